This design comes from an exercise in tuning for small area and a short achievable clock period on the open sky130 flow, not from production work.
In this exercise RTL edits were held to simulation tests only and were not proved equivalent to the original.
The runs stand in the order in which they began. Some may have run side by side, so a run need not build on the results above it, and the first need not be the original design.
Some runs may be left out. An edit can pass the tests and still lose a function that they never use.

## design/flow/design.v

```verilog
typedef enum logic [1:0] {
IDLE = 2'b00,
RUN  = 2'b01,    
ERR  = 2'b11
} state_e;
parameter rd_size_gp             = 5;
parameter rs_imm_size_gp         = 6; 
parameter instruction_size_gp    = 16;
parameter imem_addr_width_gp     = 7; 
parameter data_mem_addr_width_gp = 12;  
parameter ID_length_gp = 10;
parameter mask_length_gp = 3;
typedef struct packed{
        logic [4:0]  opcode;
        logic [rd_size_gp-1:0] rd;
        logic [rs_imm_size_gp-1:0] rs_imm;
        } instruction_s;
typedef enum logic [2:0] {
NULL  = 3'b000,
INSTR = 3'b001,
REG   = 3'b010,
PC    = 3'b011,
BAR   = 3'b100
} net_op_e;
typedef struct packed{
        logic [ID_length_gp-1:0] ID;  
        net_op_e     net_op;          
        logic [5:0]  reserved;        
        logic [13:0] net_addr;        
        logic [31:0] net_data;        
        } net_packet_s;
typedef struct packed{
        logic [31:0] write_data;
        logic valid;
        logic wen;
        logic byte_not_word;
        logic yumi;    
        } mem_in_s;
typedef struct packed{
        logic [31:0] read_data;
        logic valid;
        logic yumi;    
        } mem_out_s;
typedef struct packed{
        logic [imem_addr_width_gp-1:0] PC_r_f;
        logic [instruction_size_gp-1:0] instruction_i_f;
        logic [1:0] state_r_f;
        logic [mask_length_gp-1:0] barrier_mask_r_f;
        logic [mask_length_gp-1:0] barrier_r_f;
} debug_s;
typedef struct packed{
		instruction_s instruction_fd;
		logic [imem_addr_width_gp-1:0] pc_fd;
} fd_pipeline_s;
typedef struct packed{
		instruction_s instruction_de;
		logic [imem_addr_width_gp-1:0] pc_de;
		logic [31:0] rs_val_de;
		logic [31:0] rd_val_de;
		logic is_load_op_c_de;
		logic op_writes_rf_c_de;
		logic is_store_op_c_de;
		logic is_mem_op_c_de;
		logic is_byte_op_c_de;
} de_pipeline_s;
typedef struct packed{
		instruction_s instruction_em;
		logic [imem_addr_width_gp-1:0] pc_em;
		logic [31:0] rs_val_or_zero_em;
		logic [31:0] alu_result_em;
		logic is_load_op_c_em;
		logic op_writes_rf_c_em;
		logic is_store_op_c_em;
		logic is_mem_op_c_em;
		logic is_byte_op_c_em;
} em_pipeline_s;
typedef struct packed{
		instruction_s instruction_mw;
		logic [imem_addr_width_gp-1:0] pc_mw;
		logic [31:0] rf_wd_mw;
		logic [31:0] alu_result_mw;
		logic is_load_op_c_mw;
		logic op_writes_rf_c_mw;
} mw_pipeline_s;
module alu (input  [31:0] rd_i 
		   ,input  [31:0] rs_i 
		   ,input  instruction_s op_i
		   ,output logic [31:0] result_o
		   ,output logic jump_now_o);
always_comb
begin
	result_o   = 32'd0; 
	jump_now_o = 1'b0; 
	unique casez (op_i)
		16'b00000_?????_??????:		result_o   = rd_i +  rs_i;
		16'b00001_?????_??????:		result_o   = rd_i -  rs_i;
		16'b00010_?????_??????:		result_o   = rd_i << rs_i[4:0];
		16'b00011_?????_??????:		result_o   = $signed (rd_i)   >>> rs_i[4:0];
		16'b00100_?????_??????:		result_o   = $unsigned (rd_i) >>  rs_i[4:0]; 
		16'b00101_?????_??????: 		result_o   = rd_i & rs_i;
		16'b00110_?????_??????:    	result_o   = rd_i | rs_i;
		16'b00111_?????_??????:   	result_o   = ~ (rd_i|rs_i);
		16'b01000_?????_??????:   	result_o   = ($signed(rd_i)<$signed(rs_i))     ? 32'd1 : 32'd0;
		16'b01001_?????_??????:  	result_o   = ($unsigned(rd_i)<$unsigned(rs_i)) ? 32'd1 : 32'd0;
		16'b10000_?????_??????:  	jump_now_o = (rd_i==32'd0)                     ? 1'b1  : 1'b0;
		16'b10001_?????_??????: 	jump_now_o = (rd_i!=32'd0)                     ? 1'b1  : 1'b0;
		16'b10010_?????_??????:  	jump_now_o = ($signed(rd_i)>$signed(32'd0))    ? 1'b1  : 1'b0;
		16'b10011_?????_??????:  	jump_now_o = ($signed(rd_i)<$signed(32'd0))    ? 1'b1  : 1'b0;
		16'b01010_?????_??????, 16'b11000_?????_??????, 16'b11001_?????_??????, 16'b10111_?????_??????, 16'b01100_100??_??????:   
			result_o = rs_i;
		16'b01011_?????_??????:
			result_o = (rd_i << rs_i[4:0]) | (rd_i >> (32 - rs_i[4:0]));
		16'b01101_?????_??????:
			result_o = rd_i ^ rs_i;
		16'b01110_?????_??????:
		   result_o = (rd_i >> rs_i[4:0]) | (rd_i << (32 - rs_i[4:0]));
		16'b11010_?????_??????, 16'b11011_?????_??????:    
			result_o = rd_i;
		default: 
		begin 
			result_o = 32'd0; 
			jump_now_o = 1'b0; 
		end
	endcase
end
endmodule 
module cl_decode (input instruction_s instruction_i
                 ,output logic is_load_op_o
                 ,output logic op_writes_rf_o
                 ,output logic is_store_op_o
                 ,output logic is_mem_op_o
                 ,output logic is_byte_op_o
                 );
always_comb
  unique casez (instruction_i)
    16'b11000_?????_??????,16'b11001_?????_??????:
      is_load_op_o = 1'b1;
    default:
      is_load_op_o = 1'b0;
  endcase
always_comb
  unique casez (instruction_i)
    16'b00000_?????_??????, 16'b00001_?????_??????, 16'b00010_?????_??????, 16'b00011_?????_??????, 16'b00100_?????_??????,
    16'b00101_?????_??????,  16'b00110_?????_??????,   16'b00111_?????_??????,  16'b01000_?????_??????,  16'b01001_?????_??????, 
    16'b01010_?????_??????,  16'b01011_?????_??????, 16'b10111_?????_??????, 16'b11000_?????_??????,   16'b11001_?????_??????,
	16'b01101_?????_??????, 	16'b01110_?????_??????:
      op_writes_rf_o = 1'b1; 
    default:
      op_writes_rf_o = 1'b0;
  endcase
always_comb       
  unique casez (instruction_i)
    16'b11000_?????_??????, 16'b11001_?????_??????, 16'b11010_?????_??????, 16'b11011_?????_??????:
      is_mem_op_o = 1'b1;
    default:
      is_mem_op_o = 1'b0;
  endcase
always_comb       
  unique casez (instruction_i)
    16'b11010_?????_??????, 16'b11011_?????_??????:
      is_store_op_o = 1'b1;
    default:
      is_store_op_o = 1'b0;
  endcase
always_comb
  unique casez (instruction_i)
    16'b11001_?????_??????,16'b11011_?????_??????:
      is_byte_op_o = 1'b1;
    default: 
      is_byte_op_o = 1'b0;
  endcase
endmodule
module cl_state_machine(input  instruction_s instruction_i
                       ,input  state_e       state_i
                       ,input                exception_i
                       ,input                net_PC_write_cmd_IDLE_i
                       ,input                stall_i
                       ,output state_e       state_o
                       );
always_comb	
  if (~stall_i && exception_i)
    state_o = ERR;
  else unique case (state_i)
    IDLE:
      if (net_PC_write_cmd_IDLE_i)   
        state_o = RUN;
	  else
	    state_o = IDLE;
    RUN:
      if(instruction_i==16'b01100_00000_000000)
        state_o = IDLE;
	  else
	    state_o = RUN;
    default:
      state_o = ERR;
  endcase
endmodule
module fd_register
(
		input logic clk,
		input logic reset,
		input logic stall,
		input logic flush,
		input logic bubble,
		input logic IDLE_WAIT,
		input fd_pipeline_s fd_s_i,
		output fd_pipeline_s fd_s_o
);
always_ff @(posedge clk) 
begin
	if (!reset)
	begin
		fd_s_o <= '0;
		fd_s_o.instruction_fd <= 16'b11111_00000_000000;
	end
	else
	if (stall | bubble)
		fd_s_o <= fd_s_o;
	else
	begin
		if (flush | IDLE_WAIT)
		begin
			fd_s_o.instruction_fd <= 16'b11111_00000_000000;
			fd_s_o.pc_fd <= fd_s_o.pc_fd;
		end
		else 
			fd_s_o <= fd_s_i;
	end
end
endmodule
module de_register
(
	 input logic clk,
		input logic reset,
	 input logic stall,
	 input logic flush,
	 input logic bubble,
	 input de_pipeline_s de_s_i,
	 output de_pipeline_s de_s_o
);
always_ff @(posedge clk) 
begin
	if (!reset)
	begin
		de_s_o <= '0;
		de_s_o.instruction_de <= 16'b11111_00000_000000;
	end
	else
	if (stall)
		begin
			de_s_o <= de_s_o;
		end
	else
		begin
			if (flush | bubble)
				begin
					de_s_o.instruction_de <= 16'b11111_00000_000000;
					de_s_o.pc_de <= de_s_o.pc_de;
					de_s_o.rs_val_de <= 32'b0;
					de_s_o.rd_val_de <= 32'b0;
					de_s_o.is_load_op_c_de <= 1'b0;
					de_s_o.op_writes_rf_c_de <= 1'b0;
					de_s_o.is_store_op_c_de <= 1'b0;
					de_s_o.is_mem_op_c_de <= 1'b0;
					de_s_o.is_byte_op_c_de <= 1'b0;
				end
			else 
				de_s_o <= de_s_i;
		end
end
endmodule
module em_register
(
		input logic clk,
		input logic reset,
		input logic stall,
		input em_pipeline_s em_s_i,
		output em_pipeline_s em_s_o
);
always_ff @(posedge clk)
begin
	if (!reset)
	begin
		em_s_o <= '0;
		em_s_o.instruction_em <= 16'b11111_00000_000000;
	end
	else
	if (stall)
		em_s_o <= em_s_o;
	else
		em_s_o <= em_s_i;
end
endmodule
module mw_register
(
		input logic clk,
		input logic reset,
		input logic stall,
		input mw_pipeline_s mw_s_i,
		output mw_pipeline_s mw_s_o
);
always_ff @(posedge clk) 
begin
	if (!reset)
	begin
		mw_s_o <= '0;
		mw_s_o.instruction_mw <= 16'b11111_00000_000000;
	end
	else
	if (stall)
		mw_s_o <= mw_s_o;
	else
		mw_s_o <= mw_s_i;
end
endmodule
module detect_hazards
(
		input logic is_load_op_o,
		input logic is_store_op_o,
		input fd_pipeline_s fd_s_o,
		input de_pipeline_s de_s_o,
		input em_pipeline_s em_s_o,
		input mw_pipeline_s mw_s_o,
		output logic bubble,
		output logic [1:0] fwd_a,
		output logic [1:0] fwd_b,
		output logic [1:0] fwd_c
);
always_comb
begin
	if (em_s_o.op_writes_rf_c_em && em_s_o.instruction_em.rd &&
		(em_s_o.instruction_em.rd == de_s_o.instruction_de.rs_imm))
			fwd_a = 2'b10;
	else if (mw_s_o.op_writes_rf_c_mw && mw_s_o.instruction_mw.rd &&
			~(em_s_o.op_writes_rf_c_em && em_s_o.instruction_em.rd &&
			 (em_s_o.instruction_em.rd == de_s_o.instruction_de.rs_imm)) &&
			 (mw_s_o.instruction_mw.rd == de_s_o.instruction_de.rs_imm))
			fwd_a = 2'b01;
	else
			fwd_a = 2'b00;
end
always_comb
begin
	if (em_s_o.op_writes_rf_c_em && em_s_o.instruction_em.rd &&
		(em_s_o.instruction_em.rd === de_s_o.instruction_de.rd))
			fwd_b = 2'b10;
	else if (mw_s_o.op_writes_rf_c_mw && mw_s_o.instruction_mw.rd &&
			~(em_s_o.op_writes_rf_c_em && em_s_o.instruction_em.rd &&
			 (em_s_o.instruction_em.rd === de_s_o.instruction_de.rd)) &&
			 (mw_s_o.instruction_mw.rd === de_s_o.instruction_de.rd))
			fwd_b = 2'b01;
	else
			fwd_b = 2'b00;
end
always_comb
begin
	if (mw_s_o.is_load_op_c_mw && em_s_o.is_mem_op_c_em)
	begin
		if (mw_s_o.instruction_mw.rd == em_s_o.instruction_em.rd)
			fwd_c = 2'b10;
		else if(mw_s_o.instruction_mw.rd == em_s_o.instruction_em.rs_imm)
			fwd_c = 2'b01;
		else
			fwd_c = 2'b00;
	end
	else
		fwd_c = 2'b00;
end
always_comb
begin
	bubble = 1'b0;
	if (de_s_o.is_load_op_c_de &&
		((de_s_o.instruction_de.rd == fd_s_o.instruction_fd.rd) ||
		 (de_s_o.instruction_de.rd == fd_s_o.instruction_fd.rs_imm)))
			bubble = 1'b1;
end
endmodule
module reg_file#(parameter NUM_REG = 6, BITS = 32)
(
	input clk,
	input wen_i,
	input [NUM_REG - 1 : 0] wa_i,
	input [BITS - 1 : 0] wd_i,
	input [NUM_REG - 1 : 0] ra0_i,
	input [NUM_REG - 1 : 0] ra1_i,
	output [BITS - 1 : 0] rd0_o,
	output [BITS - 1 : 0] rd1_o
);
 logic [BITS - 1 : 0] rf [2**NUM_REG - 1 : 0];
 logic [BITS - 1 : 0] rd0_n, rd1_n;
 always_comb
 begin
	if((wa_i == ra0_i) && wen_i)
		rd0_n = wd_i;
	else
		rd0_n = rf[ra0_i];
	if((wa_i == ra1_i) && wen_i)
		rd1_n = wd_i;
	else
		rd1_n = rf[ra1_i];
 end
 assign rd0_o = rd0_n;
 assign rd1_o = rd1_n;
always_ff @(posedge clk)
begin
	if(wen_i)
	begin
		rf[wa_i] <= wd_i;
	end
end
endmodule
module instr_mem #(parameter addr_width_p = 10)
                 (input clk
                 ,input [addr_width_p-1:0] addr_i
                 ,input instruction_s instruction_i
                 ,input wen_i
                 ,output instruction_s instruction_o
                 );
logic [instruction_size_gp-1:0] mem [(2**addr_width_p)-1:0];
always_ff @ (posedge clk)
  begin
    if (wen_i)
      mem[addr_i] <= instruction_i;
    else
      instruction_o <= mem[addr_i];
  end
endmodule
module core #(parameter imem_addr_width_p=10
                       ,net_ID_p = 10'b0000000001)
             (input  clk
             ,input  reset
             ,input  net_packet_s net_packet_i
             ,output net_packet_s net_packet_o
             ,input  mem_out_s from_mem_i
             ,output mem_in_s  to_mem_o
             ,output logic [mask_length_gp-1:0] barrier_o
             ,output logic                      exception_o
             ,output debug_s                    debug_o
             ,output logic [31:0]               data_mem_addr
             );
logic [imem_addr_width_p-1:0] PC_r, PC_n,
                              pc_plus1, imem_addr,
                              imm_jump_add;
instruction_s instruction, imem_out, instruction_r;
logic [31:0] alu_result, rs_val_or_zero, rd_val_or_zero, rs_val, rd_val;
logic [($bits(instruction.rs_imm))-1:0] rd_addr;
logic [($bits(instruction.rs_imm))-1:0] rd_read_addr;
logic [31:0] rf_wd;
logic jump_now;
logic is_load_op_c,  op_writes_rf_c, valid_to_mem_c,
      is_store_op_c, is_mem_op_c,    PC_wen,
      is_byte_op_c,  PC_wen_r;
logic yumi_to_mem_c;
logic imem_wen, rf_wen;
logic net_ID_match,      net_PC_write_cmd,  net_imem_write_cmd,
      net_reg_write_cmd, net_bar_write_cmd, net_PC_write_cmd_IDLE;
logic [1:0] mem_stage_r, mem_stage_n;
logic stall, stall_non_mem;
logic exception_n;
state_e state_r,state_n;
instruction_s net_instruction;
logic [mask_length_gp-1:0] barrier_r,      barrier_n,
                           barrier_mask_r, barrier_mask_n;
logic bubble;
logic flush;
logic IDLE_WAIT;
logic [1:0] wait_count;
logic [1:0] fwd_a,fwd_b,fwd_c;
logic [31:0] mem_write_data;
fd_pipeline_s fd_s_i, fd_s_o;
de_pipeline_s de_s_i, de_s_o;
em_pipeline_s em_s_i, em_s_o;
mw_pipeline_s mw_s_i, mw_s_o;
logic [31:0] rf_wd_mw_n;
assign fd_s_i.instruction_fd = instruction;
assign fd_s_i.pc_fd = PC_r;
fd_register fd_reg(.clk(clk)
			 ,.reset(reset)
			 ,.stall(stall)
			 ,.flush(flush)
			 ,.bubble(bubble)
			 ,.IDLE_WAIT(IDLE_WAIT)
		     ,.fd_s_i(fd_s_i)
             ,.fd_s_o(fd_s_o)
			 );	 
always_comb
begin
	IDLE_WAIT = 1'b0;
	if(fd_s_o.instruction_fd==16'b01100_00000_000000 || wait_count > 2'b00)
		IDLE_WAIT = 1'b1;
	else
		IDLE_WAIT = 1'b0;
end
always_ff @(posedge clk)
begin
	if(!reset)
		wait_count <= 2'b00;
	else if(fd_s_o.instruction_fd==16'b01100_00000_000000)
		wait_count <= 2'b11;
	else if(wait_count > 2'b00)
		wait_count <= wait_count - 2'b01;
	else
		wait_count <= 2'b00;
end
assign de_s_i.instruction_de = fd_s_o.instruction_fd;
assign de_s_i.pc_de = fd_s_o.pc_fd;
assign de_s_i.rs_val_de = rs_val;
assign de_s_i.rd_val_de = rd_val;
assign de_s_i.is_load_op_c_de = is_load_op_c;
assign de_s_i.op_writes_rf_c_de = op_writes_rf_c;
assign de_s_i.is_store_op_c_de = is_store_op_c;
assign de_s_i.is_mem_op_c_de = is_mem_op_c;
assign de_s_i.is_byte_op_c_de = is_byte_op_c;			 
de_register de_reg(.clk(clk)
			 ,.reset(reset)
			 ,.stall(stall)
			 ,.flush(flush)
			 ,.bubble(bubble)
		     ,.de_s_i(de_s_i)
             ,.de_s_o(de_s_o)
			 );
assign em_s_i.instruction_em = de_s_o.instruction_de;
assign em_s_i.pc_em = de_s_o.pc_de;
assign em_s_i.alu_result_em = alu_result;
assign em_s_i.rs_val_or_zero_em = rs_val_or_zero;
assign em_s_i.is_load_op_c_em = de_s_o.is_load_op_c_de;
assign em_s_i.op_writes_rf_c_em = de_s_o.op_writes_rf_c_de;
assign em_s_i.is_store_op_c_em = de_s_o.is_store_op_c_de;
assign em_s_i.is_mem_op_c_em = de_s_o.is_mem_op_c_de;
assign em_s_i.is_byte_op_c_em = de_s_o.is_byte_op_c_de;			 
em_register em_reg(.clk(clk)
			 ,.reset(reset)
			 ,.stall(stall)
			 ,.em_s_i(em_s_i)
			 ,.em_s_o(em_s_o)
			 );
assign mw_s_i.instruction_mw = em_s_o.instruction_em;
assign mw_s_i.pc_mw = em_s_o.pc_em;
assign mw_s_i.rf_wd_mw = rf_wd_mw_n;
assign mw_s_i.op_writes_rf_c_mw = em_s_o.op_writes_rf_c_em;
assign mw_s_i.alu_result_mw = em_s_o.alu_result_em;
assign mw_s_i.is_load_op_c_mw = em_s_o.is_load_op_c_em;
always_comb
begin
	if (em_s_o.is_load_op_c_em)
		rf_wd_mw_n = from_mem_i.read_data;
	else
		rf_wd_mw_n = em_s_o.alu_result_em;
end				 
mw_register mw_reg(.clk(clk)
			 ,.reset(reset)
			 ,.stall(stall)
			 ,.mw_s_i(mw_s_i)
			 ,.mw_s_o(mw_s_o)
			 );
assign net_packet_o = net_packet_i;
assign to_mem_o.write_data = mem_write_data;
assign to_mem_o.valid = valid_to_mem_c;
assign to_mem_o.wen = em_s_o.is_store_op_c_em;
assign to_mem_o.byte_not_word = em_s_o.is_byte_op_c_em;
assign to_mem_o.yumi = yumi_to_mem_c;
assign debug_o = {mw_s_o.pc_mw, mw_s_o.instruction_mw, state_r, barrier_mask_r, barrier_r};
instr_mem #(.addr_width_p(imem_addr_width_p)) imem
           (.clk(clk)
           ,.addr_i(imem_addr)
           ,.instruction_i(net_instruction)
           ,.wen_i(imem_wen)
           ,.instruction_o(imem_out)
           );
assign instruction = (PC_wen_r) ? imem_out : instruction_r;
reg_file #(.NUM_REG($bits(instruction.rs_imm))) rf
          (.clk(clk)
          ,.ra0_i(fd_s_o.instruction_fd.rs_imm)
          ,.ra1_i(rd_read_addr)
          ,.wen_i(rf_wen)
          ,.wd_i(rf_wd)  
          ,.rd0_o(rs_val)
          ,.rd1_o(rd_val)
			 ,.wa_i(rd_addr)
          );
always_comb
begin
	unique casez (fwd_a)
		2'b10:
			rs_val_or_zero = em_s_o.alu_result_em;
		2'b01:
			rs_val_or_zero = rf_wd;
		default:
			rs_val_or_zero = de_s_o.instruction_de.rs_imm ? de_s_o.rs_val_de : 32'b0;
	endcase
end	
always_comb
begin
	unique casez(fwd_b)
		2'b10:
			rd_val_or_zero = em_s_o.alu_result_em;
		2'b01:
			rd_val_or_zero = rf_wd;
		default:
			rd_val_or_zero = de_s_o.instruction_de.rd     ? de_s_o.rd_val_de : 32'b0;
	endcase
end
always_comb
begin
	unique casez(fwd_c)
		2'b10:
		begin
			data_mem_addr = mw_s_o.rf_wd_mw;
			mem_write_data = em_s_o.rs_val_or_zero_em;
		end
		2'b01:
		begin
			data_mem_addr = em_s_o.alu_result_em;
			mem_write_data = mw_s_o.rf_wd_mw;
		end
		default:
		begin
			data_mem_addr = em_s_o.alu_result_em;
			mem_write_data = em_s_o.rs_val_or_zero_em;
		end
	endcase
end
alu alu_1 (.rd_i(rd_val_or_zero)
          ,.rs_i(rs_val_or_zero)
          ,.op_i(de_s_o.instruction_de)
          ,.result_o(alu_result)
          ,.jump_now_o(jump_now)
          );
always_comb
  begin
    if (net_reg_write_cmd)
      rf_wd = net_packet_i.net_data;
    else if (mw_s_o.instruction_mw.opcode==5'b10111)
      rf_wd = mw_s_o.pc_mw + 1;
    else
      rf_wd = mw_s_o.rf_wd_mw;
  end
assign pc_plus1     = PC_r + 1'b1;
assign imm_jump_add = $signed(de_s_o.instruction_de.rs_imm)  + $signed(de_s_o.pc_de);
always_comb
  begin
    PC_n = pc_plus1;
	if (net_PC_write_cmd_IDLE)
      PC_n = net_packet_i.net_addr;
    else
      unique casez (de_s_o.instruction_de)
        16'b10111_?????_??????: 
		  if(fwd_a == 2'b10)
			PC_n = em_s_o.alu_result_em;
		  else
			PC_n = alu_result[0+:imem_addr_width_p];
        16'b10001_?????_??????,16'b10000_?????_??????,16'b10011_?????_??????,16'b10010_?????_??????: 
          if (jump_now)
            PC_n = imm_jump_add;
        default: begin end
      endcase
  end
always_comb
begin
	if(de_s_o.instruction_de.opcode==5'b10111)
		flush = 1'b1;
	else
		flush = jump_now;
end
detect_hazards hazard (.is_load_op_o(is_load_op_c),
					.is_store_op_o(is_store_op_c),
					.fd_s_o(fd_s_o),
					.de_s_o(de_s_o),
					.em_s_o(em_s_o),
					.mw_s_o(mw_s_o),
					.bubble(bubble),
					.fwd_a(fwd_a),
					.fwd_b(fwd_b),
					.fwd_c(fwd_c)
                  );
assign PC_wen = (net_PC_write_cmd_IDLE || (~stall && ~bubble && ~IDLE_WAIT) || flush);
always_ff @ (posedge clk)
  begin
    if (!reset)
      begin
        PC_r            <= 0;
        barrier_mask_r  <= {(mask_length_gp){1'b0}};
        barrier_r       <= {(mask_length_gp){1'b0}};
        state_r         <= IDLE;
        instruction_r   <= 0;
        PC_wen_r        <= 0;
        exception_o     <= 0;
        mem_stage_r     <= 2'b00;
      end
    else
      begin
        if (PC_wen)
          PC_r         <= PC_n;
        barrier_mask_r <= barrier_mask_n;
        barrier_r      <= barrier_n;
        state_r        <= state_n;
        instruction_r  <= instruction;
        PC_wen_r       <= PC_wen;
        exception_o    <= exception_n;
        mem_stage_r    <= mem_stage_n;
      end
  end
assign stall_non_mem = (net_reg_write_cmd && mw_s_o.op_writes_rf_c_mw)
                    || (net_imem_write_cmd);
assign stall = stall_non_mem || (mem_stage_n != 2'b00) || (state_r != RUN);
assign valid_to_mem_c = em_s_o.is_mem_op_c_em & (mem_stage_r < 2'b10);
always_comb
  begin
    yumi_to_mem_c = 1'b0;
    mem_stage_n   = mem_stage_r;
    if (valid_to_mem_c)
        mem_stage_n   = 2'b01;
    if (from_mem_i.yumi)
        mem_stage_n   = 2'b10;
    if (from_mem_i.valid & ~stall_non_mem)
      begin
        mem_stage_n   = 2'b00;
        yumi_to_mem_c = 1'b1;
      end
  end
cl_decode decode (.instruction_i(fd_s_o.instruction_fd)
                  ,.is_load_op_o(is_load_op_c)
                  ,.op_writes_rf_o(op_writes_rf_c)
                  ,.is_store_op_o(is_store_op_c)
                  ,.is_mem_op_o(is_mem_op_c)
                  ,.is_byte_op_o(is_byte_op_c)
                  );
cl_state_machine state_machine (.instruction_i(mw_s_o.instruction_mw)
                               ,.state_i(state_r)
                               ,.exception_i(exception_o)
                               ,.net_PC_write_cmd_IDLE_i(net_PC_write_cmd_IDLE)
                               ,.stall_i(stall)
                               ,.state_o(state_n)
                               );
assign net_ID_match = (net_packet_i.ID==net_ID_p);
assign net_PC_write_cmd      = (net_ID_match && (net_packet_i.net_op==PC));
assign net_imem_write_cmd    = (net_ID_match && (net_packet_i.net_op==INSTR));
assign net_reg_write_cmd     = (net_ID_match && (net_packet_i.net_op==REG));
assign net_bar_write_cmd     = (net_ID_match && (net_packet_i.net_op==BAR));
assign net_PC_write_cmd_IDLE = (net_PC_write_cmd && (state_r==IDLE));
assign barrier_o = barrier_mask_r & barrier_r;
assign imem_wen  = net_imem_write_cmd;
assign rf_wen    = (net_reg_write_cmd || (mw_s_o.op_writes_rf_c_mw && ~stall));
assign imem_addr = (net_imem_write_cmd) ? net_packet_i.net_addr
                                       : PC_n;
assign rd_addr = (net_reg_write_cmd)
                 ? (net_packet_i.net_addr [0+:($bits(instruction.rs_imm))])
                 : ({{($bits(instruction.rs_imm)-$bits(instruction.rd)){1'b0}}
                    ,{mw_s_o.instruction_mw.rd}});
assign rd_read_addr = (net_reg_write_cmd)
                 ? (net_packet_i.net_addr [0+:($bits(instruction.rs_imm))])
                 : ({{($bits(instruction.rs_imm)-$bits(instruction.rd)){1'b0}}
                    ,{fd_s_o.instruction_fd.rd}});
assign net_instruction = net_packet_i.net_data [0+:($bits(instruction))];
always_comb
  if (net_bar_write_cmd && (state_r != ERR))
    barrier_mask_n = net_packet_i.net_data [0+:mask_length_gp];
  else
    barrier_mask_n = barrier_mask_r;
assign barrier_n = net_PC_write_cmd_IDLE
                   ? net_packet_i.net_data[0+:mask_length_gp]
                   : ((mw_s_o.instruction_mw[15:8]==8'b01100_100) & ~stall)
                     ? mw_s_o.alu_result_mw [0+:mask_length_gp]
                     : barrier_r;
always_comb
  if ((state_r==ERR) || (net_PC_write_cmd && (state_r!=IDLE)))
    exception_n = 1'b1;
  else
    exception_n = exception_o;
endmodule
module core_flattened 
                       (input  clk
                       ,input  reset
                       ,input  [65-1:0] net_packet_flat_i
                       ,output [65-1:0] net_packet_flat_o
                       ,input  [34-1:0] from_mem_flat_i
                       ,output [36-1:0]  to_mem_flat_o
                       ,output logic [mask_length_gp-1:0] barrier_o
                       ,output logic                      exception_o
                       ,output [31-1:0]       debug_flat_o
                       ,output logic [31:0]               data_mem_addr
                       );
core #(.imem_addr_width_p(imem_addr_width_gp),.net_ID_p(10'b0000000001)) core1
             (.clk(clk)
             ,.reset(reset)
             ,.net_packet_i(net_packet_flat_i)
             ,.net_packet_o(net_packet_flat_o)
             ,.from_mem_i(from_mem_flat_i)
             ,.to_mem_o(to_mem_flat_o)
             ,.barrier_o(barrier_o)
             ,.exception_o(exception_o)
             ,.debug_o(debug_flat_o)
             ,.data_mem_addr(data_mem_addr)
             );
endmodule
```

## design/flow/run.sh

```bash
#!/bin/bash
# synth_recipe.tcl (not shown) runs the flow's synth.tcl, then flattens the netlist and writes it again
# the make line also repeats each setting of config.mk as NAME=value (left out here)
make -C /OpenROAD-flow-scripts/flow DESIGN_CONFIG=/design/flow/config.mk WORK_HOME=/design/flow/orfs CLKGATE_MAP_FILE= SYNTH_SCRIPT=/design/flow/synth_recipe.tcl finish
```

## design/flow/config.mk

```make
export PLATFORM = sky130hd
export DESIGN_NAME = core_flattened
export DESIGN_NICKNAME = core_flattened
export VERILOG_FILES = /design/flow/design.v
export SDC_FILE = /design/flow/constraint.sdc
export NUM_CORES = 4
export LEC_CHECK = 0
export CAP_MARGIN = 20
export CORE_MARGIN = 2
export CORE_UTILIZATION = 40
export SLEW_MARGIN = 20
```

## design/flow/constraint.sdc

```tcl
create_clock -name core_clock -period 10.0 [get_ports {clk}]
set_input_delay 2.0000 -clock core_clock [delete_from_list [all_inputs] [get_ports {clk}]]
set_output_delay 2.0000 -clock core_clock [all_outputs]
set_load 0.01 [all_outputs]
```

==> results.toml, run 1 <==
[placement]
pre_cts_slack_ns = -0.574
post-place-cells = 19893
dp_hpwl_um = 453000
port-buffer-count = 242
place.gp.congestion = 1.01

[synth]
seq_area_frac_synth_pct = 67.4
synth_compound_area_share_pct = 11.7
synth_xor_area_share_pct = 0.392
synth_mux_area_share_pct = 10.6
synthFlopType = "edfxtp_1"
synth_top_family_by_area = "compound AO/OA/AOI/OAI gates"
ys_types = 105
synth_cells = 12947
synth_area_mm2 = 0.192
syn_avg_cell_area_um2 = 14.9
synth_edf_count = 4112
synth-simple-area-share_pct = 6.42
async_reset_ff_share_pct = 0
syn_nets = 13160
synth_seq_cells = 4422
yosysWarnings = 11
synthAdderAreaFrac_pct = 0.745

[setup_path]
slowest_delay_ns = 0.56
r2r-start = "core1.mw_reg.mw_s_o[84]"
r2r_cells = 31
end_kind = "flip-flop"
crit_start = "net_packet_flat_i[60]"
critPathMaxFanout = 16
critical_path_class = "primary input to flip-flop"
critPathLaunchType = "primary input"
required_ns = 10.79
worst_path_max_delay_cell = "o211ai_1"
cp_common_cell = "buf_4"
cp.arrival_ns = 10.36

[min_path]
hp-class = "flip-flop to flip-flop"
min_from = "core1.em_reg.em_s_o[69]"
whs_path_depth = 2

[detailed_routing]
ant_nets = 0
drt_iter0_drc = 18833
routed_wl_um = 685000
drc = 0
first_pass_iters = 7
wl_per_cell_um = 33.1
vias = 129147
via_per_inst = 6.23

[global_route]
grt_pass1_vias = 123723
track_usage_pct = 27.3
grt_pass1_wl_um = 955000
grt_max_degree = 129
antenna_found_initial = 44
grt.overflow.total = 0

[floorplanning]
die_h_um = 697
core-area_mm2 = 0.479
ioPinCount = 269
die-area_mm2 = 0.486
rows = 254
die-width_um = 697
initial_utilization_pct = 40.2

[cells_and_area]
final_nets = 14150
syn_to_final_growth_pct = 18.4
final_cells = 20730
final_layout_size_suffix_gt1_share_pct = 21.4

[sta]
fin_crit_ns = 9.57
setup-violations-final = 0
tightestPinTransition_ns = 1.29
relSlewSlack_pct = 13.4
rsz0062_at_grt = "false"
finalMaxSlewViolations = 0
layout_setup_ws_ns = 0.431
timing.setup.tns_ns = 0
fin_crit_sh_pct = 95.7
hold_viol_final = 0
max_freq_ghz = 0.105
finClkSkew_ns = 0.0648

[clock_network]
post-cts-setup-buffers = 0
ctsResizeCount = 0
clockBufferDepth = 4
hold_buffers = 0
htreeDepth = 5
cts-root-buf = "clkbuf_16"
clock_sink_count = 4422
clk_latency_ns = 1.06
cts_tree = "yes"
clkSlewWorstSetupHoldPaths_ns = 0.07
cts_buffers = 442

[job]
maxCapViolCount = 0

[outcome]
status = "timing/DRC/antenna clean"
[area by class of cell]
class | instances | area (um2)
clock buffers | 561 | 11700
fillers | 41069 | 251000
well taps | 6400 | 8010
clock inverters | 262 | 2740
diodes | 14 | 35.0
flip-flops and latches | 4422 | 130000
inverters | 140 | 534
repair buffers | 1641 | 16400
multi-input cells | 7290 | 58600
[registers in the layout (all words and copies together) (netlist names), named ones only]
| register | flops |
|---|---|
| core1.PC_r | 7 |
| core1.PC_wen_r | 1 |
| core1.barrier_mask_r | 3 |
| core1.barrier_r | 3 |
| core1.de_reg.de_s_o | 92 |
| core1.em_reg.em_s_o | 92 |
| core1.exception_o | 1 |
| core1.fd_reg.fd_s_o | 23 |
| core1.imem.instruction_o | 16 |
| core1.imem.mem | 2048 |
| core1.instruction_r | 16 |
| core1.mem_stage_r | 2 |
| core1.mw_reg.mw_s_o | 60 |
| core1.rf.rf | 2048 |
| core1.state_r | 2 |
| core1.wait_count | 2 |
[worst max-delay path: cells and delay by family]
kind | cells | cell delay (ns)
compound gates | 11 | 2.98
fa+ha+maj | 2 | 0.61
simple gates | 12 | 2.42
buf+inv | 12 | 2.32
[layout by cell type, fill, tap and decap left out, types with 24 or more instances in the layout]
| cell type | instances |
|---|---|
| xor2_1 | 29 |
| nor2_1 | 692 |
| nand3_1 | 148 |
| mux2_2 | 102 |
| clkbuf_16 | 447 |
| clkbuf_1 | 106 |
| o22ai_1 | 54 |
| inv_1 | 131 |
| nor2_4 | 67 |
| clkinv_2 | 86 |
| dfxtp_1 | 301 |
| nor3_1 | 75 |
| and2_1 | 119 |
| o211ai_1 | 237 |
| a22o_1 | 135 |
| mux2i_1 | 347 |
| mux4_2 | 686 |
| a221oi_1 | 164 |
| o21ai_0 | 267 |
| clkinv_1 | 93 |
| nor4_1 | 24 |
| nor2b_1 | 122 |
| a31oi_1 | 136 |
| o221ai_1 | 50 |
| a21oi_1 | 540 |
| nand2_1 | 1088 |
| mux2i_4 | 25 |
| a311oi_1 | 44 |
| xnor2_1 | 48 |
| buf_4 | 1131 |
| a211oi_1 | 515 |
| a22oi_1 | 724 |
| bufinv_16 | 44 |
| nand4_1 | 228 |
| clkdlybuf4s50_1 | 224 |
| edfxtp_1 | 4112 |
| buf_12 | 284 |
| ha_1 | 109 |
| a2bb2oi_1 | 28 |
| a21o_1 | 43 |
[layer usage]
| metal | GRT usage (%) | share of wire, % | up-vias |
|---|---|---|---|
| li1 | - | - | 53932 |
| met1 | 37.6 | 39 | 66263 |
| met2 | 41.5 | 45 | 7525 |
| met3 | 6.08 | 11 | 1415 |
| met4 | 12.5 | 5.3 | 12 |
| met5 | 0 | 0.013 | - |
[stage by stage]
stage | hold slack [ns] | instance area (um2) | utilization, %
finish | 0.452 | 228000 | 47.6
global route | 0.461 | 228000 | 47.6
CTS | 0.451 | 228000 | 47.6
detailed placement | 0.442 | 213000 | 44.6
global placement | 0.438 | 213000 | 44.6
floorplan | 0.432 | 192000 | -
[final timing paths]
check                                                     to  slack [ns]
worst min register to register       core1.mw_reg.mw_s_o[66]        0.45
worst max-delay path            core1.imem.instruction_o[11]        0.43
worst max register to register   core1.imem.instruction_o[5]        0.48
worst min-delay path                 core1.mw_reg.mw_s_o[66]        0.45
[logic make-up (layout without fill, tap and decap cells)]
kind of cell    after synthesis  in the layout
flops                      4422           4422
mux                        1162           1162
buf+inv                    1235           2604
compound gates             3186           3186
other cells                   0             14
fa+ha+maj                   113            113
simple gates               2746           2746
xor+xnor                     83             83
[synthesized netlist by cell type, types with 149 or more instances]
| master | n | area share [%] |
|---|---|---|
| nand3_1 | 149 | 0.39 |
| edfxtp_1 | 4112 | 64 |
| a21oi_1 | 548 | 1.4 |
| a211oi_1 | 516 | 2.0 |
| nand4_1 | 228 | 0.74 |
| a221oi_1 | 164 | 0.75 |
| o211ai_1 | 237 | 0.93 |
| dfxtp_1 | 310 | 3.2 |
| nor2_1 | 780 | 1.5 |
| o21ai_0 | 268 | 0.70 |
| a22oi_1 | 724 | 2.8 |
| clkbuf_1 | 722 | 1.4 |
| nand2_1 | 1092 | 2.1 |
| mux4_2 | 686 | 8.0 |
| mux2i_1 | 373 | 1.9 |
Power of run 1 is not shown: the default activity estimate is doubtful for this run.
==> inputs of run 2 (changes only) <==
==> design/flow/design.v (replaced) <==
module yumi_ctrl (input  [9:0] net_id
                 ,input  [2:0] net_op
                 ,input        mw_writes
                 ,input        mem_valid
                 ,output       yumi
                 );
wire net_stall = (net_id == 10'd1)
               & ((net_op == 3'd1) | ((net_op == 3'd2) & mw_writes));
assign yumi = mem_valid & ~net_stall;
endmodule
module net_ctrl (input  [9:0] net_id
                ,input  [2:0] net_op
                ,input        mw_writes
                ,input        mem_valid
                ,input        mem_yumi
                ,input        mem_busy      
                ,input        running       
                ,input        idle          
                ,input [31:0] net_data
                ,input        fa_mw         
                ,input        fb_mw         
                ,input        is_branch     
                ,input  [1:0] br_kind       
                ,input        jump_int      
                ,input        is_jalr       
                ,input        pc_hold       
                ,output       n_instr
                ,output       n_reg
                ,output       n_pc
                ,output       n_bar
                ,output       stall_non_mem
                ,output       stall
                ,output       n_pc_idle     
                ,output       jump_now      
                ,output       jalr_net      
                ,output       PC_wen
                );
wire net_match = (net_id == 10'd1);
assign n_instr = net_match & (net_op == 3'd1);
assign n_reg   = net_match & (net_op == 3'd2);
assign n_pc    = net_match & (net_op == 3'd3);
assign n_bar   = net_match & (net_op == 3'd4);
assign stall_non_mem = (n_reg & mw_writes) | n_instr;
assign stall = stall_non_mem | ~running | (~mem_valid & (mem_yumi | mem_busy));
wire fwd_net = fb_mw & n_reg;
wire net_zero = (net_data == 32'd0);
wire net_neg  = net_data[31];
logic jump_net;
always_comb
  case (br_kind)
    2'd0: jump_net = net_zero;
    2'd1: jump_net = ~net_zero;
    2'd2: jump_net = ~net_neg & ~net_zero;
    default: jump_net = net_neg;
  endcase
assign jump_now  = fwd_net ? (is_branch & jump_net) : jump_int;
assign jalr_net  = fa_mw & n_reg;
assign n_pc_idle = n_pc & idle;
assign PC_wen    = n_pc_idle | (~stall & ~pc_hold) | is_jalr | jump_now;
endmodule
module core_flattened
                       (input  clk
                       ,input  reset
                       ,input  [65-1:0] net_packet_flat_i
                       ,output [65-1:0] net_packet_flat_o
                       ,input  [34-1:0] from_mem_flat_i
                       ,output [36-1:0]  to_mem_flat_o
                       ,output logic [3-1:0] barrier_o
                       ,output logic         exception_o
                       ,output [31-1:0]       debug_flat_o
                       ,output logic [31:0]   data_mem_addr
                       );
localparam [1:0] IDLE = 2'b00, RUN = 2'b01, ERR = 2'b11;
wire [9:0]  net_id   = net_packet_flat_i[64:55];
wire [2:0]  net_op   = net_packet_flat_i[54:52];
wire [13:0] net_addr = net_packet_flat_i[45:32];
wire [31:0] net_data = net_packet_flat_i[31:0];
wire n_instr, n_reg, n_pc, n_bar;
assign net_packet_flat_o = net_packet_flat_i;
wire [31:0] mem_rdata = from_mem_flat_i[33:2];
wire        mem_valid = from_mem_flat_i[1];
wire        mem_yumi  = from_mem_flat_i[0];
logic [6:0]  PC_r;
logic [2:0]  barrier_mask_r, barrier_r;
logic [1:0]  state_r;
logic [15:0] instruction_alt;
logic        use_arr;
logic [1:0]  mem_stage_r;
logic [1:0]  wait_count;
logic [15:0] fd_instr;  logic [6:0] fd_pc;
logic [15:0] de_instr;  logic [6:0] de_pc;
logic [31:0] de_rs_val, de_rd_val;    
logic        de_is_load, de_writes, de_is_mem;
logic [15:0] em_instr;  logic [6:0] em_pc;
logic [31:0] em_rs_val, em_alu;
logic        em_is_load, em_writes, em_is_store, em_is_mem, em_is_byte;
logic [15:0] mw_instr;  logic [6:0] mw_pc;
logic [31:0] mw_wd;                   
logic        mw_is_load, mw_writes;
logic fa_em, fa_mw, fb_em, fb_mw, fc_rd, fc_rs;
wire net_PC_write_cmd_IDLE, jump_now, jalr_net, PC_wen;
wire stall_non_mem, yumi_to_mem_c, stall;
wire valid_to_mem_c = em_is_mem & (mem_stage_r < 2'b10);
logic [1:0] mem_stage_n;
always_comb begin
  mem_stage_n = mem_stage_r;
  if (valid_to_mem_c) mem_stage_n = 2'b01;
  if (mem_yumi)       mem_stage_n = 2'b10;
  if (mem_valid & ~stall_non_mem) mem_stage_n = 2'b00;
end
wire [4:0] de_op = de_instr[15:11];
wire [4:0] de_rd = de_instr[10:6];
wire [5:0] de_rs = de_instr[5:0];
wire [31:0] rs_op = fa_em ? em_alu : fa_mw ? mw_wd : de_rs_val;
wire [31:0] rd_op = fb_em ? em_alu : fb_mw ? mw_wd : de_rd_val;
logic de_sub, de_sh_left, de_sh_rot, de_sh_sra;
logic de_s_add, de_s_sh, de_s_and, de_s_or, de_s_nor, de_s_slt, de_s_sltu,
      de_s_xor, de_s_rs, de_s_rd, de_branch, de_jalr;
wire [31:0] add_b   = de_sub ? ~rs_op : rs_op;
wire [32:0] add_r   = {1'b0, rd_op} + {1'b0, add_b} + {32'd0, de_sub};
wire        slt_r   = (rd_op[31] ^ rs_op[31]) ? rd_op[31] : add_r[31];
wire        sltu_r  = ~add_r[32];
wire [4:0]  sh      = rs_op[4:0];
wire        sh_left = de_sh_left;
wire        sh_rot  = de_sh_rot;
wire        sh_sra  = de_sh_sra;
logic [31:0] rd_rev, sh_in, rot, sh_mask, sh_t, sh_t_rev, sh_out;
always_comb begin
  for (int i = 0; i < 32; i++) rd_rev[i] = rd_op[31-i];
  sh_in   = sh_left ? rd_rev : rd_op;
  rot     = sh_in;
  if (sh[0]) rot = {rot[0],    rot[31:1]};
  if (sh[1]) rot = {rot[1:0],  rot[31:2]};
  if (sh[2]) rot = {rot[3:0],  rot[31:4]};
  if (sh[3]) rot = {rot[7:0],  rot[31:8]};
  if (sh[4]) rot = {rot[15:0], rot[31:16]};
  sh_mask = 32'hFFFF_FFFF >> sh;
  sh_t    = sh_rot ? rot : ((rot & sh_mask) | ((sh_sra & rd_op[31]) ? ~sh_mask : 32'd0));
  for (int i = 0; i < 32; i++) sh_t_rev[i] = sh_t[31-i];
  sh_out  = sh_left ? sh_t_rev : sh_t;
end
wire [31:0] alu_result = ({32{de_s_add}}  & add_r[31:0])
                      | ({32{de_s_sh}}   & sh_out)
                      | ({32{de_s_and}}  & (rd_op & rs_op))
                      | ({32{de_s_or}}   & (rd_op | rs_op))
                      | ({32{de_s_nor}}  & ~(rd_op | rs_op))
                      | ({32{de_s_xor}}  & (rd_op ^ rs_op))
                      | ({32{de_s_rs}}   & rs_op)
                      | ({32{de_s_rd}}   & rd_op)
                      | {31'd0, (de_s_slt & slt_r) | (de_s_sltu & sltu_r)};
wire is_branch = de_branch;
wire is_jalr  = de_jalr;
logic jump_cond_p;
wire rd_zero_p = (rd_op == 32'd0);
always_comb
  case (de_op[1:0])
    2'd0: jump_cond_p = rd_zero_p;
    2'd1: jump_cond_p = ~rd_zero_p;
    2'd2: jump_cond_p = ~rd_op[31] & ~rd_zero_p;
    default: jump_cond_p = rd_op[31];
  endcase
wire jump_p  = is_branch & jump_cond_p;
wire flush_p = is_jalr | jump_p;
wire [6:0] jalr_target = jalr_net ? net_data[6:0] : rs_op[6:0];
wire [6:0] br_target   = {de_rs[5], de_rs} + de_pc;
wire [4:0] fd_op = fd_instr[15:11];
wire [4:0] fd_rd = fd_instr[10:6];
wire [5:0] fd_rs = fd_instr[5:0];
wire fd_is_load  = (fd_op == 5'd24) | (fd_op == 5'd25);
wire fd_is_store = (fd_op == 5'd26) | (fd_op == 5'd27);
wire fd_is_mem   = fd_is_load | fd_is_store;
wire fd_is_byte  = (fd_op == 5'd25) | (fd_op == 5'd27);
wire fd_writes   = (fd_op <= 5'd11) | (fd_op == 5'd13) | (fd_op == 5'd14)
                 | (fd_op == 5'd23) | fd_is_load;
wire fd_sub     = (fd_op == 5'd1) | (fd_op == 5'd8) | (fd_op == 5'd9);
wire fd_sh_left = (fd_op == 5'd2) | (fd_op == 5'd11);
wire fd_sh_rot  = (fd_op == 5'd11) | (fd_op == 5'd14);
wire fd_sh_sra  = (fd_op == 5'd3);
wire fd_s_add   = (fd_op == 5'd0) | (fd_op == 5'd1);
wire fd_s_sh    = (fd_op == 5'd2) | (fd_op == 5'd3) | (fd_op == 5'd4) | fd_sh_rot;
wire fd_s_rs    = (fd_op == 5'd10) | (fd_op == 5'd23) | fd_is_load
                | ((fd_op == 5'd12) & (fd_rd[4:2] == 3'b100));
wire [15:0] fd_ctl = {fd_sub, fd_sh_left, fd_sh_rot, fd_sh_sra,
                      fd_s_add, fd_s_sh, (fd_op == 5'd5), (fd_op == 5'd6), (fd_op == 5'd7),
                      (fd_op == 5'd8), (fd_op == 5'd9), (fd_op == 5'd13), fd_s_rs, fd_is_store,
                      (fd_op[4:2] == 3'b100), (fd_op == 5'd23)};
wire bubble = de_is_load & ((de_rd == fd_rd) | ({1'b0, de_rd} == fd_rs));
wire IDLE_WAIT = (fd_instr == 16'b01100_00000_000000) | (wait_count != 2'b00);
logic [6:0] PC_n;
always_comb begin
  if (net_PC_write_cmd_IDLE) PC_n = net_addr[6:0];
  else if (is_jalr)          PC_n = jalr_target;
  else if (jump_now)         PC_n = br_target;
  else                       PC_n = PC_r + 7'd1;
end
logic [31:0] rf [1:63];
wire        rf_wen  = n_reg | (mw_writes & ~stall);
wire [5:0]  rd_addr = n_reg ? net_addr[5:0] : {1'b0, mw_instr[10:6]};
wire [31:0] rf_wd   = n_reg ? net_data : mw_wd;
always_ff @(posedge clk)
  for (int i = 1; i < 64; i++)
    if (rf_wen && rd_addr == i[5:0]) rf[i] <= rf_wd;
logic [31:0] rf_rs_arr, rf_rd_arr;
logic [63:1] rs_dec;
logic [31:1] rd_dec;
always_comb begin
  for (int i = 1; i < 64; i++) rs_dec[i] = (fd_rs == i[5:0]);
  for (int i = 1; i < 32; i++) rd_dec[i] = (fd_rd == i[4:0]);
  rf_rs_arr = 32'd0;
  for (int i = 1; i < 64; i++) rf_rs_arr = rf_rs_arr | (rf[i] & {32{rs_dec[i]}});
  rf_rd_arr = 32'd0;
  for (int i = 1; i < 32; i++) rf_rd_arr = rf_rd_arr | (rf[i] & {32{rd_dec[i]}});
end
wire rs_nz = (fd_rs != 6'd0);
wire rd_nz = (fd_rd != 5'd0);
wire rs_hit_w = n_reg ? (net_addr[5:0] == fd_rs) : (mw_writes & ({1'b0, mw_instr[10:6]} == fd_rs));
wire [31:0] rs_read = (rs_hit_w & rs_nz) ? rf_wd : rf_rs_arr;
wire rd_hit_w = mw_writes & (mw_instr[10:6] == fd_rd);
wire [31:0] rd_read = ~rd_nz ? 32'd0 : n_reg ? net_data : rd_hit_w ? mw_wd : rf_rd_arr;
logic [15:0] imem [0:127];
logic [6:0]  imem_aq;
logic        imem_sel;
logic [15:0] imem_hold;
always_ff @(posedge clk)
  if (n_instr) imem[net_addr[6:0]] <= net_data[15:0];
logic [127:0] im_dec;
logic [15:0]  imem_arr;
always_comb begin
  for (int i = 0; i < 128; i++) im_dec[i] = (imem_aq == i[6:0]);
  imem_arr = 16'd0;
  for (int i = 0; i < 128; i++) imem_arr = imem_arr | (imem[i] & {16{im_dec[i]}});
end
wire [15:0] imem_rd = imem_sel ? imem_arr : imem_hold;
always_ff @(posedge clk)
  if (~n_instr) begin
    imem_aq  <= PC_n;
    imem_sel <= 1'b1;
  end else begin
    imem_hold <= imem_rd;
    imem_sel  <= 1'b0;
  end
wire [15:0] instruction = use_arr ? imem_arr : instruction_alt;
logic [1:0] state_n;
always_comb
  if (~stall && exception_o) state_n = ERR;
  else case (state_r)
    IDLE:    state_n = net_PC_write_cmd_IDLE ? RUN : IDLE;
    RUN:     state_n = (mw_instr == 16'b01100_00000_000000) ? IDLE : RUN;
    default: state_n = ERR;
  endcase
wire exception_n = ((state_r == ERR) || (n_pc && (state_r != IDLE))) ? 1'b1 : exception_o;
wire [2:0] barrier_mask_n = (n_bar && (state_r != ERR)) ? net_data[2:0] : barrier_mask_r;
wire [2:0] barrier_n = net_PC_write_cmd_IDLE ? net_data[2:0]
                     : ((mw_instr[15:8] == 8'b01100_100) & ~stall) ? mw_wd[2:0]
                     : barrier_r;
always_ff @(posedge clk)
  if (!reset) begin
    PC_r           <= 7'd0;
    barrier_mask_r <= 3'd0;
    barrier_r      <= 3'd0;
    state_r        <= IDLE;
    instruction_alt <= 16'd0;
    use_arr         <= 1'b0;
    exception_o    <= 1'b0;
    mem_stage_r    <= 2'b00;
  end else begin
    if (PC_wen) PC_r <= PC_n;
    barrier_mask_r <= barrier_mask_n;
    barrier_r      <= barrier_n;
    state_r        <= state_n;
    instruction_alt <= ~PC_wen ? instruction : n_instr ? imem_rd : imem_hold;
    use_arr         <= PC_wen & ~n_instr;
    exception_o    <= exception_n;
    mem_stage_r    <= mem_stage_n;
  end
always_ff @(posedge clk)
  if (!reset)                            wait_count <= 2'b00;
  else if (fd_instr == 16'b01100_00000_000000)           wait_count <= 2'b11;
  else if (wait_count != 2'b00)          wait_count <= wait_count - 2'b01;
always_ff @(posedge clk)
  if (!reset) begin
    fd_instr <= 16'b11111_00000_000000;
    fd_pc    <= 7'd0;
  end else if (~(stall | bubble)) begin
    if (flush_p | IDLE_WAIT)
      fd_instr <= 16'b11111_00000_000000;
    else begin
      fd_instr <= instruction;
      fd_pc    <= PC_r;
    end
  end
wire de_kill = flush_p | bubble;
always_ff @(posedge clk)
  if (!reset) begin
    de_instr   <= 16'b11111_00000_000000;
    de_pc      <= 7'd0;
    de_is_load <= 1'b0;
    de_writes  <= 1'b0;
    de_is_mem  <= 1'b0;
    {de_sub, de_sh_left, de_sh_rot, de_sh_sra, de_s_add, de_s_sh, de_s_and, de_s_or, de_s_nor,
     de_s_slt, de_s_sltu, de_s_xor, de_s_rs, de_s_rd, de_branch, de_jalr} <= 16'd0;
    fa_em <= 1'b0; fa_mw <= 1'b0; fb_em <= 1'b0; fb_mw <= 1'b0;
  end else if (~stall) begin
    if (de_kill) begin
      de_instr   <= 16'b11111_00000_000000;
      de_is_load <= 1'b0;
      de_writes  <= 1'b0;
      de_is_mem  <= 1'b0;
      {de_sub, de_sh_left, de_sh_rot, de_sh_sra, de_s_add, de_s_sh, de_s_and, de_s_or, de_s_nor,
       de_s_slt, de_s_sltu, de_s_xor, de_s_rs, de_s_rd, de_branch, de_jalr} <= 16'd0;
      fa_em <= 1'b0; fa_mw <= 1'b0; fb_em <= 1'b0; fb_mw <= 1'b0;
    end else begin
      de_instr   <= fd_instr;
      de_pc      <= fd_pc;
      de_is_load <= fd_is_load;
      de_writes  <= fd_writes;
      de_is_mem  <= fd_is_mem;
      {de_sub, de_sh_left, de_sh_rot, de_sh_sra, de_s_add, de_s_sh, de_s_and, de_s_or, de_s_nor,
       de_s_slt, de_s_sltu, de_s_xor, de_s_rs, de_s_rd, de_branch, de_jalr} <= fd_ctl;
      fa_em <= de_writes & (de_rd != 5'd0) & ({1'b0, de_rd} == fd_rs);
      fa_mw <= ~(de_writes & (de_rd != 5'd0) & ({1'b0, de_rd} == fd_rs))
             & em_writes & (em_instr[10:6] != 5'd0) & ({1'b0, em_instr[10:6]} == fd_rs);
      fb_em <= de_writes & (de_rd != 5'd0) & (de_rd == fd_rd);
      fb_mw <= ~(de_writes & (de_rd != 5'd0) & (de_rd == fd_rd))
             & em_writes & (em_instr[10:6] != 5'd0) & (em_instr[10:6] == fd_rd);
    end
  end
always_ff @(posedge clk)
  if (~stall) begin
    de_rs_val <= rs_read;
    de_rd_val <= rd_read;
  end
wire de_is_store = (de_op == 5'd26) | (de_op == 5'd27);
wire de_is_byte  = (de_op == 5'd25) | (de_op == 5'd27);
always_ff @(posedge clk)
  if (!reset) begin
    em_instr    <= 16'b11111_00000_000000;
    em_pc       <= 7'd0;
    em_is_load  <= 1'b0;
    em_writes   <= 1'b0;
    em_is_store <= 1'b0;
    em_is_mem   <= 1'b0;
    em_is_byte  <= 1'b0;
    fc_rd <= 1'b0; fc_rs <= 1'b0;
  end else if (~stall) begin
    em_instr    <= de_instr;
    em_pc       <= de_pc;
    em_is_load  <= de_is_load;
    em_writes   <= de_writes;
    em_is_store <= de_is_store;
    em_is_mem   <= de_is_mem;
    em_is_byte  <= de_is_byte;
    fc_rd <= em_is_load & de_is_mem & (em_instr[10:6] == de_rd);
    fc_rs <= em_is_load & de_is_mem & ~(em_instr[10:6] == de_rd)
           & ({1'b0, em_instr[10:6]} == de_rs);
  end
always_ff @(posedge clk)
  if (~stall) begin
    em_rs_val <= rs_op;
    em_alu    <= alu_result;
  end
wire [31:0] mw_wd_n = em_is_load ? mem_rdata
                    : (em_instr[15:11] == 5'd23) ? {24'd0, {1'b0, em_pc} + 8'd1}
                    : em_alu;
always_ff @(posedge clk)
  if (!reset) begin
    mw_instr   <= 16'b11111_00000_000000;
    mw_pc      <= 7'd0;
    mw_is_load <= 1'b0;
    mw_writes  <= 1'b0;
  end else if (~stall) begin
    mw_instr   <= em_instr;
    mw_pc      <= em_pc;
    mw_is_load <= em_is_load;
    mw_writes  <= em_writes;
  end
always_ff @(posedge clk)
  if (~stall) mw_wd <= mw_wd_n;
assign data_mem_addr = fc_rd ? mw_wd : em_alu;
wire [31:0] mem_write_data = fc_rs ? mw_wd : em_rs_val;
assign to_mem_flat_o = {mem_write_data, valid_to_mem_c, em_is_store, em_is_byte, yumi_to_mem_c};
assign barrier_o = barrier_mask_r & barrier_r;
assign debug_flat_o = {mw_pc, mw_instr, state_r, barrier_mask_r, barrier_r};
net_ctrl netc (.net_id(net_id), .net_op(net_op), .mw_writes(mw_writes), .mem_valid(mem_valid)
              ,.mem_yumi(mem_yumi), .mem_busy(valid_to_mem_c | (mem_stage_r != 2'b00))
              ,.running(state_r == RUN)
              ,.n_instr(n_instr), .n_reg(n_reg), .n_pc(n_pc), .n_bar(n_bar)
              ,.idle(state_r == IDLE), .net_data(net_data), .fa_mw(fa_mw), .fb_mw(fb_mw)
              ,.is_branch(is_branch), .br_kind(de_op[1:0]), .jump_int(jump_p), .is_jalr(is_jalr)
              ,.pc_hold(bubble | IDLE_WAIT)
              ,.stall_non_mem(stall_non_mem), .stall(stall)
              ,.n_pc_idle(net_PC_write_cmd_IDLE), .jump_now(jump_now), .jalr_net(jalr_net)
              ,.PC_wen(PC_wen));
yumi_ctrl yumic (.net_id(net_id), .net_op(net_op), .mw_writes(mw_writes), .mem_valid(mem_valid)
                ,.yumi(yumi_to_mem_c));
endmodule
--- a/design/flow/config.mk
+++ b/design/flow/config.mk
@@ -8,4 +8,9 @@
 export CAP_MARGIN = 20
 export CORE_MARGIN = 2
-export CORE_UTILIZATION = 40
+export CORE_UTILIZATION = 30
+export CTS_CLUSTER_DIAMETER = 100
+export CTS_CLUSTER_SIZE = 20
+export PLACE_DENSITY = 0.45
+export SETUP_SLACK_MARGIN = 5
 export SLEW_MARGIN = 20
+export SYNTH_HIERARCHICAL = 1
==> run 2 against run 1 <==
  * Still clean
  * Utilization fell by 13 points
  * Critical path depth fell by 22
  * Wire length rose by 84%
  * Non-clock buffer count fell by 387
  * Maximum frequency rose by 76%
  * Hold slack improved by 0.014 ns
  * Area after synthesis fell by 5.5%
  * Sequential share of layout area rose by 4.9 points
  * Count of clock-buffer cells in the layout fell by 266
  * Die area rose by 26%
  * Cell count rose by 0.82%
  * Cell area fell by 7.2%
  * Largest cell class unchanged
==> results.toml, run 2 <==
[detailed_routing]
ant_nets = 0
wl_per_cell_um = 60.4
vias = 151326
drc = 0
drt_iter0_drc = 37560
wl_met1_um = 468000
via_per_inst = 7.24
first_pass_iters = 22
wl_met2_um = 488000
routed_wl_um = 1260000
wl_met3_um = 211000
highest_layer = "met5"

[cells_and_area]
final_nets = 12816
regArea_mm2 = 0.131
mostFrequentLayoutCells = "edfxtp_1, a22oi_1, buf_4"
final_layout_size_suffix_gt1_share_pct = 17.4
layout_commonest_cell = "edfxtp_1"
largest_register_ffs = 2048
n_fill_cell = 57222
syn_to_final_growth_pct = 16.2
fin_util_pct = 35.0
multi_input_area_mm2 = 0.0503

[sta]
relSlewSlack_pct = 0.658
rsz0062_at_grt = "true"
timing.setup.tns_ns = 0
finClkSkew_ns = 0.0901
max_freq_ghz = 0.184
finalMaxSlewViolations = 0
hold_viol_final = 0
hold_slack_ns = 0.466
setup-violations-final = 0
tightestPinTransition_ns = 1.49
fin_crit_sh_pct = 54.5
fin_crit_ns = 5.45

[floorplanning]
die_h_um = 782
core-area_mm2 = 0.603
die-width_um = 782
die-area_mm2 = 0.612
rows = 285
ioPinCount = 269
initial_utilization_pct = 30.1

[setup_path]
critPathLaunchType = "flip-flop"
slowest_delay_ns = 0.68
r2r_setup_slack_ns = 4.55
crit_family = "compound AO/OA/AOI/OAI gates"
critical_path_class = "flip-flop to flip-flop"
cp.arrival_ns = 6.40
crit_start = "imem_aq[1]"
worst-path-buf-inv = 6
critPathMaxFanout = 27
required_ns = 10.95
worst_path_max_delay_cell = "or4_4"
crit_end = "fd_instr[5]"
r2r-end = "fd_instr[5]"
r2r_cells = 15
r2r-start = "imem_aq[1]"
crit_chain = "buf_8 -> buf_12 -> nor4b_2 -> buf_12 -> buf_6 -> buf_4 -> a22oi_2 -> o21ai_1 -> a21oi_1 -> o2111ai_1 -> or4_4 -> nor4_2 -> buf_4 -> a21oi_1 -> a32o_1"
cp_num_cells = 15
end_kind = "flip-flop"

[outcome]
status = "timing/DRC/antenna clean"

[synth]
yosysWarnings = 9
synth_seq_cells = 4408
synthFlopType = "edfxtp_1"
syn_nets = 12217
synth_area_mm2 = 0.182
synth_cells = 12010
synth_edf_count = 4231
ys_types = 107
async_reset_ff_share_pct = 0
yosysMostFrequentCell = "edfxtp_1"
synth_area_leaders = "edfxtp_1, a22oi_1, a22o_1, a221oi_1, dfxtp_1"
syn_avg_cell_area_um2 = 15.1
yosys.area.top_type_share_pct = 69.9
synth_common_cells = "edfxtp_1, a22oi_1, nor2_1, clkbuf_1, a22o_1"
synth_top_area_cell = "edfxtp_1"
seq_area_frac_synth_pct = 71.8

[global_route]
grt_max_degree = 119
grt_pass1_wl_um = 1550000
antenna_found_initial = 229
track_usage_pct = 39.5
grt.overflow.total = 0
grt_pass1_vias = 131988

[clock_network]
clkSlewWorstSetupHoldPaths_ns = 0.09
htreeDepth = 5
cts_buffers = 268
cts-root-buf = "clkbuf_16"
clk_latency_ns = 1.09
cts_tree = "yes"
clockBufferDepth = 4
clock_sink_count = 4408

[min_path]
hp-class = "flip-flop to flip-flop"

[placement]
port-buffer-count = 242
dp_hpwl_um = 820000
place.gp.congestion = 1.08

[job]
maxCapViolCount = 0
==> run 2: cell types whose count changed after synthesis, moves of 287 or more <==
cell,delta
a211oi_1,-471
a22o_1,+460
a221oi_1,+386
mux4_2,-652
a22oi_1,+287
nand2_1,-625
==> run 2: how the worst min path moves through the flow <==
stage | start | endpoint | slack, ns | depth (start not counted)
floorplan | fd_pc[6] | de_pc[6] | 0.43 | 2
global placement | fd_pc[0] | de_pc[0] | 0.45 | 2
detailed placement | fd_pc[0] | de_pc[0] | 0.45 | 2
CTS | fd_pc[0] | de_pc[0] | 0.47 | 2
global route | fd_pc[1] | de_pc[1] | 0.49 | 2
finish | fd_pc[1] | de_pc[1] | 0.47 | 2
==> run 2: kinds of logic (layout without fill, tap and decap cells) <==
kind of cell    count (synthesis)  count (layout)  share of synthesized area, %
compound gates               3535            3535                          15.1
xor+xnor                      117             117                         0.564
fa+ha+maj                     107             107                         0.743
buf+inv                      1037            1704                          2.36
flops                        4408            4408                          71.8
mux                           494             494                          3.10
other cells                     0             181                             0
simple gates                 2312            2317                          6.29
==> run 2: what timing repair did <==
action	4_1_cts	5_1_grt
hold buffers	0	0
cloned	11	1
gates resized for setup	284	39
pin swaps	72	15
buffers inserted	109	16
endpoints found under the setup margin	3146	876
==> run 2: Yosys stat by module (local to each module, per instance) <==
module	cells	area (um2)
net_ctrl	46	345
core_flattened	11957	181000
yumi_ctrl	7	61.3
==> run 2: final cells by class <==
class | count | area share [%]
sequential | 4408 | 61.8
antenna | 181 | 0.214
timing repair buffer | 1254 | 5.62
clock inverter | 48 | 0.302
timing repair inverter | 1 | 0.00355
multi-input combinational | 6570 | 23.8
inverter | 106 | 0.197
tap | 8036 | 4.76
clock buffer | 295 | 3.26
==> run 2: per-stage QoR <==
step | cell area, um2 | setup slack (ns) | instances
after floorplan | 182000 | 4.80 | 12010
after global placement | 199000 | 2.61 | 20175
after detailed placement | 201000 | 2.74 | 20232
after CTS | 210000 | 5.00 | 20695
after global routing | 211000 | 4.80 | 20766
final | 211000 | 4.55 | 20899
==> run 2: worst register-to-register path, delay by kind of cell, from the launching register on <==
kind / cells / cell delay (ns)
AND/OR/NAND/NOR: 3 / 1.15
flip-flops: 1 / 0.41
AO/OA/AOI/OAI: 6 / 1.85
buffers and inverters: 6 / 1.97
==> run 2: layer usage <==
| layer | vias to the layer above | GRT usage (%) |
|---|---|---|
| met5 | - | 1.66 |
| met4 | 120 | 23.2 |
| met3 | 4061 | 20.9 |
| met2 | 17479 | 52.3 |
| met1 | 78819 | 50.4 |
| li1 | 50847 | - |
Power of run 2 is not shown: the default activity estimate is doubtful for this run.
==> inputs of run 3 (changes only) <==
--- a/design/flow/config.mk
+++ b/design/flow/config.mk
@@ -12,5 +12,5 @@
 export CTS_CLUSTER_SIZE = 20
 export PLACE_DENSITY = 0.45
-export SETUP_SLACK_MARGIN = 5
+export SETUP_SLACK_MARGIN = 4.5
 export SLEW_MARGIN = 20
 export SYNTH_HIERARCHICAL = 1
==> run 3 against run 2 <==
  * Non-clock buffer count fell by 56
  * Setup slack got worse by 0.43 ns
  * Utilization fell by 0.29 points
  * Global-route usage rose by 0.79 points
  * Wire length rose by 1.8%
  * First-iteration DRC count fell by 4.5%
  * Clock skew fell by 0.011 ns
  * Area after synthesis did not move
  * Critical path depth fell by 2
  * Maximum frequency fell by 7.3%
  * Via count fell by 1.4%
  * Die area did not move
  * Largest cell class unchanged
  * Highest routed layer unchanged
==> results.toml, run 3 <==
[setup_path]
critical_path_class = "flip-flop to flip-flop"
worst-path-buf-inv = 4
r2r_setup_slack_ns = 4.12
critPathLaunchType = "flip-flop"
critPathMaxFanout = 22
r2r-start = "imem_aq[0]"
r2r_cells = 13
cp_common_cell = "buf_4"
required_ns = 10.94
end_kind = "flip-flop"
crit_family = "compound AO/OA/AOI/OAI gates"
r2r-end = "fd_instr[15]"
crit_chain = "buf_4 -> buf_4 -> nor2_2 -> buf_4 -> a22oi_1 -> nor3_1 -> a31oi_1 -> nand4_1 -> or4_1 -> a2111oi_4 -> buf_4 -> a21oi_1 -> o32a_1"
worst_path_max_delay_cell = "a22oi_1"
cp.arrival_ns = 6.81
slowest_delay_ns = 0.93

[cells_and_area]
mostFrequentLayoutCells = "edfxtp_1, a22oi_1, buf_4"
final_layout_size_suffix_gt1_share_pct = 16.6
largest_register_ffs = 2048
final_nets = 12754
layout_commonest_cell = "edfxtp_1"
fin_util_pct = 34.7
syn_to_final_growth_pct = 15.2
final_cells = 20810
n_fill_cell = 57294

[synth]
synth_xor_area_share_pct = 0.564
seq_area_frac_synth_pct = 71.8
synthAdderAreaFrac_pct = 0.743
async_reset_ff_share_pct = 0
syn_avg_cell_area_um2 = 15.1
synthFlopType = "edfxtp_1"
synth_top_area_cell = "edfxtp_1"
yosysMostFrequentCell = "edfxtp_1"
synth_mux_area_share_pct = 3.10
synth_compound_area_share_pct = 15.1
synth_common_cells = "edfxtp_1, a22oi_1, nor2_1, clkbuf_1, a22o_1"
synth_seq_cells = 4408
synth_edf_count = 4231
synth_area_leaders = "edfxtp_1, a22oi_1, a22o_1, a221oi_1, dfxtp_1"
synth_cells = 12010
ys_types = 107
yosys.area.top_type_share_pct = 69.9
synth_top_family_by_area = "compound AO/OA/AOI/OAI gates"
yosysWarnings = 9
synth-simple-area-share_pct = 6.29
synth_area_mm2 = 0.182
syn_nets = 12217

[sta]
hold_viol_final = 0
tightestPinTransition_ns = 1.40
timing.setup.tns_ns = 0
fin_crit_ns = 5.88
finClkSkew_ns = 0.0793
fin_crit_sh_pct = 58.8
rsz0062_at_grt = "true"
relSlewSlack_pct = 6.69
setup-violations-final = 0
finalMaxSlewViolations = 0
max_freq_ghz = 0.170
layout_setup_ws_ns = 4.12

[floorplanning]
ioPinCount = 269
rows = 285
die-width_um = 782
core-area_mm2 = 0.603
initial_utilization_pct = 30.1
die_h_um = 782
die-area_mm2 = 0.612

[global_route]
grt_pass1_vias = 131181
grt_max_degree = 109
grt_pass1_wl_um = 1580000
grt.overflow.total = 0
track_usage_pct = 40.3
antenna_found_initial = 231

[min_path]
hp-class = "flip-flop to flip-flop"
hold_path_end = "de_pc[4]"
min_from = "fd_pc[4]"
whs_path_depth = 2

[clock_network]
htreeDepth = 5
cts_buffers = 266
clock_sink_count = 4408
clkSlewWorstSetupHoldPaths_ns = 0.09
clk_latency_ns = 1.10
cts_tree = "yes"
cts-root-buf = "clkbuf_16"
clockBufferDepth = 4

[placement]
place.gp.congestion = 1.05
port-buffer-count = 242
dp_hpwl_um = 843000
post-place-cells = 20230
pre_cts_slack_ns = 2.58

[detailed_routing]
drt_iter0_drc = 35852
first_pass_iters = 10
drc = 0
ant_nets = 0
via_per_inst = 7.17
wl_per_cell_um = 61.7
routed_wl_um = 1280000
vias = 149212

[job]
maxCapViolCount = 0

[outcome]
status = "timing/DRC/antenna clean"
==> run 3: kinds of logic (layout without fill, tap and decap cells) <==
family	count (synthesis)	count (layout)
buf+inv	1037	1641
fa+ha+maj	107	107
simple gates	2312	2313
flops	4408	4408
xor+xnor	117	117
compound gates	3535	3535
mux	494	494
other cells	0	159
==> run 3: Yosys stat by module, one instance, submodules excluded <==
module / times used / area [um2] / cells inside
yumi_ctrl: 1 / 61.3 / 7
net_ctrl: 1 / 345 / 46
core_flattened: 1 / 181000 / 11957
==> run 3: how the worst max path moves through the flow <==
| stage | startpoint | end | depth (start not counted) |
|---|---|---|---|
| after floorplan | net_packet_flat_i[55] | rf[10][14] | 7 |
| after global placement | net_packet_flat_i[11] | instruction_alt[14] | 10 |
| after detailed placement | net_packet_flat_i[59] | rf[3][27] | 10 |
| after CTS | imem_aq[3] | fd_instr[12] | 13 |
| after global routing | imem_aq[0] | fd_instr[15] | 13 |
| final | imem_aq[0] | fd_instr[15] | 13 |
==> run 3: layer usage <==
layer | vias to the layer above | share of wire [%] | wire (um) | GRT usage [%]
li1 | 50683 | - | - | -
met1 | 78360 | 38 | 487000 | 52.4
met2 | 16467 | 39 | 502000 | 54.1
met3 | 3604 | 16 | 209000 | 20.4
met4 | 98 | 6.6 | 84200 | 21.4
met5 | - | 0.092 | 1180 | 0.384
==> run 3: worst min-delay path, cell delays in order, from the launching register on <==
cell and delay (ns):
dfxtp_1 0.32, nand2_1 0.06, a21oi_1 0.05
==> run 3: cell type report <==
type / instances / area [um2] / share of cell area, %
Clock inverter: 42 / 504 / 0.241
Sequential cell: 4408 / 131000 / 62.3
Antenna cell: 159 / 398 / 0.190
Inverter: 106 / 417 / 0.199
Clock buffer: 294 / 6980 / 3.33
Tap cell: 8036 / 10100 / 4.80
Timing Repair Buffer: 1198 / 10600 / 5.05
Timing Repair inverter: 1 / 7.51 / 0.00358
Multi-Input combinational cell: 6566 / 50000 / 23.8
==> run 3: timing repair <==
| item | CTS | global route |
|---|---|---|
| hold buffers | 0 | 0 |
| gates resized for setup | 104 | 28 |
| gates cloned | 2 | 0 |
| buffers inserted | 48 | 20 |
| pin swaps | 42 | 9 |
| endpoints found under the setup margin | 2181 | 307 |
==> run 3: per-stage QoR <==
stage | hold WS (ns) | area [um2]
finish | 0.454 | 209000
global route | 0.463 | 209000
CTS | 0.455 | 209000
detailed placement | 0.454 | 200000
global placement | 0.459 | 200000
floorplan | 0.432 | 182000
Power of run 3 is not shown: the default activity estimate is doubtful for this run.

[re-timing with driven ports]
The flow's constraints put no driver on any port. The routed layouts listed below were extracted and timed again, unchanged, in two steps.
Step 1 (the two cells are an assumption about what drives the block):
set clk [get_ports {clk}]
set_driving_cell -lib_cell sky130_fd_sc_hd__clkbuf_16 $clk
set_driving_cell -lib_cell sky130_fd_sc_hd__buf_2 [delete_from_list [all_inputs] $clk]
Step 2, shift: input delay + t, output delay - t, t = (earliest + latest rising clock arrival at the registers) / 2. This alone moves slack from input paths to output paths.
a / b / c = ideal ports / drivers / drivers and shift; a / b = the first two.
| run | shift t [ns] | slack for setup (ns) | worst register clock-pin slew, ns |
|---|---|---|---|
| run 1 | 1.137 | 0.431 / 0.484 / -0.606 | 0.07 / 0.07 |
| run 2 | 1.182 | 4.551 / 4.551 / 3.760 | 0.11 / 0.11 |
| run 3 | 1.200 | 4.124 / 4.124 / 3.445 | 0.11 / 0.11 |
With both steps, setup timing fails in run 1, where it was met with ideal ports. For run 1, which loses most, drivers alone change the setup slack by +0.053 ns; drivers and shift together by -1.037 ns.
